This design comes from an exercise in tuning for a short achievable clock period and few clock cycles on the open sky130 flow, not from production work. At most, simulation tests tie the RTL to the original design; equivalence was not proved. Runs are listed by start time; runs that overlapped did not see each other's results, and the first one shown may already differ from the original design. The series may have gaps, and a smaller design here may also do less where the tests do not look. Function not checked in run 1: the RTL went through the layout flow alone. Power is estimated from default activity; no workload was simulated.

**flow/config.mk**
```make
export PLATFORM = sky130hd
export DESIGN_NAME = eve_core
export DESIGN_NICKNAME = eve_core
export VERILOG_FILES = /design/flow/design.v
export SDC_FILE = /design/flow/constraint.sdc
export NUM_CORES = 4
export LEC_CHECK = 0
export CAP_MARGIN = 20
export CORE_MARGIN = 2
export CORE_UTILIZATION = 40
export SLEW_MARGIN = 20
```
**flow/design.v**
```verilog
module ALU (
    input   [3:0] func_code,
    input   [7:0] A_in,
    input   [7:0] B_in,
    input         ALU_CY_in,
    output logic  [7:0] ALU_out,
    output logic        ALU_CY_out,
    output logic        ALU_SN_out,
    output logic        ALU_ZE_out,
    output logic        ALU_OV_out
  );
  logic  [8:0] ADD_result;
  logic        ADD_overflow;
  logic  [8:0] SUB_result;
  logic        SUB_overflow;
  assign ADD_result =  A_in + B_in  + ((func_code == 4'd5) ? ALU_CY_in : 0);
  assign SUB_result = (A_in - B_in) - ((func_code == 4'd7) ? ALU_CY_in : 0);
  assign ADD_overflow = (A_in[7] &  B_in[7] & ~ADD_result[7]) | (~A_in[7] & ~B_in[7] & ADD_result[7]);
  assign SUB_overflow = (A_in[7] & ~B_in[7] & ~SUB_result[7]) | (~A_in[7] &  B_in[7] & SUB_result[7]);
  always_comb begin
    ALU_out = 0;
    ALU_CY_out = 0;
    ALU_SN_out = 0;
    ALU_ZE_out = 0;
    ALU_OV_out = 0;
    case (func_code)
      4'd0:
        begin
          ALU_out = A_in & B_in;
        end
      4'd1:
        begin
          ALU_out = A_in | B_in;
        end
      4'd2:
        begin
          ALU_out = A_in ^ B_in;
        end
      4'd3:
        begin
          ALU_out = ~A_in;
        end
      4'd4:
        begin
          ALU_out = ADD_result[7:0];
          ALU_CY_out = ADD_result[8];
          ALU_OV_out = ADD_overflow;
        end
      4'd5:
        begin
          ALU_out = ADD_result[7:0];
          ALU_CY_out = ADD_result[8];
          ALU_OV_out = ADD_overflow;
        end
      4'd6:
        begin
          ALU_out = SUB_result[7:0];
          ALU_CY_out = SUB_result[8];
          ALU_OV_out = SUB_overflow;
        end
      4'd7:
        begin
          ALU_out = SUB_result[7:0];
          ALU_CY_out = SUB_result[8];
          ALU_OV_out = SUB_overflow;
        end
      4'd14:
        begin
          ALU_out = A_in + 8'b00000001;   
        end
      4'd15:
        begin
          ALU_out = A_in - 8'b00000001;   
        end
      4'd9:
        begin
          ALU_out = 8'b00000000;
        end
      4'd8:
        begin
          ALU_out = (~A_in) + 8'b1;   
          ALU_OV_out = (A_in == 8'h80) ? 1'b1 : 1'b0;
       end
      4'd10:
        begin
          ALU_out = { A_in [6: 0] , 1'b0 };
          ALU_CY_out = A_in [7];
        end
      4'd11:
        begin
          ALU_out = { A_in [6: 0] , ALU_CY_in };
          ALU_CY_out = A_in [7];
        end
      4'd12:
        begin
          ALU_out = { 1'b0 , A_in [7: 1] };
          ALU_CY_out = A_in [0];
        end
      4'd13:
        begin
          ALU_out = { ALU_CY_in , A_in [7: 1] };
          ALU_CY_out = A_in [0];
        end
      default:
        begin
          ALU_out = 8'hff;
        end
    endcase
    ALU_SN_out = ALU_out[7];
    ALU_ZE_out = (ALU_out == 8'b0) ? 1'b1 : 1'b0;
  end
endmodule   
module INSTRUCTION_DECODER (
    input        [7:0] inst,
    output logic [4:0] op_type,
    output logic [2:0] reg_d,          
    output logic [2:0] reg_s,
    output logic       add16_reg_d,    
    output logic [1:0] add16_reg_s,    
    output logic [3:0] func_code,
    output logic [3:0] cond_code
  );
  assign reg_d = inst[2:0];
  assign reg_s = inst[5:3];
  assign add16_reg_d = inst[0];
  assign add16_reg_s = inst[2:1];
  assign func_code = inst[3:0];
  assign cond_code = inst[3:0];
  always_comb begin
    case (inst[7:4])
      4'b0000: op_type = (inst[3:0] == 4'b0000) ? 5'd19 : 5'd20;
      4'b0100: op_type = 5'd0;
      4'b0101: op_type = 5'd0;
      4'b0110: op_type = 5'd0;
      4'b0111: op_type = 5'd0;
      4'b1000: op_type = inst[3] ? 5'd3 : 5'd2;
      4'b1001: op_type = inst[3] ? 5'd5 : 5'd4;
      4'b1010: op_type = inst[3] ? 5'd6 : 5'd1;
      4'b1011: op_type = 5'd7;
      4'b1100: case (inst[3:0])
                 4'b0000: op_type = 5'd8;
                 4'b0001: op_type = 5'd9;
                 4'b0010: op_type = 5'd10;
                 4'b0011: op_type = 5'd11;
                 4'b0100: op_type = 5'd12;
                 4'b0101: op_type = 5'd13;
                 4'b0110: op_type = 5'd14;
                 4'b0111: op_type = 5'd15;
                 4'b1000: op_type = 5'd16;
                 4'b1001: op_type = 5'd17;
                 default: op_type = 5'd20;
               endcase
      4'b1101: op_type = 5'd18;
      default: op_type = 5'd20;
    endcase
  end  
endmodule   
module REGISTERS (
    input  wire         clock,
    input  wire         reset,
    input  wire         reg_write_en_8,
    input  wire         reg_write_en_xy,
    input  wire         reg_write_en_m,
    input  wire   [2:0] reg_rd_addr,
    input  wire   [2:0] reg_wr_addr,
    input  wire  [15:0] data_in,
    output wire   [7:0] data_out,
    output wire   [7:0] a_out,
    output wire   [7:0] b_out,
    output wire  [15:0] xy_out,
    output wire  [15:0] m_out
  );       
  reg [63:0] regs;    
  assign data_out = regs[8*reg_rd_addr +: 8];
  assign a_out    = regs[ 7: 0];
  assign b_out    = regs[15: 8];
  assign xy_out   = { regs[39:32], regs[47:40] };
  assign m_out    = { regs[55:48], regs[63:56] };
  always_ff @(posedge clock)
    begin
      if (reset)
        begin
          regs <= 64'h0;
        end
      else if (reg_write_en_8)
        begin
          regs[8*reg_wr_addr +: 8] <= data_in [7:0];
        end
      else if (reg_write_en_xy)
        begin
          regs[39:32] <= data_in [15:8];
          regs[47:40] <= data_in [7:0];
        end
      else if (reg_write_en_m)
        begin
          regs[55:48] <= data_in [15:8];
          regs[63:56] <= data_in [7:0];
        end
    end
endmodule   
module eve_core (
    input  logic         clock,
    input  logic         reset,
    output logic [15:0]  mem_addr,              
    output logic         mem_wr_en,             
    output logic [7:0]   mem_wdata,             
    input  logic [7:0]   mem_rdata,             
    output logic [7:0]   o_OUT_reg_num,         
    output logic [7:0]   o_OUT_reg_data,        
    output logic         o_OUT_wr_en,           
    input  logic         i_OUT_wait,            
    output logic [7:0]   o_IN_reg_num,          
    output logic         o_IN_read,             
    input  logic [7:0]   i_IN_reg_data,         
    input  logic         i_IN_ready             
  );
  localparam [2:0] START_STATE   = 3'd0,
                   FETCH_STATE   = 3'd1,
                   EXEC_STATE    = 3'd2,
                   EXEC_STATE_2  = 3'd3,
                   EXEC_STATE_3  = 3'd4,
                   EXEC_STATE_4  = 3'd5,
                   ILLEGAL_STATE = 3'd6;
  logic [2:0]  state;
  logic [15:0] pc;             
  logic [15:0] sp;             
  logic [7:0]  inst_save;      
  logic [7:0]  msb;            
  logic        CY;             
  logic        SN;
  logic        ZE;
  logic        OV;
  logic [7:0]  inst;           
  logic [2:0]  next_state;
  logic        pc_wr_en;
  logic [15:0] next_pc;
  logic [15:0] pc_plus_2;
  logic        cond_wr_en;
  logic        sp_wr_en;
  logic [15:0] next_sp;
  logic [15:0] sp_minus_one;
  logic [15:0] sp_minus_two;
  logic        msb_wr_en;
  logic [7:0]  next_msb;
  logic [15:0] add16_result;
  logic        take_the_jump;
  logic        LT_signed;
  logic        LE_signed;
  logic [15:0] mem_addr_in;
  logic [7:0]  mem_data_in;
  wire [7:0]   mem_data_out;
  wire [4:0]   op_type;
  wire [2:0]   reg_d;            
  wire [2:0]   reg_s;
  wire         add16_reg_d;      
  wire [1:0]   add16_reg_s;      
  wire [3:0]   func_code;
  wire [3:0]   cond_code;
  logic         reg_write_en_8;
  logic         reg_write_en_xy;
  logic         reg_write_en_m;
  logic   [2:0] reg_rd_addr;
  logic   [2:0] reg_wr_addr;         
  logic  [15:0] reg_data_in;
  wire    [7:0] reg_data_out;
  wire    [7:0] reg_a_out;
  wire    [7:0] reg_b_out;
  wire   [15:0] reg_xy_out;
  wire   [15:0] reg_m_out;
  logic   [3:0] ALU_func_code;
  logic   [7:0] ALU_A_in;
  logic   [7:0] ALU_B_in;
  logic         ALU_CY_in;
  wire    [7:0] ALU_result_out;
  wire          ALU_CY_out;
  wire          ALU_SN_out;
  wire          ALU_ZE_out;
  wire          ALU_OV_out;
  assign mem_addr     = mem_addr_in;
  assign mem_wdata    = mem_data_in;
  assign mem_data_out = mem_rdata;
  INSTRUCTION_DECODER MyDecoder
    ( .inst         (inst),
      .op_type      (op_type),
      .reg_d        (reg_d),
      .reg_s        (reg_s),
      .add16_reg_d  (add16_reg_d),
      .add16_reg_s  (add16_reg_s),
      .func_code    (func_code),
      .cond_code    (cond_code) );
  REGISTERS MyRegisters
    ( .clock           (clock),
      .reset           (reset),
      .reg_write_en_8  (reg_write_en_8),   
      .reg_write_en_xy (reg_write_en_xy),
      .reg_write_en_m  (reg_write_en_m),
      .reg_rd_addr     (reg_rd_addr),
      .reg_wr_addr     (reg_wr_addr),
      .data_in         (reg_data_in),
      .data_out        (reg_data_out),     
      .a_out           (reg_a_out),
      .b_out           (reg_b_out),
      .xy_out          (reg_xy_out),
      .m_out           (reg_m_out) );      
  ALU MyALU
  ( .func_code      (ALU_func_code),    
    .A_in           (ALU_A_in),
    .B_in           (ALU_B_in),
    .ALU_CY_in      (ALU_CY_in),
    .ALU_out        (ALU_result_out),   
    .ALU_CY_out     (ALU_CY_out),
    .ALU_SN_out     (ALU_SN_out),
    .ALU_ZE_out     (ALU_ZE_out),
    .ALU_OV_out     (ALU_OV_out) );
  always_ff @(posedge clock)
    begin
      if (reset)
        begin
          state            <= START_STATE;
          pc               <= 16'h0000;
          sp               <= 16'h0000;
          inst_save        <= 8'h00;
          CY               <= 1'b0;
          SN               <= 1'b0;
          ZE               <= 1'b0;
          OV               <= 1'b0;
        end
      else
        begin
          state <= next_state;
          if (state == FETCH_STATE)
            inst_save <= mem_data_out;
          if (pc_wr_en)
            pc <= next_pc;
          if (msb_wr_en)
            msb <= next_msb;
          if (sp_wr_en)
            sp <= next_sp;
          if (cond_wr_en)
            begin
              CY <= ALU_CY_out;
              SN <= ALU_SN_out;
              ZE <= ALU_ZE_out;
              OV <= ALU_OV_out;
            end
        end
    end
  always_comb begin
    inst = (state == FETCH_STATE) ? mem_data_out : inst_save;
    mem_addr_in = pc;
    mem_wr_en = 0;
    mem_data_in = reg_data_out;
    reg_write_en_8 = 0;
    reg_write_en_xy = 0;
    reg_write_en_m = 0;
    reg_rd_addr = reg_s;
    reg_wr_addr = reg_d;         
    reg_data_in = mem_data_out;
    ALU_func_code = func_code;
    ALU_A_in = reg_a_out;
    ALU_B_in = reg_b_out;
    ALU_CY_in = CY;
    o_OUT_reg_num = 0;
    o_OUT_reg_data = 0;
    o_OUT_wr_en = 0;
    o_IN_reg_num = 0;
    o_IN_read = 0;
    next_state = FETCH_STATE;
    pc_wr_en = 1;
    next_pc = pc + 1;
    pc_plus_2 = pc + 2;
    msb_wr_en = 0;
    next_msb = 0;
    sp_wr_en = 0;
    next_sp = sp + 1;
    sp_minus_one = sp - 1;
    sp_minus_two = sp - 2;
    cond_wr_en = 0;
    take_the_jump = 0;
    LT_signed = SN ^ OV;
    LE_signed = LT_signed | ZE;
    case (inst [3:0])
      4'd0:    take_the_jump = ZE;
      4'd1:    take_the_jump = ~ZE;
      4'd2:    take_the_jump = LT_signed;
      4'd3:    take_the_jump = LE_signed;
      4'd4:    take_the_jump = ~LE_signed;
      4'd5:    take_the_jump = ~LT_signed;
      4'd6:   take_the_jump = CY;
      4'd7:   take_the_jump = CY | ZE;
      4'd8:   take_the_jump = ~(CY | ZE);
      4'd9:   take_the_jump = ~CY;
      4'd10:   take_the_jump = ~SN;
      4'd11:   take_the_jump = SN;
      4'd12:   take_the_jump = ~OV;
      4'd13:   take_the_jump = OV;
      4'd14:  take_the_jump = 1;
      4'd15: take_the_jump = 1;
    endcase
    case (add16_reg_s)
      2'b00: add16_result = reg_xy_out;
      2'b01: add16_result = reg_m_out;
      2'b10: add16_result = 16'b0;
      2'b11: add16_result = { 8'b0, reg_a_out };
    endcase
    add16_result = add16_result + { msb, mem_data_out };
    case (state)
      START_STATE:
          begin
          end
      FETCH_STATE:
        begin
          case (op_type)
            5'd0:
              begin
                reg_data_in = reg_data_out;
                reg_write_en_8 = 1;
              end
            5'd7:
              begin
                reg_data_in = ALU_result_out;
                reg_wr_addr = 0;    
                reg_write_en_8 = 1;
                cond_wr_en = 1;
              end
            5'd17:
              begin
                ALU_func_code = 4'd6;
                cond_wr_en = 1;
              end
            5'd1:
              begin
                next_state = EXEC_STATE;
              end
            5'd14:
              begin
                next_state = EXEC_STATE;
              end
            5'd13:
              begin
                next_state = EXEC_STATE;
              end
            5'd18:
              begin
                if (~take_the_jump)
                  begin
                    next_pc = pc + 3;
                    mem_addr_in = pc_plus_2;
                  end
                else
                  begin
                    next_state = EXEC_STATE;
                  end
              end
            5'd6:
              begin
                next_state = EXEC_STATE;
              end
            5'd8:
              begin
                next_state = EXEC_STATE;
              end
            5'd2:
              begin
                next_state = EXEC_STATE;
              end
            5'd15:
              begin
                next_state = EXEC_STATE;
              end
            5'd3:
              begin
                next_state = EXEC_STATE;
              end
            5'd16:
              begin
                next_state = EXEC_STATE;
              end
            5'd11:
              begin
                next_state = EXEC_STATE;
              end
            5'd12:
              begin
                next_state = EXEC_STATE;
                mem_addr_in = sp;
                sp_wr_en = 1;
             end
            5'd9:
              begin
                next_state = EXEC_STATE;
                pc_wr_en = 0;
                mem_addr_in = reg_xy_out;
              end
            5'd4:
              begin
                next_state = EXEC_STATE;
                pc_wr_en = 0;
                reg_rd_addr = reg_d;
                mem_addr_in = sp_minus_one;
                next_sp = sp_minus_one;
                sp_wr_en = 1;
                mem_wr_en = 1;
              end
            5'd5:
              begin
                next_state = EXEC_STATE;
                pc_wr_en = 0;
                mem_addr_in = sp;
                sp_wr_en = 1;
              end
            5'd10:
              begin
                mem_addr_in = reg_xy_out;
                next_pc = reg_xy_out + 1;
              end
            5'd20:
              begin
                next_state = ILLEGAL_STATE;
                pc_wr_en = 0;
              end
            default:
              begin
              end
          endcase
        end
      EXEC_STATE:
        begin
          case (op_type)
            5'd1:
              begin
                reg_write_en_8 = 1;
              end
            5'd8:
              begin
                next_state = EXEC_STATE_2;
                next_msb = mem_data_out;
                msb_wr_en = 1;
              end
            5'd6:
              begin
                next_state = EXEC_STATE_2;
                next_msb = mem_data_out;
                msb_wr_en = 1;
              end
            5'd14:
              begin
                next_state = EXEC_STATE_2;
                pc_wr_en = 0;
                o_OUT_reg_num = mem_data_out;
                o_OUT_wr_en = 1;
                o_OUT_reg_data = reg_a_out;
              end
            5'd13:
              begin
                next_state = EXEC_STATE_2;
                pc_wr_en = 0;
                o_IN_reg_num = mem_data_out;
                o_IN_read = 1;
                next_msb = mem_data_out;
                msb_wr_en = 1;
              end
            5'd18:
              begin
                next_state = EXEC_STATE_2;
                next_msb = mem_data_out;
                msb_wr_en = 1;
              end
            5'd2:
              begin
                next_state = EXEC_STATE_2;
                next_msb = mem_data_out;
                msb_wr_en = 1;
              end
            5'd15:
              begin
                next_state = EXEC_STATE_2;
                next_msb = mem_data_out;
                msb_wr_en = 1;
              end
            5'd3:
              begin
                next_state = EXEC_STATE_2;
                next_msb = mem_data_out;
                msb_wr_en = 1;
              end
            5'd16:
              begin
                next_state = EXEC_STATE_2;
                next_msb = mem_data_out;
                msb_wr_en = 1;
              end
            5'd11:
              begin
                next_state = EXEC_STATE_2;
                next_msb = mem_data_out;
                msb_wr_en = 1;
                pc_wr_en = 0;
                mem_data_in = next_pc[7:0];
                mem_addr_in = sp_minus_one;
                mem_wr_en = 1;
              end
            5'd12:
              begin
                next_state = EXEC_STATE_2;
                next_msb = mem_data_out;
                msb_wr_en = 1;
                mem_addr_in = sp;
                sp_wr_en = 1;
              end
            5'd9:
              begin
                reg_wr_addr = 0;   
                reg_write_en_8 = 1;
              end
            5'd5:
              begin
                reg_write_en_8 = 1;
              end
          endcase
        end
      EXEC_STATE_2:
        begin
          case (op_type)
            5'd8:
              begin
                next_sp = { msb, mem_data_out };
                sp_wr_en = 1;
              end
            5'd6:
              begin
                reg_data_in = add16_result;
                if (add16_reg_d == 1'b0)   
                  reg_write_en_xy = 1;
                else                       
                  reg_write_en_m = 1;
              end
            5'd14:
              if (i_OUT_wait)
                begin
                  next_state = EXEC_STATE_2;
                  pc_wr_en = 0;
                end
            5'd13:
              begin
                o_IN_reg_num = msb;
                o_IN_read = 1;
                if (i_IN_ready)
                  begin
                    reg_data_in = i_IN_reg_data;
                    reg_wr_addr = 0;   
                    reg_write_en_8 = 1;
                  end
                else
                  begin
                    next_state = EXEC_STATE_2;
                    pc_wr_en = 0;
                  end
              end
            5'd18:
              begin
                mem_addr_in = { msb , mem_data_out };
                next_pc  = { msb , mem_data_out } + 1;
              end
            5'd2:
              begin
                next_state = EXEC_STATE_3;
                mem_addr_in = { msb, mem_data_out };
                pc_wr_en = 0;
              end
            5'd15:
              begin
                next_state = EXEC_STATE_3;
                mem_addr_in = { msb, mem_data_out } + reg_m_out;
                pc_wr_en = 0;
              end
            5'd3:
              begin
                next_state = EXEC_STATE_3;
                mem_addr_in = { msb, mem_data_out };
                reg_rd_addr = reg_d;
                mem_wr_en = 1;
                pc_wr_en = 0;
              end
            5'd16:
              begin
                next_state = EXEC_STATE_3;
                mem_addr_in = { msb, mem_data_out } + reg_m_out;
                mem_data_in = reg_a_out;
                mem_wr_en = 1;
                pc_wr_en = 0;
              end
            5'd11:
              begin
                next_state = EXEC_STATE_3;
                pc_wr_en = 0;
              end
            5'd12:
              begin
                mem_addr_in = { msb, mem_data_out };
                next_pc = { msb, mem_data_out } + 1;
              end
            endcase
          end
      EXEC_STATE_3:
        begin
          case (op_type)
            5'd2:
              begin
                reg_write_en_8 = 1;
              end
            5'd15:
              begin
                reg_wr_addr = 3'b000;   
                reg_write_en_8 = 1;
              end
            5'd11:
              begin
                next_state = EXEC_STATE_4;
                mem_data_in = next_pc[15:8];   
                next_pc = { msb, mem_data_out };
                mem_addr_in = sp_minus_two;
                mem_wr_en = 1;
                next_sp = sp_minus_two;
                sp_wr_en = 1;
              end
          endcase
        end
      EXEC_STATE_4:
        begin
        end
      default:
        begin
          next_state = ILLEGAL_STATE;
          pc_wr_en = 0;
        end
    endcase
  end
endmodule   
```
**flow/run.sh**
```bash
#!/bin/bash
# synth_recipe.tcl (not shown) runs the flow's synth.tcl, then flattens the netlist and writes it again
# the make line also repeats each setting of config.mk as NAME=value (left out here)
make -C /OpenROAD-flow-scripts/flow DESIGN_CONFIG=/design/flow/config.mk WORK_HOME=/design/flow/orfs CLKGATE_MAP_FILE= SYNTH_SCRIPT=/design/flow/synth_recipe.tcl finish
```
**flow/constraint.sdc**
```tcl
create_clock -name core_clock -period 9.0 [get_ports {clock}]
set_input_delay 1.8000 -clock core_clock [delete_from_list [all_inputs] [get_ports {clock}]]
set_output_delay 1.8000 -clock core_clock [all_outputs]
set_load 0.01 [all_outputs]
```
==> impl_metrics.tcl, run 1 <==
set metrics [dict create \
    status "finished clean" \
    tritoncts "done" \
    netlist_area_um2 16950 \
    finalSetupViolCount 0 \
    finalNonFillerCells 2944 \
    drt-vias-per-instance 7.045 \
    fp.coreArea_um2 41850 \
    max_stage_delay_ns 0.86 \
    leakage_nw 6.539 \
    antenna_found_initial 3 \
    hold_violations 0 \
    worstPathMaxFanout 13 \
    async_flop_share_pct 0 \
    syn_area_per_cell_um2 6.963 \
    seq_area_frac_synth_pct 14.53 \
    io_buffers 70 \
    p_clk_share_pct 12.3 \
    fp-row-count 75 \
    dpl.cell_count 2912 \
    drtAntennaViolNets 0 \
    clock-sinks 119 \
    ios 71 \
    skew_ns 0.01498 \
    yosys-top-cells-area "dfxtp_1, nand2_1, ha_1" \
    clkTransAtPathRegs_ns 0.07 \
    num-fill-cells 4414 \
    drt-total-wl_um 89850 \
    gr-usage-all-layers_pct 40.23 \
    rr_worst_depth 16 \
    arrival_ns 6.55 \
    antennaDiodeCount 0 \
    synth_top_cell_area_share_pct 13.11 \
    synthDistinctLibCells 115 \
    ir_worst_vdd_mv 0.2020 \
    r2r_setup_slack_ns 2.00 \
    slowest_stage "nor3_2" \
    postCtsSetupBuffers 0 \
    grt_overflow_total 0 \
    crit_family "simple AND/OR/NAND/NOR gates" \
    cts_root_buffer "clkbuf_16" \
    synthFlopType "dfxtp_1" \
    worst_slew_pin_slew_ns 1.240 \
    worstPathCellList "clkdlybuf4s50_1, nor2b_1, o2111ai_1, o21ai_0, nor3_2, buf_4, nor2_1, nand2_1, or4b_1, nand2_1, a21oi_1, o21ai_0, clkdlybuf4s50_1" \
    path_buf_inv 3 \
    initial_utilization_pct 40.49 \
    cap_violations 0 \
    numCtsBuffers 17 \
    hp-start "MyRegisters.regs[27]" \
    final-max-slew-violation-count 0 \
    drt_pass1_iterations 6 \
    grt_pass1_vias 19320 \
    worstReg2RegStart "state[1]" \
    htreeDepth 4 \
    grt_setup_unrepaired "false" \
    yosysTopAreaCell "dfxtp_1" \
    drive_gt1_share_pct 8.191 \
    drtIter0Drc 3267 \
    ys_warn_count 4 \
    synth_seq_cells 119 \
    area_growth_pct 9.878 \
    fin_area_um2 18620 \
    hold_path_depth 2 \
    cp.required_ns 7.20 \
    switching_share_pct 59.65 \
    power_frac_comb_pct 73.7 \
    crit_type "input pin to output pin" \
    grt_max_degree 76 \
    p_int_mw 2.275 \
    vias 20740 \
    drc 0 \
    power.density_nw_per_um2 302.7 \
    p_seq_share_pct 14.0 \
    hold_path.class "flop to flop" \
    gp_congestion 1.007 \
    cts_resized 0 \
    timing.rr.end "MyRegisters.regs[61]" \
    power.net_switching_mw 3.363 \
    grt_pass1_wl_um 132200 \
    utilization_pct 44.49 \
    die_area_um2 44030 \
    synth_fp_nets 2537 \
    clk_path_buf_depth 2 \
    dpl-instance-area_um2 18080 \
    dp_hpwl_um 66860 \
    max_slew_margin_pct 16.91 \
    final.setup.tns_ns 0 \
    synthCells 2434 \
    worstHoldEndpoint "MyRegisters.regs[27]" \
    nets 2495 \
    final.period_utilization_pct 92.76 \
    wl_per_cell_um 30.52 \
    cp-start-kind "input pin" \
    path_depth 13 \
    synth_edf_count 8 \
    min_period_ns 8.349 \
    cp-end-kind "output pin" \
    chipHeight_um 209.8 \
    cts_hold_buffers 0 \
    worstSkewPairLatency_ns 0.48 \
    die_w_um 209.8 \
    fmax_ghz 0.1198 \
]
-- cell type report --
class	instances	area, µm²	area share, %
Timing Repair Buffer	146	1279	6.867
Inverter	63	236.5	1.270
Multi-Input combinational cell	2045	13430	72.12
Clock buffer	17	425.4	2.284
Sequential cell	119	2462	13.22
Clock inverter	15	115.1	0.6182
Tap cell	539	674.4	3.622
-- synth_stat cells, drive strengths merged, types with 31 or more instances --
| library cell | instances |
|---|---|
| buf | 45 |
| a31oi | 36 |
| dfxtp | 111 |
| inv | 60 |
| nor3 | 89 |
| and3 | 31 |
| a22o | 34 |
| ha | 77 |
| a22oi | 31 |
| o211ai | 38 |
| clkbuf | 162 |
| nand2 | 302 |
| o21ai | 184 |
| nand3 | 77 |
| xnor2 | 86 |
| a211oi | 48 |
| xor2 | 47 |
| a21oi | 174 |
| mux2i | 50 |
| nor2 | 221 |
-- how the worst max path moves through the flow --
| stage | from | slack [ns] | to |
|---|---|---|---|
| 2_1_floorplan | mem_rdata[6] | 2.24 | mem_wdata[3] |
| 3_3_place_gp | mem_rdata[1] | 0.86 | mem_addr[12] |
| 3_5_place_dp | mem_rdata[1] | 0.85 | mem_addr[12] |
| 4_1_cts | mem_rdata[1] | 0.83 | mem_addr[12] |
| 5_1_grt | mem_rdata[6] | 0.47 | mem_addr[3] |
| 6_report | mem_rdata[6] | 0.65 | mem_addr[3] |
-- metrics by stage --
step	total power [mW]	worst slack, ns	hold slack (ns)
6_report	5.637	0.6513	0.4738
5_1_grt	5.860	0.4672	0.4897
4_1_cts	5.439	0.8335	0.4768
3_5_place_dp	4.734	0.8516	0.4558
3_3_place_gp	4.730	0.8556	0.4532
2_1_floorplan	3.353	2.236	0.4248
-- cell usage in the layout, fill, tap and decap left out, drive strengths merged, types with 30 or more instances in the layout --
cell,count
a211oi,48
a21oi,174
a221oi,30
a22o,34
a22oi,31
a31oi,36
and3,31
buf,77
clkdlybuf4s50,69
dfxtp,111
ha,77
inv,69
mux2i,50
nand2,302
nand3,77
nor2,221
nor3,89
o211ai,38
o21ai,184
xnor2,86
xor2,47
-- kinds of logic after synthesis --
group,share of synthesized area [%]
AND/OR/NAND/NOR,25.88
AO/OA/AOI/OAI,35.62
buffers and inverters,6.416
XOR/XNOR,6.873
flip-flops,14.53
adder cells (fa/ha/maj),6.394
multiplexers,4.282
-- power by group through the flow --
stage	Clock (mW)	Combinational, mW	Sequential (mW)
CTS	0.692	3.97	0.774
global placement	0	3.94	0.785
detailed placement	0	3.95	0.784
floorplan	0	2.72	0.635
finish	0.696	4.15	0.789
global route	0.708	4.36	0.793
-- tightest hold or removal path, delay by kind of cell (launching register included) --
family | cells | cell delay (ns)
flops | 1 | 0.32
compound gates | 1 | 0.05
simple gates | 1 | 0.05
-- registers in the layout, summed over array words and instances (netlist names) --
register and count:
inst_save 8, state 3, OV 1, SN 1, CY 1, sp 16
pc 16, ZE 1, msb 8, MyRegisters.regs 64
-- per-layer routing --
layer  part of all wire, %  GRT usage, %
met1                    42         57.40
met2                    40         57.48
met3                    14         10.44
met4                   3.9         15.31
met5                 0.011             0
==> inputs of run 2 (changes only) <==
==> flow/design.v (replaced) <==
module ALU (
    input   [3:0] func_code,
    input   [7:0] A_in,
    input   [7:0] B_in,
    input         ALU_CY_in,
    output logic  [7:0] ALU_out,
    output logic        ALU_CY_out,
    output logic        ALU_SN_out,
    output logic        ALU_ZE_out,
    output logic        ALU_OV_out
  );
  logic  [8:0] ADD_result;
  logic        ADD_overflow;
  logic  [8:0] SUB_result;
  logic        SUB_overflow;
  assign ADD_result = {1'b0, A_in} + {1'b0, B_in} + {8'b0, (func_code[0] & ALU_CY_in)};
  assign SUB_result = {1'b0, A_in} - {1'b0, B_in} - {8'b0, (func_code[0] & ALU_CY_in)};
  assign ADD_overflow = (A_in[7] &  B_in[7] & ~ADD_result[7]) | (~A_in[7] & ~B_in[7] & ADD_result[7]);
  assign SUB_overflow = (A_in[7] & ~B_in[7] & ~SUB_result[7]) | (~A_in[7] &  B_in[7] & SUB_result[7]);
  always_comb begin
    ALU_out = 8'h00;
    ALU_CY_out = 1'b0;
    ALU_OV_out = 1'b0;
    case (func_code)
      4'd0:  ALU_out = A_in & B_in;
      4'd1:  ALU_out = A_in | B_in;
      4'd2:  ALU_out = A_in ^ B_in;
      4'd3:  ALU_out = ~A_in;
      4'd4, 4'd5:
        begin
          ALU_out = ADD_result[7:0];
          ALU_CY_out = ADD_result[8];
          ALU_OV_out = ADD_overflow;
        end
      4'd6, 4'd7:
        begin
          ALU_out = SUB_result[7:0];
          ALU_CY_out = SUB_result[8];
          ALU_OV_out = SUB_overflow;
        end
      4'd8:
        begin
          ALU_out = (~A_in) + 8'd1;
          ALU_OV_out = (A_in == 8'h80);
        end
      4'd9:  ALU_out = 8'h00;
      4'd10: begin ALU_out = {A_in[6:0], 1'b0};      ALU_CY_out = A_in[7]; end
      4'd11: begin ALU_out = {A_in[6:0], ALU_CY_in}; ALU_CY_out = A_in[7]; end
      4'd12: begin ALU_out = {1'b0, A_in[7:1]};      ALU_CY_out = A_in[0]; end
      4'd13: begin ALU_out = {ALU_CY_in, A_in[7:1]}; ALU_CY_out = A_in[0]; end
      4'd14: ALU_out = A_in + 8'd1;
      4'd15: ALU_out = A_in - 8'd1;
    endcase
    ALU_SN_out = ALU_out[7];
    ALU_ZE_out = (ALU_out == 8'h00);
  end
endmodule   
module eve_core (
    input  logic         clock,
    input  logic         reset,
    output logic [15:0]  mem_addr,
    output logic         mem_wr_en,
    output logic [7:0]   mem_wdata,
    input  logic [7:0]   mem_rdata,
    output logic [7:0]   o_OUT_reg_num,
    output logic [7:0]   o_OUT_reg_data,
    output logic         o_OUT_wr_en,
    input  logic         i_OUT_wait,
    output logic [7:0]   o_IN_reg_num,
    output logic         o_IN_read,
    input  logic [7:0]   i_IN_reg_data,
    input  logic         i_IN_ready
  );
  localparam int L = 5;             
  localparam int N = 1 << L;
  localparam [3:0] S_F     = 4'd0,    
                   S_E1    = 4'd1,    
                   S_E2    = 4'd2,    
                   S_LDW   = 4'd3,    
                   S_IDX   = 4'd4,    
                   S_CALL2 = 4'd5,    
                   S_R1    = 4'd6,    
                   S_R2    = 4'd7,    
                   S_INW   = 4'd8,    
                   S_ILL   = 4'd9;    
  logic [3:0]  state;
  logic [15:0] ipc;           
  logic        fetched;       
  logic [15:0] sp;
  logic [15:0] tmp;           
  logic [7:0]  inst_save;     
  logic [7:0]  msb;           
  logic        CY, SN, ZE, OV;
  logic [63:0] regs;          
  logic        w1v;           
  logic [15:0] w1;            
  logic [N-1:0]  c_valid;
  logic [15-L:0] c_tag [0:N-1];
  logic [7:0]    c_op  [0:N-1];
  logic [7:0]    c_b1  [0:N-1];
  logic [7:0]    c_b2  [0:N-1];
  wire [L-1:0] idx  = ipc[L-1:0];
  wire [15:0]  ipc1 = ipc + 16'd1;
  wire [15:0]  ipc2 = ipc + 16'd2;
  wire [15:0]  ipc3 = ipc + 16'd3;
  wire         w1cov = w1v & ((w1 == ipc) | (w1 == ipc1) | (w1 == ipc2));
  wire         hit  = c_valid[idx] & (c_tag[idx] == ipc[15:L]) & ~w1cov;
  wire [7:0] A  = regs[7:0];
  wire [7:0] B  = regs[15:8];
  wire [15:0] XY = {regs[39:32], regs[47:40]};
  wire [15:0] M  = {regs[55:48], regs[63:56]};
  logic [7:0] op;
  logic [7:0] b1, b2;
  always_comb begin
    if (state == S_F) begin
      op = hit ? c_op[idx] : mem_rdata;
      b1 = c_b1[idx];
      b2 = c_b2[idx];
    end else begin
      op = inst_save;
      b1 = (state == S_E1) ? mem_rdata : msb;
      b2 = mem_rdata;
    end
  end
  wire [15:0] nn = {b1, b2};
  wire is_nop    = (op == 8'h00);
  wire is_mov    = (op[7:6] == 2'b01);
  wire is_ld     = (op[7:3] == 5'b10000);
  wire is_st     = (op[7:3] == 5'b10001);
  wire is_push   = (op[7:3] == 5'b10010);
  wire is_pop    = (op[7:3] == 5'b10011);
  wire is_movi   = (op[7:3] == 5'b10100);
  wire is_add16  = (op[7:3] == 5'b10101);
  wire is_alu    = (op[7:4] == 4'b1011);
  wire is_ldsp   = (op == 8'hC0);
  wire is_ldcode = (op == 8'hC1);
  wire is_gotoxy = (op == 8'hC2);
  wire is_call   = (op == 8'hC3);
  wire is_ret    = (op == 8'hC4);
  wire is_in     = (op == 8'hC5);
  wire is_out    = (op == 8'hC6);
  wire is_ldm    = (op == 8'hC7);
  wire is_stm    = (op == 8'hC8);
  wire is_cmp    = (op == 8'hC9);
  wire is_br     = (op[7:4] == 4'b1101);
  wire len2 = is_movi | is_in | is_out;
  wire len3 = is_ld | is_st | is_add16 | is_ldsp | is_call | is_ldm | is_stm | is_br;
  wire len1 = is_nop | is_mov | is_push | is_pop | is_alu | is_ldcode | is_gotoxy | is_ret | is_cmp;
  logic taken;
  wire lt_s = SN ^ OV;
  wire le_s = lt_s | ZE;
  always_comb begin
    case (op[3:0])
      4'd0:  taken = ZE;
      4'd1:  taken = ~ZE;
      4'd2:  taken = lt_s;
      4'd3:  taken = le_s;
      4'd4:  taken = ~le_s;
      4'd5:  taken = ~lt_s;
      4'd6:  taken = CY;
      4'd7:  taken = CY | ZE;
      4'd8:  taken = ~(CY | ZE);
      4'd9:  taken = ~CY;
      4'd10: taken = ~SN;
      4'd11: taken = SN;
      4'd12: taken = ~OV;
      4'd13: taken = OV;
      default: taken = 1'b1;
    endcase
  end
  wire [7:0] r_lo  = regs[8*op[2:0] +: 8];      
  wire [7:0] r_mid = regs[8*op[5:3] +: 8];      
  wire [7:0] alu_out;
  wire alu_cy, alu_sn, alu_ze, alu_ov;
  ALU MyALU (
    .func_code  (is_cmp ? 4'd6 : op[3:0]),
    .A_in       (A),
    .B_in       (B),
    .ALU_CY_in  (CY),
    .ALU_out    (alu_out),
    .ALU_CY_out (alu_cy),
    .ALU_SN_out (alu_sn),
    .ALU_ZE_out (alu_ze),
    .ALU_OV_out (alu_ov));
  logic [15:0] add16_src;
  always_comb begin
    case (op[2:1])
      2'b00: add16_src = XY;
      2'b01: add16_src = M;
      2'b10: add16_src = 16'h0000;
      2'b11: add16_src = {8'h00, A};
    endcase
  end
  wire [15:0] add16_result = add16_src + nn;
  logic [3:0]  next_state;
  logic [15:0] ipc_n;
  logic        fetched_n;
  logic        sp_we;
  logic [15:0] sp_n;
  logic        tmp_we;
  logic [15:0] tmp_n;
  logic        msb_we;
  logic [7:0]  msb_n;
  logic        rf_we8, rf_wexy, rf_wem;
  logic [2:0]  rf_wa;
  logic [7:0]  rf_wd8;
  logic        flags_we;
  logic        exec;
  logic        fill;
  always_comb begin
    next_state = state;
    ipc_n = ipc;
    fetched_n = 1'b0;
    sp_we = 1'b0;
    sp_n = sp + 16'd1;
    tmp_we = 1'b0;
    tmp_n = ipc3;
    msb_we = 1'b0;
    msb_n = mem_rdata;
    rf_we8 = 1'b0;
    rf_wexy = 1'b0;
    rf_wem = 1'b0;
    rf_wa = op[2:0];
    rf_wd8 = mem_rdata;
    flags_we = 1'b0;
    exec = 1'b0;
    fill = 1'b0;
    mem_addr = ipc1;
    mem_wr_en = 1'b0;
    mem_wdata = r_lo;
    o_OUT_reg_num = b1;
    o_OUT_reg_data = A;
    o_OUT_wr_en = 1'b0;
    o_IN_reg_num = (state == S_E1) ? mem_rdata : msb;
    o_IN_read = 1'b0;
    case (state)
      S_F:
        begin
          if (!hit && !fetched)
            begin
              mem_addr = ipc;
              fetched_n = 1'b1;
            end
          else if (!(len1 | len2 | len3))
            next_state = S_ILL;
          else if (hit || len1)
            exec = 1'b1;
          else if (is_br && !taken)
            begin
              mem_addr = ipc3;
              ipc_n = ipc3;
              fetched_n = 1'b1;
            end
          else
            begin
              mem_addr = ipc1;
              next_state = S_E1;
              if (is_in)
                o_IN_read = 1'b1;     
            end
        end
      S_E1:
        begin
          if (len2)
            exec = 1'b1;
          else
            begin
              msb_we = 1'b1;
              mem_addr = ipc2;
              next_state = S_E2;
            end
        end
      S_E2:
        exec = 1'b1;
      S_LDW:
        begin
          rf_we8 = 1'b1;
          rf_wa = (inst_save[7:4] == 4'b1001 || inst_save[7:4] == 4'b1000) ? inst_save[2:0] : 3'd0;
          mem_addr = ipc;
          fetched_n = 1'b1;
          next_state = S_F;
        end
      S_IDX:
        begin
          mem_addr = tmp;
          if (inst_save[3])
            begin
              mem_wr_en = 1'b1;
              mem_wdata = A;
              next_state = S_F;
            end
          else
            next_state = S_LDW;
        end
      S_CALL2:
        begin
          mem_addr = sp - 16'd1;
          mem_wr_en = 1'b1;
          mem_wdata = tmp[15:8];
          sp_we = 1'b1;
          sp_n = sp - 16'd1;
          next_state = S_F;
        end
      S_R1:
        begin
          mem_addr = sp;
          sp_we = 1'b1;
          msb_we = 1'b1;
          next_state = S_R2;
        end
      S_R2:
        begin
          mem_addr = {msb, mem_rdata};
          ipc_n = {msb, mem_rdata};
          fetched_n = 1'b1;
          next_state = S_F;
        end
      S_INW:
        begin
          o_IN_read = 1'b1;
          if (i_IN_ready)
            begin
              rf_we8 = 1'b1;
              rf_wa = 3'd0;
              rf_wd8 = i_IN_reg_data;
              mem_addr = ipc;
              fetched_n = 1'b1;
              next_state = S_F;
            end
        end
      default:
        begin
          next_state = S_ILL;
        end
    endcase
    if (exec)
      begin
        fill = !(state == S_F && hit);
        next_state = S_F;
        if (len1) begin ipc_n = ipc1; end
        if (len2) begin ipc_n = ipc2; end
        if (len3) begin ipc_n = ipc3; end
        mem_addr = ipc_n;
        fetched_n = 1'b1;
        if (is_mov)
          begin
            rf_we8 = 1'b1;
            rf_wd8 = r_mid;
          end
        if (is_alu)
          begin
            rf_we8 = 1'b1;
            rf_wa = 3'd0;
            rf_wd8 = alu_out;
            flags_we = 1'b1;
          end
        if (is_cmp)
          flags_we = 1'b1;
        if (is_movi)
          begin
            rf_we8 = 1'b1;
            rf_wd8 = b1;
          end
        if (is_add16)
          begin
            rf_wexy = ~op[0];
            rf_wem  =  op[0];
          end
        if (is_ldsp)
          begin
            sp_we = 1'b1;
            sp_n = nn;
          end
        if (is_gotoxy)
          begin
            ipc_n = XY;
            mem_addr = XY;
          end
        if (is_br)
          begin
            if (taken)
              begin
                ipc_n = nn;
                mem_addr = nn;
              end
          end
        if (is_ld)
          begin
            mem_addr = nn;
            fetched_n = 1'b0;
            next_state = S_LDW;
          end
        if (is_st)
          begin
            mem_addr = nn;
            mem_wr_en = 1'b1;
            mem_wdata = r_lo;
            fetched_n = 1'b0;
          end
        if (is_ldm | is_stm)
          begin
            tmp_we = 1'b1;
            tmp_n = nn + M;
            fetched_n = 1'b0;
            next_state = S_IDX;
          end
        if (is_push)
          begin
            mem_addr = sp - 16'd1;
            mem_wr_en = 1'b1;
            mem_wdata = r_lo;
            sp_we = 1'b1;
            sp_n = sp - 16'd1;
            fetched_n = 1'b0;
          end
        if (is_pop)
          begin
            mem_addr = sp;
            sp_we = 1'b1;
            fetched_n = 1'b0;
            next_state = S_LDW;
          end
        if (is_ldcode)
          begin
            mem_addr = XY;
            fetched_n = 1'b0;
            next_state = S_LDW;
          end
        if (is_call)
          begin
            mem_addr = sp - 16'd1;
            mem_wr_en = 1'b1;
            mem_wdata = ipc3[7:0];
            tmp_we = 1'b1;
            tmp_n = ipc3;
            sp_we = 1'b1;
            sp_n = sp - 16'd1;
            ipc_n = nn;
            fetched_n = 1'b0;
            next_state = S_CALL2;
          end
        if (is_ret)
          begin
            mem_addr = sp;
            sp_we = 1'b1;
            fetched_n = 1'b0;
            next_state = S_R1;
          end
        if (is_out)
          begin
            if (i_OUT_wait)
              begin
                ipc_n = ipc;
                fetched_n = 1'b0;
              end
            else
              o_OUT_wr_en = 1'b1;
          end
        if (is_in)
          begin
            o_IN_read = 1'b1;
            msb_we = 1'b1;
            msb_n = b1;
            if (state == S_E1 && i_IN_ready)
              begin
                rf_we8 = 1'b1;
                rf_wa = 3'd0;
                rf_wd8 = i_IN_reg_data;
              end
            else
              begin
                fetched_n = 1'b0;
                next_state = S_INW;
              end
          end
      end
  end
  wire [15:0] w1m1 = w1 - 16'd1;
  wire [15:0] w1m2 = w1 - 16'd2;
  always_ff @(posedge clock)
    begin
      if (reset)
        begin
          state     <= S_F;
          ipc       <= 16'h0000;
          fetched   <= 1'b0;
          sp        <= 16'h0000;
          CY        <= 1'b0;
          SN        <= 1'b0;
          ZE        <= 1'b0;
          OV        <= 1'b0;
          regs      <= 64'h0;
          w1v       <= 1'b0;
          c_valid   <= '0;
        end
      else
        begin
          state   <= next_state;
          ipc     <= ipc_n;
          fetched <= fetched_n;
          if (sp_we)
            sp <= sp_n;
          if (flags_we)
            begin
              CY <= alu_cy;
              SN <= alu_sn;
              ZE <= alu_ze;
              OV <= alu_ov;
            end
          if (rf_we8)
            regs[8*rf_wa +: 8] <= rf_wd8;
          else if (rf_wexy)
            begin
              regs[39:32] <= add16_result[15:8];
              regs[47:40] <= add16_result[7:0];
            end
          else if (rf_wem)
            begin
              regs[55:48] <= add16_result[15:8];
              regs[63:56] <= add16_result[7:0];
            end
          w1v <= mem_wr_en;
          for (int i = 0; i < N; i++)
            begin
              if (w1v && ((c_tag[i] == w1[15:L]   && i == w1[L-1:0]) ||
                          (c_tag[i] == w1m1[15:L] && i == w1m1[L-1:0]) ||
                          (c_tag[i] == w1m2[15:L] && i == w1m2[L-1:0])))
                c_valid[i] <= 1'b0;
              else if (fill && i == idx)
                c_valid[i] <= 1'b1;
            end
        end
      w1 <= mem_addr;
      if (state == S_F)
        inst_save <= op;
      if (msb_we)
        msb <= msb_n;
      if (tmp_we)
        tmp <= tmp_n;
      if (fill)
        begin
          c_tag[idx] <= ipc[15:L];
          c_op[idx]  <= op;
          c_b1[idx]  <= b1;
          c_b2[idx]  <= b2;
        end
    end
endmodule   
==> run 2 against run 1 <==
Now fails the layout checks on negative setup slack. Synthesized cell count rose to 2.7 times the previous value. Die area rose to 4.4 times the previous value. Fmax fell by 9.4%. Register-to-register slack got worse by 1.8 ns. Non-clock buffer count rose by 804. Critical path depth rose by 14. Count of clock-buffer cells in the layout rose by 169. Flip-flop and latch count rose by 1192. Routed wire length rose to 4.5 times the previous value. Area after synthesis rose to 4.5 times the previous value. Via count rose to 3.2 times the previous value. Sequential share of layout area rose by 27 points. Critical path type is now flop to output pin.
==> impl_metrics.tcl, run 2 <==
set metrics [dict create \
    status "finished with violations" \
    check.faults "negative setup slack" \
    regArea_um2 37830 \
    die_area_um2 195200 \
    crit_type "flop to output pin" \
    worstPathMaxFanout 17 \
    drtAntennaViolNets 0 \
    cp-end-kind "output pin" \
    seq_area_frac_synth_pct 49.27 \
    clk_path_buf_depth 3 \
    fp-row-count 160 \
    grt_pass1_vias 62050 \
    netlist_area_um2 76670 \
    worst_slew_pin_slew_ns 1.308 \
    synth_most_common_cell "edfxtp_1" \
    final_cell_mix "edfxtp_1, buf_4, xnor2_1" \
    multi_input_area_um2 38340 \
    fmax_ghz 0.1085 \
    pre_cts_ws_ns -0.5865 \
    skew_ns 0.05001 \
    htreeDepth 4 \
    ios 71 \
    min_period_ns 9.215 \
    area_growth_pct 21.81 \
    cts_root_buffer "clkbuf_16" \
    finalNonFillerCells 9807 \
    max_flop_register "c_tag" \
    synthCells 6531 \
    drive_gt1_share_pct 24.51 \
    dpl.cell_count 9461 \
    setup_ws_ns -0.2145 \
    worstSkewPairLatency_ns 0.85 \
    drt_pass1_iterations 8 \
    synthFlopType "edfxtp_1" \
    clock-sinks 1311 \
    hold_path.class "flop to flop" \
    die_w_um 441.8 \
    syn_area_per_cell_um2 11.74 \
    layout_commonest_cell "edfxtp_1" \
    cap_violations 0 \
    grt_max_degree 65 \
    synth_seq_cells 1311 \
    finalSetupViolCount 16 \
    cp.required_ns 7.20 \
    wl_per_cell_um 41.66 \
    nets 7280 \
    ys_warn_count 2 \
    arrival_ns 7.41 \
    ir_worst_vdd_mv 0.3089 \
    antenna_found_initial 47 \
    drtIter0Drc 9966 \
    final.period_utilization_pct 102.4 \
    max_slew_margin_pct 12.82 \
    fp.coreArea_um2 190400 \
    drt-total-wl_um 408600 \
    gr-usage-all-layers_pct 40.82 \
    final-max-slew-violation-count 0 \
    synth_fp_nets 6644 \
    hold_violations 0 \
    chipHeight_um 441.8 \
    synthDistinctLibCells 101 \
    numCtsBuffers 149 \
    dp_hpwl_um 292100 \
    synth_edf_count 1152 \
    async_flop_share_pct 0 \
    gp_congestion 1.034 \
    num-fill-cells 17000 \
    cts_hold_buffers 0 \
    io_buffers 70 \
    power.density_nw_per_um2 410.4 \
    yosys-top-cells-count "edfxtp_1, xnor2_1, nand2_1" \
    yosys-top-cells-area "edfxtp_1, mux4_2, xnor2_1" \
    largest_reg_flops 352 \
    cp-start-kind "flop" \
    drc 0 \
    grt_pass1_wl_um 547200 \
    grt_setup_unrepaired "true" \
    clkTransAtPathRegs_ns 0.06 \
    leakage_nw 31.12 \
    grt_overflow_total 0 \
    yosysTopAreaCell "edfxtp_1" \
    synth_top_cell_area_share_pct 45.12 \
    finalPower_mw 38.32 \
    vias 65670 \
    tritoncts "done" \
    initial_utilization_pct 40.27 \
    drt-vias-per-instance 6.696 \
]
[run 2: cell types whose count changed in the layout (fill, tap and decap cells not counted), moves of 135 or more]
cell       before   now
buf_4          75   753
clkbuf_16      17   152
xnor2_1        86   606
nand4_1        20   160
mux4_2          0   311
xor2_1         47   439
edfxtp_1        8  1152
nand2_1       300   476
[run 2: kinds of logic (layout without fill, tap and decap cells)]
family / count (synthesis) / in the layout / share of synthesized area [%]
XOR/XNOR: 1069 / 1069 / 12.21
AO/OA/AOI/OAI: 1271 / 1271 / 11.17
AND/OR/NAND/NOR: 1709 / 1709 / 10.99
other: 0 / 12 / 0
flip-flops: 1311 / 1311 / 49.27
buffers and inverters: 572 / 1325 / 3.032
multiplexers: 506 / 506 / 11.73
adder cells (fa/ha/maj): 93 / 93 / 1.586
[run 2: routing by layer]
metal  global-route usage [%]  up-vias  wire length, µm
li1                         -    26390                -
met1                    56.72    33490           164800
met2                    59.36     4758           173200
met3                    10.65     1014            47340
met4                    19.31       18            23070
met5                        0        -              203
[run 2: worst max-delay path: stages (launching register included)]
cell,delay (ns)
dfxtp_4,0.39
buf_4,0.31
mux2i_1,0.58
a22oi_1,0.19
nand4_1,0.18
nand4_1,0.39
xor2_1,0.31
a211o_1,0.35
nor4_4,0.42
buf_12,0.23
mux2i_4,0.32
nor2_4,0.08
buf_12,0.16
buf_6,0.11
nor4_4,0.20
a2111oi_4,0.12
buf_4,0.18
buf_4,0.14
nor2_4,0.19
nor2_4,0.08
buf_4,0.15
buf_4,0.14
a221o_1,0.37
o2111a_2,0.33
o211ai_1,0.21
a211oi_1,0.11
buf_4,0.15
buf_2,0.16
[run 2: path summary, 6_finish.rpt]
path	start	cells past startpoint	slack (ns)	endpoint
max	flop	27	-0.21	mem_addr[10]
min	c_valid[27]	1	0.47	c_valid[27]
max reg2reg	flop	34	0.17	regs[62]
min reg2reg	c_valid[27]	1	0.47	c_valid[27]
[run 2: through the flow]
step	instance area (µm²)	setup TNS [ns]	util, %	hold slack (ns)
floorplan	76700	0	-	0.4356
CTS	92660	-0.5046	48.67	0.4696
global placement	86500	-7.455	45.44	0.4491
global route	93360	-1.931	49.04	0.4905
finish	93380	-1.480	49.05	0.4697
detailed placement	86550	-7.968	45.46	0.4556
[run 2: layout make-up]
cell class / instances / area share, %
multi-input cells: 4648 / 41.05
flip-flops and latches: 1311 / 40.51
repair buffers: 950 / 9.254
clock buffers: 186 / 4.219
well taps: 2511 / 3.364
clock inverters: 82 / 1.124
inverters: 107 / 0.4475
diodes: 12 / 0.03216
[run 2: repair_timing]
item,CTS,global route
resized for setup,241,91
buffers inserted,40,27
pin swaps,63,31
gates cloned,1,1
endpoints found under the setup margin,43,43
[run 2: power breakdown]
group	leakage (nW)	switching [mW]	internal (mW)	total, mW
logic	17.0	15.5	7.70	23.2
clock network	2.39	2.75	3.54	6.29
registers	11.8	0.557	8.24	8.80
Testbench counts for the RTL of run 2, summed over its fixed seeds: cycles 308,610.
==> inputs of run 3 (changes only) <==
==> flow/design.v (replaced) <==
module ALU (
    input   [3:0] func_code,
    input   [7:0] A_in,
    input   [7:0] B_in,
    input         ALU_CY_in,
    output logic  [7:0] ALU_out,
    output logic        ALU_CY_out,
    output logic        ALU_SN_out,
    output logic        ALU_ZE_out,
    output logic        ALU_OV_out
  );
  logic  [8:0] ADD_result;
  logic        ADD_overflow;
  logic  [8:0] SUB_result;
  logic        SUB_overflow;
  assign ADD_result = {1'b0, A_in} + {1'b0, B_in} + {8'b0, (func_code[0] & ALU_CY_in)};
  assign SUB_result = {1'b0, A_in} - {1'b0, B_in} - {8'b0, (func_code[0] & ALU_CY_in)};
  assign ADD_overflow = (A_in[7] &  B_in[7] & ~ADD_result[7]) | (~A_in[7] & ~B_in[7] & ADD_result[7]);
  assign SUB_overflow = (A_in[7] & ~B_in[7] & ~SUB_result[7]) | (~A_in[7] &  B_in[7] & SUB_result[7]);
  always_comb begin
    ALU_out = 8'h00;
    ALU_CY_out = 1'b0;
    ALU_OV_out = 1'b0;
    case (func_code)
      4'd0:  ALU_out = A_in & B_in;
      4'd1:  ALU_out = A_in | B_in;
      4'd2:  ALU_out = A_in ^ B_in;
      4'd3:  ALU_out = ~A_in;
      4'd4, 4'd5:
        begin
          ALU_out = ADD_result[7:0];
          ALU_CY_out = ADD_result[8];
          ALU_OV_out = ADD_overflow;
        end
      4'd6, 4'd7:
        begin
          ALU_out = SUB_result[7:0];
          ALU_CY_out = SUB_result[8];
          ALU_OV_out = SUB_overflow;
        end
      4'd8:
        begin
          ALU_out = (~A_in) + 8'd1;
          ALU_OV_out = (A_in == 8'h80);
        end
      4'd9:  ALU_out = 8'h00;
      4'd10: begin ALU_out = {A_in[6:0], 1'b0};      ALU_CY_out = A_in[7]; end
      4'd11: begin ALU_out = {A_in[6:0], ALU_CY_in}; ALU_CY_out = A_in[7]; end
      4'd12: begin ALU_out = {1'b0, A_in[7:1]};      ALU_CY_out = A_in[0]; end
      4'd13: begin ALU_out = {ALU_CY_in, A_in[7:1]}; ALU_CY_out = A_in[0]; end
      4'd14: ALU_out = A_in + 8'd1;
      4'd15: ALU_out = A_in - 8'd1;
    endcase
    ALU_SN_out = ALU_out[7];
    ALU_ZE_out = (ALU_out == 8'h00);
  end
endmodule   
module CTRL (
    input  logic [9:0]  st,            
    input  logic        hit,           
    input  logic        fetched,       
    input  logic [7:0]  op,
    input  logic [7:0]  b1,
    input  logic [7:0]  b2,
    input  logic [7:0]  inst_save,
    input  logic [7:0]  msb,
    input  logic [7:0]  mem_rdata,
    input  logic [15:0] ipc,
    input  logic [15:0] ipc1,
    input  logic [15:0] ipc2,
    input  logic [15:0] ipc3,
    input  logic [15:0] sp,
    input  logic [15:0] spm1,
    input  logic [15:0] spp1,
    input  logic [15:0] tmp,
    input  logic [63:0] regs,
    input  logic        CY, SN, ZE, OV,
    input  logic        i_OUT_wait,
    input  logic [7:0]  i_IN_reg_data,
    input  logic        i_IN_ready,
    output logic [9:0]  st_n,
    output logic [15:0] ipc_n,
    output logic        fetched_n,
    output logic        sp_we,
    output logic [15:0] sp_n,
    output logic        tmp_we,
    output logic [15:0] tmp_n,
    output logic        msb_we,
    output logic [7:0]  msb_n,
    output logic        rf_we8,
    output logic        rf_wexy,
    output logic        rf_wem,
    output logic [2:0]  rf_wa,
    output logic [7:0]  rf_wd8,
    output logic [15:0] add16_result,
    output logic        flags_we,
    output logic        cy_n, sn_n, ze_n, ov_n,
    output logic        fill,
    output logic [15:0] mem_addr,
    output logic        mem_wr_en,
    output logic [7:0]  mem_wdata,
    output logic        o_OUT_wr_en,
    output logic        o_IN_read
  );
  localparam int F = 0, E1 = 1, E2 = 2, LDW = 3, IDX = 4, CALL2 = 5, R1 = 6, R2 = 7, INW = 8, ILL = 9;
  wire [7:0]  A  = regs[7:0];
  wire [7:0]  B  = regs[15:8];
  wire [15:0] XY = {regs[39:32], regs[47:40]};
  wire [15:0] M  = {regs[55:48], regs[63:56]};
  wire [15:0] nn = {b1, b2};
  wire is_nop    = (op == 8'h00);
  wire is_mov    = (op[7:6] == 2'b01);
  wire is_ld     = (op[7:3] == 5'b10000);
  wire is_st     = (op[7:3] == 5'b10001);
  wire is_push   = (op[7:3] == 5'b10010);
  wire is_pop    = (op[7:3] == 5'b10011);
  wire is_movi   = (op[7:3] == 5'b10100);
  wire is_add16  = (op[7:3] == 5'b10101);
  wire is_alu    = (op[7:4] == 4'b1011);
  wire is_ldsp   = (op == 8'hC0);
  wire is_ldcode = (op == 8'hC1);
  wire is_gotoxy = (op == 8'hC2);
  wire is_call   = (op == 8'hC3);
  wire is_ret    = (op == 8'hC4);
  wire is_in     = (op == 8'hC5);
  wire is_out    = (op == 8'hC6);
  wire is_ldm    = (op == 8'hC7);
  wire is_stm    = (op == 8'hC8);
  wire is_cmp    = (op == 8'hC9);
  wire is_br     = (op[7:4] == 4'b1101);
  wire len2 = is_movi | is_in | is_out;
  wire len3 = is_ld | is_st | is_add16 | is_ldsp | is_call | is_ldm | is_stm | is_br;
  wire len1 = is_nop | is_mov | is_push | is_pop | is_alu | is_ldcode | is_gotoxy | is_ret | is_cmp;
  logic taken;
  wire lt_s = SN ^ OV;
  wire le_s = lt_s | ZE;
  always_comb begin
    case (op[3:0])
      4'd0:  taken = ZE;
      4'd1:  taken = ~ZE;
      4'd2:  taken = lt_s;
      4'd3:  taken = le_s;
      4'd4:  taken = ~le_s;
      4'd5:  taken = ~lt_s;
      4'd6:  taken = CY;
      4'd7:  taken = CY | ZE;
      4'd8:  taken = ~(CY | ZE);
      4'd9:  taken = ~CY;
      4'd10: taken = ~SN;
      4'd11: taken = SN;
      4'd12: taken = ~OV;
      4'd13: taken = OV;
      default: taken = 1'b1;
    endcase
  end
  wire [7:0] r_lo  = regs[8*op[2:0] +: 8];      
  wire [7:0] r_mid = regs[8*op[5:3] +: 8];      
  wire [7:0] alu_out;
  wire alu_cy, alu_sn, alu_ze, alu_ov;
  ALU MyALU (
    .func_code  (is_cmp ? 4'd6 : op[3:0]),
    .A_in       (A),
    .B_in       (B),
    .ALU_CY_in  (CY),
    .ALU_out    (alu_out),
    .ALU_CY_out (alu_cy),
    .ALU_SN_out (alu_sn),
    .ALU_ZE_out (alu_ze),
    .ALU_OV_out (alu_ov));
  assign cy_n = alu_cy;
  assign sn_n = alu_sn;
  assign ze_n = alu_ze;
  assign ov_n = alu_ov;
  logic [15:0] add16_src;
  always_comb begin
    case (op[2:1])
      2'b00: add16_src = XY;
      2'b01: add16_src = M;
      2'b10: add16_src = 16'h0000;
      2'b11: add16_src = {8'h00, A};
    endcase
  end
  assign add16_result = add16_src + nn;
  logic exec;
  always_comb begin
    st_n = st;
    ipc_n = ipc;
    fetched_n = 1'b0;
    sp_we = 1'b0;
    sp_n = spp1;
    tmp_we = 1'b0;
    tmp_n = ipc3;
    msb_we = 1'b0;
    msb_n = mem_rdata;
    rf_we8 = 1'b0;
    rf_wexy = 1'b0;
    rf_wem = 1'b0;
    rf_wa = op[2:0];
    rf_wd8 = mem_rdata;
    flags_we = 1'b0;
    exec = 1'b0;
    fill = 1'b0;
    mem_addr = ipc1;
    mem_wr_en = 1'b0;
    mem_wdata = r_lo;
    o_OUT_wr_en = 1'b0;
    o_IN_read = 1'b0;
    if (st[F])
      begin
        if (!hit && !fetched)
          begin
            mem_addr = ipc;
            fetched_n = 1'b1;
          end
        else if (!(len1 | len2 | len3))
          st_n = 10'b1 << ILL;
        else if (hit || len1)
          exec = 1'b1;
        else if (is_br && !taken)
          begin
            mem_addr = ipc3;
            ipc_n = ipc3;
            fetched_n = 1'b1;
          end
        else
          begin
            mem_addr = ipc1;
            st_n = 10'b1 << E1;
            if (is_in)
              o_IN_read = 1'b1;     
          end
      end
    if (st[E1])
      begin
        if (len2)
          exec = 1'b1;
        else
          begin
            msb_we = 1'b1;
            mem_addr = ipc2;
            st_n = 10'b1 << E2;
          end
      end
    if (st[E2])
      exec = 1'b1;
    if (st[LDW])
      begin
        rf_we8 = 1'b1;
        rf_wa = (inst_save[7:4] == 4'b1001 || inst_save[7:4] == 4'b1000) ? inst_save[2:0] : 3'd0;
        mem_addr = ipc;
        fetched_n = 1'b1;
        st_n = 10'b1 << F;
      end
    if (st[IDX])
      begin
        mem_addr = tmp;
        if (inst_save[3])
          begin
            mem_wr_en = 1'b1;
            mem_wdata = A;
            st_n = 10'b1 << F;
          end
        else
          st_n = 10'b1 << LDW;
      end
    if (st[CALL2])
      begin
        mem_addr = spm1;
        mem_wr_en = 1'b1;
        mem_wdata = tmp[15:8];
        sp_we = 1'b1;
        sp_n = spm1;
        st_n = 10'b1 << F;
      end
    if (st[R1])
      begin
        mem_addr = sp;
        sp_we = 1'b1;
        msb_we = 1'b1;
        st_n = 10'b1 << R2;
      end
    if (st[R2])
      begin
        mem_addr = {msb, mem_rdata};
        ipc_n = {msb, mem_rdata};
        fetched_n = 1'b1;
        st_n = 10'b1 << F;
      end
    if (st[INW])
      begin
        o_IN_read = 1'b1;
        if (i_IN_ready)
          begin
            rf_we8 = 1'b1;
            rf_wa = 3'd0;
            rf_wd8 = i_IN_reg_data;
            mem_addr = ipc;
            fetched_n = 1'b1;
            st_n = 10'b1 << F;
          end
      end
    if (exec)
      begin
        fill = !hit;
        st_n = 10'b1 << F;
        if (len1) ipc_n = ipc1;
        if (len2) ipc_n = ipc2;
        if (len3) ipc_n = ipc3;
        mem_addr = ipc_n;
        fetched_n = 1'b1;
        if (is_mov)
          begin
            rf_we8 = 1'b1;
            rf_wd8 = r_mid;
          end
        if (is_alu)
          begin
            rf_we8 = 1'b1;
            rf_wa = 3'd0;
            rf_wd8 = alu_out;
            flags_we = 1'b1;
          end
        if (is_cmp)
          flags_we = 1'b1;
        if (is_movi)
          begin
            rf_we8 = 1'b1;
            rf_wd8 = b1;
          end
        if (is_add16)
          begin
            rf_wexy = ~op[0];
            rf_wem  =  op[0];
          end
        if (is_ldsp)
          begin
            sp_we = 1'b1;
            sp_n = nn;
          end
        if (is_gotoxy)
          begin
            ipc_n = XY;
            mem_addr = XY;
          end
        if (is_br)
          begin
            if (taken)
              begin
                ipc_n = nn;
                mem_addr = nn;
              end
          end
        if (is_ld)
          begin
            mem_addr = nn;
            fetched_n = 1'b0;
            st_n = 10'b1 << LDW;
          end
        if (is_st)
          begin
            mem_addr = nn;
            mem_wr_en = 1'b1;
            mem_wdata = r_lo;
            fetched_n = 1'b0;
          end
        if (is_ldm | is_stm)
          begin
            tmp_we = 1'b1;
            tmp_n = nn + M;
            fetched_n = 1'b0;
            st_n = 10'b1 << IDX;
          end
        if (is_push)
          begin
            mem_addr = spm1;
            mem_wr_en = 1'b1;
            mem_wdata = r_lo;
            sp_we = 1'b1;
            sp_n = spm1;
            fetched_n = 1'b0;
          end
        if (is_pop)
          begin
            mem_addr = sp;
            sp_we = 1'b1;
            fetched_n = 1'b0;
            st_n = 10'b1 << LDW;
          end
        if (is_ldcode)
          begin
            mem_addr = XY;
            fetched_n = 1'b0;
            st_n = 10'b1 << LDW;
          end
        if (is_call)
          begin
            mem_addr = spm1;
            mem_wr_en = 1'b1;
            mem_wdata = ipc3[7:0];
            tmp_we = 1'b1;
            tmp_n = ipc3;
            sp_we = 1'b1;
            sp_n = spm1;
            ipc_n = nn;
            fetched_n = 1'b0;
            st_n = 10'b1 << CALL2;
          end
        if (is_ret)
          begin
            mem_addr = sp;
            sp_we = 1'b1;
            fetched_n = 1'b0;
            st_n = 10'b1 << R1;
          end
        if (is_out)
          begin
            if (i_OUT_wait)
              begin
                ipc_n = ipc;
                fetched_n = 1'b0;
              end
            else
              o_OUT_wr_en = 1'b1;
          end
        if (is_in)
          begin
            o_IN_read = 1'b1;
            msb_we = 1'b1;
            msb_n = b1;
            if (st[E1] && i_IN_ready)
              begin
                rf_we8 = 1'b1;
                rf_wa = 3'd0;
                rf_wd8 = i_IN_reg_data;
              end
            else
              begin
                fetched_n = 1'b0;
                st_n = 10'b1 << INW;
              end
          end
      end
    if (st[ILL])
      st_n = 10'b1 << ILL;
  end
endmodule   
module eve_core (
    input  logic         clock,
    input  logic         reset,
    output logic [15:0]  mem_addr,
    output logic         mem_wr_en,
    output logic [7:0]   mem_wdata,
    input  logic [7:0]   mem_rdata,
    output logic [7:0]   o_OUT_reg_num,
    output logic [7:0]   o_OUT_reg_data,
    output logic         o_OUT_wr_en,
    input  logic         i_OUT_wait,
    output logic [7:0]   o_IN_reg_num,
    output logic         o_IN_read,
    input  logic [7:0]   i_IN_reg_data,
    input  logic         i_IN_ready
  );
  localparam int L = 5;             
  localparam int N = 1 << L;
  localparam int F = 0, E1 = 1;
  logic [9:0]  st;            
  logic [15:0] ipc;           
  logic        fetched;       
  logic [15:0] sp;
  logic [15:0] tmp;           
  logic [7:0]  inst_save;     
  logic [7:0]  msb;           
  logic        CY, SN, ZE, OV;
  logic [63:0] regs;          
  logic        w1v;           
  logic [15:0] w1, w1m1, w1m2;
  logic [N-1:0]  c_valid;
  logic [15-L:0] c_tag [0:N-1];
  logic [7:0]    c_op  [0:N-1];
  logic [7:0]    c_b1  [0:N-1];
  logic [7:0]    c_b2  [0:N-1];
  logic [14:0]   c_pd  [0:N-1];    
  logic          e_hit;
  logic [14:0]   e_pd;
  logic [7:0]    e_op, e_b1, e_b2;
  logic [15:0] ipc1, ipc2, ipc3, spm1, spp1;
  wire hit   = e_hit;
  wire use_h = st[F] & hit;
  logic [9:0]  h_st_n,        o_st_n;
  logic [15:0] h_ipc_n,       o_ipc_n;
  logic        h_fetched_n,   o_fetched_n;
  logic        h_sp_we,       o_sp_we;
  logic [15:0] h_sp_n,        o_sp_n;
  logic        h_tmp_we,      o_tmp_we;
  logic [15:0] h_tmp_n,       o_tmp_n;
  logic        h_msb_we,      o_msb_we;
  logic [7:0]  h_msb_n,       o_msb_n;
  logic        h_rf_we8,      o_rf_we8;
  logic        h_rf_wexy,     o_rf_wexy;
  logic        h_rf_wem,      o_rf_wem;
  logic [2:0]  h_rf_wa,       o_rf_wa;
  logic [7:0]  h_rf_wd8,      o_rf_wd8;
  logic [15:0] h_add16,       o_add16;
  logic        h_flags_we,    o_flags_we;
  logic        h_cy, h_sn, h_ze, h_ov, o_cy, o_sn, o_ze, o_ov;
  logic        h_fill,        o_fill;
  logic [15:0] h_mem_addr,    o_mem_addr;
  logic        h_mem_wr_en,   o_mem_wr_en;
  logic [7:0]  h_mem_wdata,   o_mem_wdata;
  logic        h_out_wr_en,   o_out_wr_en;
  logic        h_in_read,     o_in_read;
  wire [7:0] o_op = st[F]  ? mem_rdata : inst_save;
  wire [7:0] o_b1 = st[E1] ? mem_rdata : msb;
  localparam int PD_IPC1 = 0, PD_IPC2 = 1, PD_IPC3 = 2, PD_NN = 3, PD_BR = 4, PD_XY = 5,
                 PD_SP = 6, PD_SPM1 = 7, PD_WR = 8, PD_CALL = 9, PD_OUT = 10, PD_IN = 11,
                 PD_L1 = 12, PD_L2 = 13, PD_GOTO = 14;
  wire [14:0] pd;
  assign pd[PD_L1]   = (o_op == 8'h00) | (o_op[7:6] == 2'b01) | (o_op[7:4] == 4'b1001) | (o_op[7:4] == 4'b1011) |
                       (o_op == 8'hC1) | (o_op == 8'hC2) | (o_op == 8'hC4) | (o_op == 8'hC9);
  assign pd[PD_L2]   = (o_op[7:3] == 5'b10100) | (o_op == 8'hC5) | (o_op == 8'hC6);
  assign pd[PD_GOTO] = (o_op == 8'hC2);
  assign pd[PD_IPC1] = (o_op == 8'h00) | (o_op[7:6] == 2'b01) | (o_op[7:4] == 4'b1011) | (o_op == 8'hC9);
  assign pd[PD_IPC2] = (o_op[7:3] == 5'b10100) | (o_op == 8'hC5) | (o_op == 8'hC6);
  assign pd[PD_IPC3] = (o_op[7:3] == 5'b10101) | (o_op == 8'hC0) | (o_op == 8'hC7) | (o_op == 8'hC8);
  assign pd[PD_NN]   = (o_op[7:4] == 4'b1000);
  assign pd[PD_BR]   = (o_op[7:4] == 4'b1101);
  assign pd[PD_XY]   = (o_op == 8'hC1) | (o_op == 8'hC2);
  assign pd[PD_SP]   = (o_op[7:3] == 5'b10011) | (o_op == 8'hC4);
  assign pd[PD_SPM1] = (o_op[7:3] == 5'b10010) | (o_op == 8'hC3);
  assign pd[PD_WR]   = (o_op[7:3] == 5'b10001) | (o_op[7:3] == 5'b10010) | (o_op == 8'hC3);
  assign pd[PD_CALL] = (o_op == 8'hC3);
  assign pd[PD_OUT]  = (o_op == 8'hC6);
  assign pd[PD_IN]   = (o_op == 8'hC5);
  CTRL HitCtrl (
    .st(10'b1), .hit(1'b1), .fetched(1'b1),
    .op(e_op), .b1(e_b1), .b2(e_b2), .inst_save(inst_save), .msb(msb), .mem_rdata(mem_rdata),
    .ipc(ipc), .ipc1(ipc1), .ipc2(ipc2), .ipc3(ipc3), .sp(sp), .spm1(spm1), .spp1(spp1), .tmp(tmp),
    .regs(regs), .CY(CY), .SN(SN), .ZE(ZE), .OV(OV),
    .i_OUT_wait(i_OUT_wait), .i_IN_reg_data(i_IN_reg_data), .i_IN_ready(i_IN_ready),
    .st_n(h_st_n), .ipc_n(h_ipc_n), .fetched_n(h_fetched_n), .sp_we(h_sp_we), .sp_n(h_sp_n),
    .tmp_we(h_tmp_we), .tmp_n(h_tmp_n), .msb_we(h_msb_we), .msb_n(h_msb_n),
    .rf_we8(h_rf_we8), .rf_wexy(h_rf_wexy), .rf_wem(h_rf_wem), .rf_wa(h_rf_wa), .rf_wd8(h_rf_wd8),
    .add16_result(h_add16), .flags_we(h_flags_we), .cy_n(h_cy), .sn_n(h_sn), .ze_n(h_ze), .ov_n(h_ov),
    .fill(h_fill), .mem_addr(h_mem_addr), .mem_wr_en(h_mem_wr_en), .mem_wdata(h_mem_wdata),
    .o_OUT_wr_en(h_out_wr_en), .o_IN_read(h_in_read));
  CTRL BusCtrl (
    .st(st), .hit(1'b0), .fetched(fetched),
    .op(o_op), .b1(o_b1), .b2(mem_rdata), .inst_save(inst_save), .msb(msb), .mem_rdata(mem_rdata),
    .ipc(ipc), .ipc1(ipc1), .ipc2(ipc2), .ipc3(ipc3), .sp(sp), .spm1(spm1), .spp1(spp1), .tmp(tmp),
    .regs(regs), .CY(CY), .SN(SN), .ZE(ZE), .OV(OV),
    .i_OUT_wait(i_OUT_wait), .i_IN_reg_data(i_IN_reg_data), .i_IN_ready(i_IN_ready),
    .st_n(o_st_n), .ipc_n(o_ipc_n), .fetched_n(o_fetched_n), .sp_we(o_sp_we), .sp_n(o_sp_n),
    .tmp_we(o_tmp_we), .tmp_n(o_tmp_n), .msb_we(o_msb_we), .msb_n(o_msb_n),
    .rf_we8(o_rf_we8), .rf_wexy(o_rf_wexy), .rf_wem(o_rf_wem), .rf_wa(o_rf_wa), .rf_wd8(o_rf_wd8),
    .add16_result(o_add16), .flags_we(o_flags_we), .cy_n(o_cy), .sn_n(o_sn), .ze_n(o_ze), .ov_n(o_ov),
    .fill(o_fill), .mem_addr(o_mem_addr), .mem_wr_en(o_mem_wr_en), .mem_wdata(o_mem_wdata),
    .o_OUT_wr_en(o_out_wr_en), .o_IN_read(o_in_read));
  wire [9:0]  st_n      = use_h ? h_st_n      : o_st_n;
  wire        fetched_n = use_h ? h_fetched_n : o_fetched_n;
  wire        sp_we     = use_h ? h_sp_we     : o_sp_we;
  wire [15:0] sp_n      = use_h ? h_sp_n      : o_sp_n;
  wire        tmp_we    = use_h ? h_tmp_we    : o_tmp_we;
  wire [15:0] tmp_n     = use_h ? h_tmp_n     : o_tmp_n;
  wire        msb_we    = use_h ? h_msb_we    : o_msb_we;
  wire [7:0]  msb_n     = use_h ? h_msb_n     : o_msb_n;
  wire        rf_we8    = use_h ? h_rf_we8    : o_rf_we8;
  wire        rf_wexy   = use_h ? h_rf_wexy   : o_rf_wexy;
  wire        rf_wem    = use_h ? h_rf_wem    : o_rf_wem;
  wire [2:0]  rf_wa     = use_h ? h_rf_wa     : o_rf_wa;
  wire [7:0]  rf_wd8    = use_h ? h_rf_wd8    : o_rf_wd8;
  wire [15:0] add16     = use_h ? h_add16     : o_add16;
  wire        flags_we  = use_h ? h_flags_we  : o_flags_we;
  wire        cy_n      = use_h ? h_cy        : o_cy;
  wire        sn_n      = use_h ? h_sn        : o_sn;
  wire        ze_n      = use_h ? h_ze        : o_ze;
  wire        ov_n      = use_h ? h_ov        : o_ov;
  wire        fill      = ~use_h & o_fill;
  localparam int E2 = 2, LDW = 3, IDX = 4, CALL2 = 5, R1 = 6, R2 = 7, INW = 8;
  wire fm = st[F] & ~hit &  fetched;      
  wire fb = st[F] & ~hit & ~fetched;      
  logic r_taken;
  wire  r_lt = SN ^ OV;
  wire  r_le = r_lt | ZE;
  always_comb begin
    case (mem_rdata[3:0])
      4'd0:  r_taken = ZE;
      4'd1:  r_taken = ~ZE;
      4'd2:  r_taken = r_lt;
      4'd3:  r_taken = r_le;
      4'd4:  r_taken = ~r_le;
      4'd5:  r_taken = ~r_lt;
      4'd6:  r_taken = CY;
      4'd7:  r_taken = CY | ZE;
      4'd8:  r_taken = ~(CY | ZE);
      4'd9:  r_taken = ~CY;
      4'd10: r_taken = ~SN;
      4'd11: r_taken = SN;
      4'd12: r_taken = ~OV;
      4'd13: r_taken = OV;
      default: r_taken = 1'b1;
    endcase
  end
  wire r_brnt = (mem_rdata[7:4] == 4'b1101) & ~r_taken;
  wire r_xy   = (mem_rdata == 8'hC1) | (mem_rdata == 8'hC2);
  wire r_sp   = (mem_rdata[7:3] == 5'b10011) | (mem_rdata == 8'hC4);
  wire r_push = (mem_rdata[7:3] == 5'b10010);
  wire r_in   = (mem_rdata == 8'hC5);
  logic h_taken;
  always_comb begin
    case (e_op[3:0])
      4'd0:  h_taken = ZE;
      4'd1:  h_taken = ~ZE;
      4'd2:  h_taken = r_lt;
      4'd3:  h_taken = r_le;
      4'd4:  h_taken = ~r_le;
      4'd5:  h_taken = ~r_lt;
      4'd6:  h_taken = CY;
      4'd7:  h_taken = CY | ZE;
      4'd8:  h_taken = ~(CY | ZE);
      4'd9:  h_taken = ~CY;
      4'd10: h_taken = ~SN;
      4'd11: h_taken = SN;
      4'd12: h_taken = ~OV;
      4'd13: h_taken = OV;
      default: h_taken = 1'b1;
    endcase
  end
  wire h_call  = e_pd[PD_CALL];
  wire h_out   = e_pd[PD_OUT];
  wire h_in    = e_pd[PD_IN];
  wire h_ipc1  = e_pd[PD_IPC1];
  wire h_ipc2  = e_pd[PD_IPC2];
  wire h_ipc3  = e_pd[PD_IPC3];
  wire h_nn    = e_pd[PD_NN];
  wire h_br    = e_pd[PD_BR];
  wire h_xy    = e_pd[PD_XY];
  wire h_sp    = e_pd[PD_SP];
  wire h_spm1  = e_pd[PD_SPM1];
  wire s_nn    = (inst_save[7:4] == 4'b1000) | (inst_save[7:4] == 4'b1101);    
  wire s_st    = (inst_save[7:3] == 5'b10001);
  wire s_call  = (inst_save == 8'hC3);
  wire a_ipc  = fb | st[LDW] | st[INW];
  wire a_ipc1 = (fm & ~(r_brnt | r_xy | r_sp | r_push)) | (use_h & h_ipc1);
  wire a_ipc2 = st[E1] | (use_h & h_ipc2);
  wire a_ipc3 = (fm & r_brnt) | (use_h & h_ipc3) | (use_h & h_br & ~h_taken) | (st[E2] & ~s_nn & ~s_call);
  wire a_hnn  = (use_h & h_nn) | (use_h & h_br & h_taken);
  wire a_rnn  = (st[E2] & s_nn) | st[R2];
  wire a_xy   = (fm & r_xy) | (use_h & h_xy);
  wire a_sp   = (fm & r_sp) | (use_h & h_sp) | st[R1];
  wire a_spm1 = (fm & r_push) | (use_h & h_spm1) | (st[E2] & s_call) | st[CALL2];
  wire a_tmp  = st[IDX];
  assign mem_addr = ({16{a_ipc}}  & ipc)
                  | ({16{a_ipc1}} & ipc1)
                  | ({16{a_ipc2}} & ipc2)
                  | ({16{a_ipc3}} & ipc3)
                  | ({16{a_hnn}}  & {e_b1, e_b2})
                  | ({16{a_rnn}}  & {msb, mem_rdata})
                  | ({16{a_xy}}   & {regs[39:32], regs[47:40]})
                  | ({16{a_sp}}   & sp)
                  | ({16{a_spm1}} & spm1)
                  | ({16{a_tmp}}  & tmp);
  assign mem_wr_en = (use_h & e_pd[PD_WR])
                   | (fm & r_push)
                   | (st[E2] & (s_st | s_call))
                   | (st[IDX] & inst_save[3])
                   | st[CALL2];
  wire [7:0] wd_bus  = regs[8*mem_rdata[2:0] +: 8];
  wire [7:0] wd_hit  = h_call ? ipc3[7:0] : regs[8*e_op[2:0] +: 8];
  wire [7:0] wd_save = s_call ? ipc3[7:0] : regs[8*inst_save[2:0] +: 8];
  assign mem_wdata = fm       ? wd_bus :
                     use_h    ? wd_hit :
                     st[IDX]  ? regs[7:0] :
                     st[CALL2] ? tmp[15:8] :
                     wd_save;
  assign o_OUT_wr_en = ~i_OUT_wait & ((use_h & h_out) | (st[E1] & (inst_save == 8'hC6)));
  assign o_IN_read   = (use_h & h_in) | (fm & r_in) | (st[E1] & (inst_save == 8'hC5)) | st[INW];
  wire r_goto = (mem_rdata == 8'hC2);
  wire r_len1 = (mem_rdata == 8'h00) | (mem_rdata[7:6] == 2'b01) | (mem_rdata[7:4] == 4'b1001) |
                (mem_rdata[7:4] == 4'b1011) | (mem_rdata == 8'hC1) | (mem_rdata == 8'hC2) |
                (mem_rdata == 8'hC4) | (mem_rdata == 8'hC9);
  wire s_len2 = (inst_save[7:3] == 5'b10100) | (inst_save == 8'hC5) | (inst_save == 8'hC6);
  wire s_out  = (inst_save == 8'hC6);
  wire s_jump = (inst_save[7:4] == 4'b1101) | (inst_save == 8'hC3);      
  wire h_wait = e_pd[PD_OUT] & i_OUT_wait;
  wire h_jump = e_pd[PD_CALL] | (e_pd[PD_BR] & h_taken);
  wire n_ipc  = fb | (fm & ~r_len1 & ~r_brnt) | (use_h & h_wait) |
                (st[E1] & ~(s_len2 & ~(s_out & i_OUT_wait))) |
                st[LDW] | st[IDX] | st[CALL2] | st[R1] | st[INW] | st[9];
  wire n_ipc1 = (fm & r_len1 & ~r_goto) | (use_h & e_pd[PD_L1] & ~e_pd[PD_GOTO]);
  wire n_ipc2 = (use_h & e_pd[PD_L2] & ~h_wait) | (st[E1] & s_len2 & ~(s_out & i_OUT_wait));
  wire n_ipc3 = (fm & r_brnt) | (use_h & ~e_pd[PD_L1] & ~e_pd[PD_L2] & ~h_jump) | (st[E2] & ~s_jump);
  wire n_xy   = (fm & r_goto) | (use_h & e_pd[PD_GOTO]);
  wire n_hnn  = use_h & h_jump;
  wire n_rnn  = (st[E2] & s_jump) | st[R2];
  wire [15:0] xy   = {regs[39:32], regs[47:40]};
  wire [15:0] hnn  = {e_b1, e_b2};
  wire [15:0] rnn  = {msb, mem_rdata};
  wire [15:0] ipc4 = ipc + 16'd4;
  wire [15:0] ipc5 = ipc + 16'd5;
  wire [15:0] ipc6 = ipc + 16'd6;
  function automatic [15:0] pick(input [15:0] v_ipc, v_ipc1, v_ipc2, v_ipc3, v_xy, v_hnn, v_rnn);
    pick = ({16{n_ipc}}  & v_ipc)  | ({16{n_ipc1}} & v_ipc1) | ({16{n_ipc2}} & v_ipc2) |
           ({16{n_ipc3}} & v_ipc3) | ({16{n_xy}}   & v_xy)   | ({16{n_hnn}}  & v_hnn)  |
           ({16{n_rnn}}  & v_rnn);
  endfunction
  wire [15:0] ipc_n  = pick(ipc,  ipc1, ipc2, ipc3, xy,          hnn,          rnn);
  wire [15:0] ipc1_n = pick(ipc1, ipc2, ipc3, ipc4, xy + 16'd1, hnn + 16'd1, rnn + 16'd1);
  wire [15:0] ipc2_n = pick(ipc2, ipc3, ipc4, ipc5, xy + 16'd2, hnn + 16'd2, rnn + 16'd2);
  wire [15:0] ipc3_n = pick(ipc3, ipc4, ipc5, ipc6, xy + 16'd3, hnn + 16'd3, rnn + 16'd3);
  assign o_OUT_reg_num  = use_h ? e_b1 : mem_rdata;
  assign o_OUT_reg_data = regs[7:0];
  assign o_IN_reg_num   = st[E1] ? mem_rdata : msb;
  wire [L-1:0] idx   = ipc[L-1:0];
  wire [L-1:0] idx_n = ipc_n[L-1:0];
  wire [15:0] w1m1_n = mem_addr - 16'd1;
  wire [15:0] w1m2_n = mem_addr - 16'd2;
  logic [N-1:0] inval;      
  logic [N-1:0] match;      
  always_comb
    for (int i = 0; i < N; i++)
      begin
        inval[i] = w1v && ((c_tag[i] == w1[15:L]   && i == w1[L-1:0]) ||
                           (c_tag[i] == w1m1[15:L] && i == w1m1[L-1:0]) ||
                           (c_tag[i] == w1m2[15:L] && i == w1m2[L-1:0]));
        match[i] = c_valid[i] && !inval[i] && (c_tag[i] == ipc_n[15:L]);
      end
  always_ff @(posedge clock)
    begin
      if (reset)
        begin
          st        <= 10'b1;
          ipc       <= 16'h0000;
          ipc1      <= 16'h0001;
          ipc2      <= 16'h0002;
          ipc3      <= 16'h0003;
          spm1      <= 16'hFFFF;
          spp1      <= 16'h0001;
          fetched   <= 1'b0;
          sp        <= 16'h0000;
          CY        <= 1'b0;
          SN        <= 1'b0;
          ZE        <= 1'b0;
          OV        <= 1'b0;
          regs      <= 64'h0;
          w1v       <= 1'b0;
          c_valid   <= '0;
          e_hit     <= 1'b0;
        end
      else
        begin
          st      <= st_n;
          ipc     <= ipc_n;
          ipc1    <= ipc1_n;
          ipc2    <= ipc2_n;
          ipc3    <= ipc3_n;
          fetched <= fetched_n;
          if (sp_we)
            begin
              sp   <= sp_n;
              spm1 <= sp_n - 16'd1;
              spp1 <= sp_n + 16'd1;
            end
          if (flags_we)
            begin
              CY <= cy_n;
              SN <= sn_n;
              ZE <= ze_n;
              OV <= ov_n;
            end
          if (rf_we8)
            regs[8*rf_wa +: 8] <= rf_wd8;
          else if (rf_wexy)
            begin
              regs[39:32] <= add16[15:8];
              regs[47:40] <= add16[7:0];
            end
          else if (rf_wem)
            begin
              regs[55:48] <= add16[15:8];
              regs[63:56] <= add16[7:0];
            end
          w1v <= mem_wr_en;
          for (int i = 0; i < N; i++)
            begin
              if (inval[i])
                c_valid[i] <= 1'b0;
              else if (fill && i == idx)
                c_valid[i] <= 1'b1;
            end
          e_hit <= match[idx_n] && !(fill && idx_n == idx) &&
                   !(mem_wr_en && ((mem_addr == ipc_n) || (w1m1_n == ipc_n) || (w1m2_n == ipc_n)));
        end
      w1   <= mem_addr;
      w1m1 <= w1m1_n;
      w1m2 <= w1m2_n;
      e_op <= c_op[idx_n];
      e_b1 <= c_b1[idx_n];
      e_b2 <= c_b2[idx_n];
      e_pd <= c_pd[idx_n];
      if (st[F])
        inst_save <= use_h ? e_op : mem_rdata;
      if (msb_we)
        msb <= msb_n;
      if (tmp_we)
        tmp <= tmp_n;
      if (fill)
        begin
          c_tag[idx] <= ipc[15:L];
          c_op[idx]  <= o_op;
          c_b1[idx]  <= o_b1;
          c_b2[idx]  <= mem_rdata;
          c_pd[idx]  <= pd;
        end
    end
endmodule   
--- a/flow/config.mk
+++ b/flow/config.mk
@@ -8,4 +8,6 @@
 export CAP_MARGIN = 20
 export CORE_MARGIN = 2
 export CORE_UTILIZATION = 40
+export SETUP_SLACK_MARGIN = 4
 export SLEW_MARGIN = 20
+export TNS_END_PERCENT = 5
==> run 3 against run 2 <==
Now clean on timing, DRC and antenna. Flip-flop and latch count is 598 higher. Synthesized cell count is 62% higher. Worst setup slack better by 3.0 ns. Global-route usage is 6.3 points lower. Clock skew is 0.034 ns higher. Combinational power is 33% lower. Routed wire length is 20% higher. Register-to-register slack better by 2.8 ns. Critical path depth is 11 lower. Hold slack better by 0.043 ns. Clock power is 38% higher. Largest power group unchanged.
==> impl_metrics.tcl, run 3 <==
set metrics [dict create \
    grt_setup_unrepaired "true" \
    leakage_nw 43.24 \
    antenna_found_initial 35 \
    fmax_ghz 0.1598 \
    hold_violations 0 \
    drt_pass1_iterations 16 \
    gp_congestion 1.065 \
    num-fill-cells 24410 \
    arrival_ns 4.46 \
    drive_gt1_share_pct 13.63 \
    power.density_nw_per_um2 280.7 \
    max_slew_margin_pct 13.32 \
    skew_ns 0.08393 \
    ir_worst_vdd_mv 0.2230 \
    fp.coreArea_um2 268600 \
    chipHeight_um 524.1 \
    drt-total-wl_um 490700 \
    worstPathMaxFanout 14 \
    worstReg2RegStart "e_hit" \
    die_w_um 524.1 \
    clk_path_buf_depth 4 \
    final_cell_mix "nand2_1, edfxtp_1, xor2_1" \
    area_growth_pct 16.60 \
    synthCells 10560 \
    timing.rr.end "e_hit" \
    synthFlopType "edfxtp_1" \
    crit_type "input pin to output pin" \
    status "finished clean" \
    dp_hpwl_um 297300 \
    largest_reg_flops 448 \
    synth_most_common_cell "nand2_1" \
    slowest_stage "a211oi_4" \
    layout_commonest_cell "nand2_1" \
    clock-sinks 1909 \
    drtIter0Drc 15440 \
    synth_seq_cells 1909 \
    final.setup.tns_ns 0 \
    finalNonFillerCells 14380 \
    rr_worst_depth 17 \
    tritoncts "done" \
    wl_per_cell_um 34.13 \
    yosys-top-cells-count "nand2_1, edfxtp_1, xor2_1" \
    cap_violations 0 \
    grt_overflow_total 0 \
    synth_fp_nets 10710 \
    gr-usage-all-layers_pct 34.49 \
    async_flop_share_pct 0 \
    drtAntennaViolNets 0 \
    synth_top_cell_area_share_pct 44.40 \
    numCtsBuffers 208 \
    nets 10790 \
    seq_area_frac_synth_pct 50.12 \
    r2r_setup_slack_ns 3.01 \
    drc 0 \
    yosysTopAreaCell "edfxtp_1" \
    htreeDepth 4 \
    cp.required_ns 7.20 \
    ys_warn_count 3 \
    clkTransAtPathRegs_ns 0.06 \
    max_flop_register "c_pd" \
    yosys-top-cells-area "edfxtp_1, xor2_1, xnor2_1" \
    worst_slew_pin_slew_ns 1.287 \
    cp-end-kind "output pin" \
    grt_max_degree 110 \
    final.period_utilization_pct 69.53 \
    die_area_um2 274700 \
    vias 94620 \
    min_period_ns 6.258 \
    io_buffers 70 \
    worstPathCellList "buf_16, clkinv_8, buf_12, ha_4, o21ai_0, o311a_1, mux2i_2, o22ai_4, buf_4, buf_6, o21ai_4, buf_12, a22o_1, a211oi_4, inv_2, buf_6" \
    synth_edf_count 1600 \
    drt-vias-per-instance 6.580 \
    fp-row-count 190 \
    crit_end "mem_addr[1]" \
    cp-start-kind "input pin" \
    grt_pass1_wl_um 678000 \
    synthDistinctLibCells 96 \
    finalSetupViolCount 0 \
    worstSkewPairLatency_ns 0.93 \
    ios 71 \
    max_stage_delay_ns 0.40 \
    final-max-slew-violation-count 0 \
    cts_root_buffer "clkbuf_16" \
    startpoint "mem_rdata[0]" \
    dpl.cell_count 13700 \
    grt_pass1_vias 88280 \
    netlist_area_um2 108200 \
    initial_utilization_pct 40.28 \
    reg_top3 "c_pd: 448 flops, c_tag: 352 flops" \
    syn_area_per_cell_um2 10.25 \
    hold_path.class "flop to flop" \
]
[run 3: per-layer routing]
layer,global-route usage [%],wire (µm)
met5,0,232
met4,19.46,33770
met3,10.79,66840
met2,49.60,202600
met1,45.84,187300
[run 3: cells by family (layout without fill, tap and decap cells)]
| group | after synthesis | in the layout | synth area share (%) |
|---|---|---|---|
| and+or+nand+nor | 3881 | 3883 | 16.84 |
| DFF | 1909 | 1909 | 50.12 |
| xor gates and xnor gates | 1763 | 1763 | 14.27 |
| AOI/OAI and AO/OA | 1691 | 1695 | 11.25 |
| buffers and inverters | 1015 | 1256 | 3.678 |
| muxes | 162 | 163 | 2.259 |
| adders and majority gates | 134 | 134 | 1.591 |
| other | 0 | 24 | 0 |
[run 3: what timing repair did]
action / CTS / global route
buffers inserted: 160 / 82
hold buffers: 0 / 0
resized for setup: 432 / 156
pin swaps: 75 / 64
setup endpoints to repair: 1750 / 661
cloned: 29 / 2
[run 3: worst min-delay path by stage]
| stage | from | end | slack (ns) | cells past startpoint |
|---|---|---|---|---|
| after detailed placement | c_valid[23] | c_valid[23] | 0.50 | 2 |
| after floorplan | sp[10] | sp[10] | 0.43 | 2 |
| after global placement | c_valid[22] | c_valid[22] | 0.50 | 2 |
| after global routing | c_valid[1] | c_valid[1] | 0.53 | 2 |
| final | c_valid[1] | c_valid[1] | 0.51 | 2 |
| after CTS | c_valid[23] | c_valid[23] | 0.51 | 2 |
[run 3: cell type report]
class / count / area (µm²) / share of cell area (%)
multi-input combinational: 7638 / 52040 / 41.25
timing repair buffer: 738 / 7939 / 6.292
inverter: 140 / 588.1 / 0.4661
sequential: 1909 / 54320 / 43.05
tap: 3552 / 4444 / 3.522
antenna: 24 / 60.06 / 0.04760
clock buffer: 278 / 5725 / 4.538
clock inverter: 100 / 1056 / 0.8370
[run 3: critical path, delay by kind of cell]
kind | cells | cell delay [ns]
mux | 1 | 0.09
compound gates | 6 | 1.36
fa+ha+maj | 1 | 0.18
buf+inv | 8 | 1.00
[run 3: metrics by stage]
| step | power [mW] | worst slack [ns] | cell area, µm² | hold slack (ns) | util, % |
|---|---|---|---|---|---|
| final | 35.42 | 2.742 | 126200 | 0.5132 | 46.97 |
| after CTS | 34.35 | 2.955 | 124700 | 0.5114 | 46.43 |
| after detailed placement | 24.73 | 1.394 | 114500 | 0.5034 | 42.61 |
| after floorplan | 19.26 | 2.877 | 108500 | 0.4316 | - |
| after global routing | 36.33 | 2.771 | 126100 | 0.5285 | 46.95 |
| after global placement | 24.63 | 1.439 | 114400 | 0.4987 | 42.60 |
[run 3: where the power goes]
group | total [mW] | switching (mW) | leakage [nW] | internal [mW]
Combinational | 15.5 | 10.3 | 23.2 | 5.24
Sequential | 11.3 | 1.07 | 16.8 | 10.2
Clock | 8.65 | 3.69 | 3.29 | 4.96
Total | 35.4 | 15.0 | 43.2 | 20.4
Testbench counts for the RTL of run 3, summed over its fixed seeds: cycles 308,610.
==> inputs of run 4 (changes only) <==
==> flow/flow/run.sh (new file) <==
#!/bin/bash
# Layout flow: the standard flow (standard.sh) with two changes to how the
# layout is made: the I/O port buffers inserted at placement are
# sky130_fd_sc_hd__buf_6 cells, and timing repair may resize a cell to any cell
# of the same function (not only one with the same footprint). The make output
# goes to flow_make.log in the work folder; ORFS's own logs stay under orfs/logs.
set -euo pipefail
bash standard.sh "BUFFER_PORTS_ARGS=-buffer_cell sky130_fd_sc_hd__buf_6" MATCH_CELL_FOOTPRINT=0 finish > flow_make.log 2>&1
==> flow/standard.sh (new file) <==
#!/bin/bash
# synth_recipe.tcl (not shown) runs the flow's synth.tcl, then flattens the netlist and writes it again
# the make line also repeats each setting of config.mk as NAME=value (left out here)
make -C /OpenROAD-flow-scripts/flow DESIGN_CONFIG=/design/flow/config.mk WORK_HOME=/design/flow/orfs CLKGATE_MAP_FILE= SYNTH_SCRIPT=/design/flow/synth_recipe.tcl "${@:-finish}"
--- a/flow/config.mk
+++ b/flow/config.mk
@@ -10,4 +10,4 @@
 export CORE_UTILIZATION = 40
 export SETUP_SLACK_MARGIN = 4
 export SLEW_MARGIN = 20
-export TNS_END_PERCENT = 5
+export TNS_END_PERCENT = 100
removed: flow/run.sh
==> run 4 against run 3 <==
Via count increased by 3.1%. Worst setup slack improved by 0.17 ns. Count of clock-buffer cells in the layout increased by 2. Routed wire length increased by 7.5%. Clock power up 3.5%. Hold slack got worse by 0.056 ns. Power is 6.7% higher. Global-route usage is 1.8 points higher. Final cell count rose by 1.4%. Flip-flop and latch count unchanged. Critical path type unchanged. Critical endpoint is now mem_addr[10].
==> impl_metrics.tcl, run 4 <==
set metrics [dict create \
    numCtsBuffers 209 \
    final.setup.tns_ns 0 \
    cp-start-kind "input pin" \
    drtAntennaViolNets 0 \
    seq_area_frac_synth_pct 50.12 \
    synth_fp_nets 10710 \
    status "finished clean" \
    m1WireLength_um 193000 \
    synthDistinctLibCells 96 \
    netlist_area_um2 108200 \
    routed-wl-met3_um 77980 \
    routed.top_layer "met5" \
    drive_gt1_share_pct 18.12 \
    ys_warn_count 3 \
    layout_commonest_cell "nand2_1" \
    yosys.area_share.simple_pct 16.84 \
    synth_edf_count 1600 \
    p_clk_share_pct 23.7 \
    antenna_found_initial 44 \
    nets 10990 \
    final-max-slew-violation-count 0 \
    crit_type "input pin to output pin" \
    synthCells 10560 \
    grt_pass1_vias 89610 \
    finalNonFillerCells 14580 \
    fp-row-count 190 \
    grt_overflow_total 0 \
    synthAdderAreaFrac_pct 1.591 \
    async_flop_share_pct 0 \
    worstPathMaxFanout 16 \
    max_slew_margin_pct 8.354 \
    clk_path_buf_depth 4 \
    synth_xor_xnor_area_share_pct 14.27 \
    cts_root_buffer "clkbuf_16" \
    final.period_utilization_pct 67.64 \
    drtIter0Drc 16530 \
    drt-total-wl_um 527600 \
    synth_compound_area_share_pct 11.25 \
    yosys-top-cells-count "nand2_1, edfxtp_1, xor2_1" \
    worst_slew_pin_slew_ns 1.360 \
    syn_area_per_cell_um2 10.25 \
    clock-sinks 1909 \
    leakage_nw 45.54 \
    reg_top3 "c_pd: 448 flops, c_tag: 352 flops" \
    cp.required_ns 7.20 \
    clkTransAtPathRegs_ns 0.06 \
    drc 0 \
    tritoncts "done" \
    synthFlopType "edfxtp_1" \
    muxShareOfSynthArea_pct 2.259 \
    wl_per_cell_um 36.18 \
    fmax_ghz 0.1643 \
    min_period_ns 6.087 \
    final_cell_mix "nand2_1, edfxtp_1, xor2_1" \
    finalSetupViolCount 0 \
    grt_pass1_wl_um 707800 \
    yosysTopAreaCell "edfxtp_1" \
    die_w_um 524.1 \
    synth_seq_cells 1909 \
    fp.coreArea_um2 268600 \
    dpl.cell_count 13680 \
    worstSkewPairLatency_ns 0.93 \
    area_growth_pct 21.39 \
    dp_hpwl_um 299100 \
    met2_length_um 214400 \
    largest_reg_flops 448 \
    power_frac_comb_pct 46.6 \
    switching_share_pct 42.90 \
    utilization_pct 48.90 \
    yosys-top-cells-area "edfxtp_1, xor2_1, xnor2_1" \
    chipHeight_um 524.1 \
    gr-usage-all-layers_pct 36.26 \
    grt_setup_unrepaired "true" \
    hold_violations 0 \
    ios 71 \
    p_seq_share_pct 29.7 \
    power.density_nw_per_um2 287.8 \
    drt-vias-per-instance 6.690 \
    gp_congestion 1.033 \
    io_buffers 70 \
    htreeDepth 4 \
    die_area_um2 274700 \
    grt_max_degree 108 \
    vias 97570 \
    initial_utilization_pct 40.28 \
    p_int_mw 21.59 \
    drt_pass1_iterations 8 \
    max_flop_register "c_pd" \
    power.net_switching_mw 16.22 \
    synth_top_cell_area_share_pct 44.40 \
    ir_worst_vdd_mv 0.2419 \
    cap_violations 0 \
    hold_path.class "flop to flop" \
    cp-end-kind "output pin" \
    skew_ns 0.06375 \
    synth_most_common_cell "nand2_1" \
    arrival_ns 4.29 \
    r2r_setup_slack_ns 3.63 \
    synth_top_family_by_area "simple AND/OR/NAND/NOR gates" \
]
==> run 4: cell count changes in the layout (fill, tap and decap cells not counted), sizes merged, moves of 2 or more <==
cell and change:
clkdlybuf4s50 -34, inv -2, buf +179, clkbuf +76
a21o -2, diode +2, bufbuf -17, bufinv +5
==> run 4: final cells by class <==
type | instances | area (µm²)
Tap cell | 3552 | 4444
Fill cell | 23770 | 137300
Clock inverter | 103 | 1136
Multi-Input combinational cell | 7636 | 53710
Clock buffer | 280 | 5844
Inverter | 140 | 603.1
Sequential cell | 1909 | 54320
Timing Repair Buffer | 937 | 11220
Antenna cell | 26 | 65.06
Timing Repair inverter | 1 | 5.005
==> run 4: power by group through the flow <==
stage	Sequential, mW	Clock (mW)	Combinational (mW)
after floorplan	10.6	0	9.17
after global placement	11.4	0	13.5
after detailed placement	11.4	0	13.6
after CTS	11.1	8.95	15.5
after global routing	11.2	9.28	18.1
final	11.2	8.95	17.6
==> run 4: final timing paths <==
| path | from | end | cells after the start |
|---|---|---|---|
| min | sp[7] | sp[7] | 2 |
| min reg2reg | sp[7] | sp[7] | 2 |
| max | mem_rdata[0] | mem_addr[10] | 13 |
| max reg2reg | st[0] | e_hit | 17 |
==> run 4: metal layers <==
layer	up-vias	global-route usage [%]
met3	2124	12.28
li1	39140	-
met4	36	22.17
met5	-	0
met1	48090	47.41
met2	8190	51.57
==> run 4: metrics by stage <==
step / instance area (µm²) / worst slack [ns] / total power, mW / hold slack [ns]
finish: 131400 / 2.913 / 37.81 / 0.4572
global route: 131300 / 2.992 / 38.51 / 0.4772
CTS: 127300 / 3.074 / 35.59 / 0.4557
detailed placement: 115200 / 1.318 / 24.99 / 0.4473
global placement: 115100 / 1.435 / 24.86 / 0.4451
floorplan: 110000 / 2.924 / 19.72 / 0.4316
==> run 4: what timing repair did <==
item,CTS,global route
pin swaps,94,219
buffers inserted,222,162
cloned,68,42
setup endpoints to repair,1766,153
resized for setup,392,372
hold buffers,0,0
==> run 4: kinds of logic (layout without fill, tap and decap cells) <==
logic type | count (synthesis) | count (layout)
XOR/XNOR | 1763 | 1763
flip-flops | 1909 | 1909
AO/OA/AOI/OAI | 1691 | 1694
AND/OR/NAND/NOR | 3881 | 3882
buffers and inverters | 1015 | 1461
multiplexers | 162 | 163
other | 0 | 26
adder cells (fa/ha/maj) | 134 | 134
==> run 4: critical path, stage by stage <==
cell and delay [ns]:
buf_16 0.12, clkinv_8 0.07, ha_4 0.18, buf_12 0.14, buf_4 0.13, a32oi_1 0.20
o41ai_2 0.09, buf_6 0.21, a22oi_1 0.43, o211ai_1 0.26, a221oi_4 0.38, inv_2 0.11
buf_6 0.14

[what the ideal ports hide]
No port has a modelled driver above. Below, the same layouts with a new extraction and two added sets of constraints.
Step 1: set_driving_cell puts a clkbuf_16 on clock and a buf_2 on each other input, an assumption about the parent block.
Step 2, shift: input delay + t, output delay - t, t = (earliest + latest rising clock arrival at the registers) / 2. This alone moves slack from input paths to output paths.
Slacks: no drivers / after step 1 / after step 2; pairs: no drivers / after step 1.
run | shift t [ns] | setup slack, ns | worst register clock-pin slew, ns | worst data-port slew with drivers (ns)
run 1 | 0.528 | 0.651 / 0.625 / 0.625 | 0.08 / 0.08 | 0.06
run 2 | 0.922 | -0.215 / -0.315 / 0.172 | 0.07 / 0.07 | 0.15
run 3 | 0.983 | 2.742 / 2.658 / 1.980 | 0.07 / 0.07 | 0.11
run 4 | 1.010 | 2.913 / 2.601 / 2.242 | 0.07 / 0.07 | 0.44
For run 3, which loses most, drivers alone change the setup slack by -0.084 ns; drivers and shift together by -0.762 ns.
